This is an optimization exercise on Yosys and OpenROAD, whose aim is a short achievable clock period and few clock cycles, not a production implementation.
In this exercise RTL edits were held to simulation tests only and were not proved equivalent to the original.
The runs stand in the order in which they began. Some may have run side by side, so a run need not build on the results above it, and the first need not be the original design.
The series may have gaps, and a smaller design here may also do less where the tests do not look.
Power is estimated from default activity; no workload was simulated.

File: design/flow/design.v
module PC(
    input clk,rst,
    input [31:0]Next_PC,
    output reg [31:0]PC
    );
    always @(posedge clk, posedge rst) 
    begin
        if(rst) 
            PC <= 0;
        else 
            PC <= Next_PC;
    end
endmodule
`timescale 1ns / 1ps
module ADD
    #(parameter Width = 32)(
    input [Width-1:0] a,b,
    output [Width-1:0] sum
    );
    assign sum = a + b;
endmodule
module MUX_2_1
#(parameter Width = 32)(
input [Width-1:0] a,
input [Width-1:0] b,
input sel,
output reg [Width-1:0] out
);
always @(*)
begin
    case(sel)
        0:out = a;
        1:out = b;
    endcase        
end
endmodule
module MUX_3_1
#(parameter Width = 32)(
input [Width-1:0] a,
input [Width-1:0] b,
input [Width-1:0] c,
input [1:0] sel,
output reg [Width-1:0] out
);
always @(*)
begin
    case(sel)
        2'b00:out=a;
        2'b01:out=b;
        2'b10:out=c;
        default:out=0;   
    endcase        
end
endmodule
module Control(
    input   wire [6:0] opcode,
    output  reg jal,
    output  reg Branch,
    output  reg [1:0] Imm_gen,
    output  reg [1:0] RegScr,
    output  reg [1:0] ALUop,
    output  reg MemWrite,
    output  reg ALUSrc,
    output  reg RegWrite
    );
     always @(*) begin
        case(opcode)
            7'b0110011:          
            begin   
                jal      = 0;
                Branch   = 0;
                Imm_gen  = 2'b00; 
                RegScr   = 2'b00;
                ALUop    = 2'b10;
                MemWrite = 0;
                ALUSrc   = 0;
                RegWrite = 1;
            end
            7'b0010011:          
            begin   
                jal      = 0;
                Branch   = 0;
                Imm_gen  = 2'b00; 
                RegScr   = 2'b00;
                ALUop    = 2'b10;
                MemWrite = 0;
                ALUSrc   = 1;
                RegWrite = 1;
            end
            7'b0000011:          
            begin
                jal      = 0;
                Branch   = 0;
                Imm_gen  = 2'b00; 
                RegScr   = 2'b01;
                ALUop    = 2'b00;
                MemWrite = 0;
                ALUSrc   = 1;
                RegWrite = 1;
            end
            7'b0100011:          
            begin   
                jal      = 0;
                Branch   = 0;
                Imm_gen  = 2'b01; 
                RegScr   = 2'b00;
                ALUop    = 2'b00;
                MemWrite = 1;
                ALUSrc   = 1;
                RegWrite = 0;
            end
            7'b1100011:          
            begin   
                jal      = 0;
                Branch   = 1;
                Imm_gen  = 2'b10; 
                RegScr   = 2'b00;
                ALUop    = 2'b01;
                MemWrite = 0;
                ALUSrc   = 0;
                RegWrite = 0;
            end
            7'b1101111:          
            begin   
                jal      = 1;
                Branch   = 1;
                Imm_gen  = 2'b11; 
                RegScr   = 2'b10;
                ALUop    = 2'b00;
                MemWrite = 0;
                ALUSrc   = 0;
                RegWrite = 1;
            end
            default: begin 
                jal      = 0;
                Branch   = 0;
                Imm_gen  = 2'b00; 
                RegScr   = 2'b00;
                ALUop    = 2'b00;
                MemWrite = 0;
                ALUSrc   = 0;
                RegWrite = 0;  
            end
        endcase
    end
endmodule
`timescale 1ns / 1ps
module ALU_Control(
    input [1:0] ALUop,
    input [6:0] func7,
    input [2:0] func3,
    output reg [2:0] ALU_ctl_input
    );
      always @(*) 
    begin
        case (ALUop)
            2'b01: ALU_ctl_input=3'd1;
            default: ALU_ctl_input=3'd0;
        endcase   
    end
endmodule
module  ALU
    #(parameter WIDTH = 32)(
    input [WIDTH -1: 0]  a, b,
    input [2:0] s,
    output reg[WIDTH -1: 0] y,
    output zf
    );
    localparam ADD=3'd0,SUB=3'd1;
    reg tempt;
    always @(*)
    begin
        case(s)
            ADD:{tempt,y} =a + b;
            SUB:{tempt,y} =a - b;
            default:{tempt,y}=0;
        endcase
    end
    assign zf = ~|y;
endmodule
module ImmGen (
    input [1:0] Imm_gen,
    input [31:0] instruct,
    output reg [31:0]Imm
);
    always @(*) begin
        case(Imm_gen)
            2'b00:   
            begin     
                Imm[11:0] = instruct[31:20];
                if(instruct[31] == 1)
                     Imm[31:12] = 20'hfffff;
                else Imm[31:12] = 20'h00000;
            end
            2'b01:  
            begin   
                Imm[11:5] = instruct[31:25];
                Imm[4:0]  = instruct[11:7];
                if(instruct[31] == 1)
                     Imm[31:12] = 20'hfffff;
                else Imm[31:12] = 20'h00000;
            end
            2'b10:  
            begin   
                Imm[11]   = instruct[31];
                Imm[9:4]  = instruct[30:25];
                Imm[3:0]  = instruct[11:8];
                Imm[10]   = instruct[7];
                if(instruct[31] == 1)
                    Imm[31:12] = 19'h7ffff;
                else 
                    Imm[31:12] = 19'h00000;
            end
            2'b11:  
            begin   
                Imm[19]     = instruct[31];
                Imm[9:0]    = instruct[30:21];
                Imm[10]     = instruct[20];
                Imm[18:11]  = instruct[19:12];
                if(instruct[31] == 1)
                    Imm[31:20] = 11'h7ff;
                else 
                    Imm[31:20] = 11'h000;
            end
            default: 
            begin   
                Imm[31:0] = 32'd0;
            end
        endcase
    end
endmodule
module RF(
    input wire clk,we,
    input wire [4:0] wa, 
    input wire [31:0] wd, 
    input wire [4:0] ra1, ra2, ra3,
    output wire [31:0] rd1, rd2, rd3
    );
    reg [31:0] regfile[0:31];
    assign  rd1 = (ra1 == 5'd0) ? 32'd0 : regfile[ra1];
    assign  rd2 = (ra2 == 5'd0) ? 32'd0 : regfile[ra2];
    assign  rd3 = (ra3 == 5'd0) ? 32'd0 : regfile[ra3];
    always @ (posedge clk)
    begin
        if(we && wa != 0)
            regfile[wa] <= wd;
    end
endmodule
module  CPU(
  	input clk, 
  	input rst,
  	output [31:0] pc,           	 
  	input [31:0] instr,         	 
  	output [7:0] dmem_addr,     	 
  	output [31:0] dmem_wdata,   	 
  	output dmem_we,             	 
  	input [31:0] dmem_rdata,    	 
  	output [7:0] io_addr,      	 
  	output [31:0] io_dout,     	 
  	output io_we,              	 
  	input [31:0] io_din,    	 
  	input [7:0] m_rf_addr,   	 
  	output [31:0] rf_data    	 
);
	wire [31:0]Next_PC;
  	PC MY_PC(
		.clk(clk),
	  	.rst(rst),
	  	.Next_PC(Next_PC),
		.PC(pc)
  	);
	wire [31:0]PCADD4;
	ADD #(32)MY_PC_ADD(
		.a(pc),
		.b(32'd4),
		.sum(PCADD4)
	);
	wire [31:0] instruct;
	assign instruct = instr;
	wire jal; 
	wire Branch; 
	wire [1:0] Imm_gen;
	wire [1:0] RegScr; 
	wire [1:0] ALUop;
	wire MemWrite;
	wire ALUSrc;
	wire RegWrite;
	Control MY_Control(
        .opcode(instruct[6:0]),
        .jal(jal),
		.Branch(Branch),
        .Imm_gen(Imm_gen),
        .RegScr(RegScr),
        .ALUop(ALUop),
        .MemWrite(MemWrite),
        .ALUSrc(ALUSrc),
        .RegWrite(RegWrite)
    );
	wire [31:0]rd1, rd2, WriteData;
	RF MY_RF(
        .clk(clk),
        .we(RegWrite),
        .wa(instruct[11:7]),
        .ra1(instruct[19:15]),
        .ra2(instruct[24:20]),
        .ra3(m_rf_addr[4:0]),
        .rd1(rd1),
        .rd2(rd2),
        .rd3(rf_data),
        .wd(WriteData)
    );
	wire [31:0] Imm;
    ImmGen MY_ImmGen(
		.Imm_gen(Imm_gen),
		.instruct(instruct),
		.Imm(Imm)
	);
	wire [31:0] ALU_in2;
	MUX_2_1 #(32)MUX_ALU_SRC(
		.a(rd2),
        .b(Imm),
        .sel(ALUSrc),
        .out(ALU_in2)
	);
	wire [2:0] ALU_ctl_input;
	ALU_Control MY_ALU_Control(
    .ALUop(ALUop),
    .func7(instruct[31:25]),
    .func3(instruct[14:12]),
    .ALU_ctl_input(ALU_ctl_input)
	);
	wire [31:0] ALUresult;
    wire zero;
    ALU #(32)ALU(
        .a(rd1),
        .b(ALU_in2),
        .s(ALU_ctl_input),
        .y(ALUresult),
        .zf(zero)
    );
	wire [31:0] ReadData1;
	wire [7:0] DM_a_in;
    assign DM_a_in = ALUresult[9:0] >> 2;
    assign dmem_addr = DM_a_in;
    assign dmem_wdata = rd2;
    assign dmem_we = MemWrite & (~ALUresult[10]);
    assign ReadData1 = dmem_rdata;
	wire [31:0] mem_data_out;
	MUX_2_1 #(32)MUX_MEM_OUT(
		.a(ReadData1),
		.b(io_din),
		.sel(ALUresult[10]),
		.out(mem_data_out)
	);
    MUX_3_1 #(32)WriteData_MUX(
        .a(ALUresult),
        .b(mem_data_out),
		.c(PCADD4),
        .sel(RegScr),
        .out(WriteData)
    );
	wire [31:0] PCADDIMM;
	ADD #(32)PC_ADD_IMM(
		.a(pc),
		.b(Imm << 1),
		.sum(PCADDIMM)
	);
	MUX_2_1 #(32)MUX_PC_NEXT(
		.a(PCADD4),
		.b(PCADDIMM),
		.sel((Branch & zero) | jal),
		.out(Next_PC)
	);
	assign io_addr = ALUresult[7:0];
	assign io_dout = rd2;
	assign io_we = MemWrite & ALUresult[10];
endmodule
File: design/flow/run.sh
#!/bin/bash
# synth_recipe.tcl (not shown) runs the flow's synth.tcl, then flattens the netlist and writes it again
# the make line also repeats each setting of config.mk as NAME=value (left out here)
make -C /OpenROAD-flow-scripts/flow DESIGN_CONFIG=/design/flow/config.mk WORK_HOME=/design/flow/orfs CLKGATE_MAP_FILE= SYNTH_SCRIPT=/design/flow/synth_recipe.tcl finish
File: design/flow/config.mk
export PLATFORM = sky130hd
export DESIGN_NAME = CPU
export DESIGN_NICKNAME = CPU
export VERILOG_FILES = /design/flow/design.v
export SDC_FILE = /design/flow/constraint.sdc
export NUM_CORES = 4
export LEC_CHECK = 0
export CAP_MARGIN = 20
export CORE_MARGIN = 2
export CORE_UTILIZATION = 40
export SLEW_MARGIN = 20
File: design/flow/constraint.sdc
create_clock -name core_clock -period 8.5 [get_ports {clk}]
set_input_delay 1.7000 -clock core_clock [delete_from_list [all_inputs] [get_ports {clk}]]
set_output_delay 1.7000 -clock core_clock [all_outputs]
set_load 0.01 [all_outputs]
==> out/summary.md, run 1 <==
Setup repair after global routing could not meet its margin everywhere. The via count of the routed design is 43.0k. Row generation in the floorplan step produced 145 rows. The arrival time at the worst endpoint was 6.64 ns; the register clock-pin slew on the reported worst setup and hold paths was 0.06 ns.

Buffers placed on the I/O ports in this run total 247. The horizontal die dimension was 401 um; the worst path required time was 6.80 ns. The tools report the utilization of the core after routing as 48.4%. Number of levels in the clock H-tree: 3. Type of element capturing the critical path: an output port.

STA classifies the critical path startpoint as a primary input. By area the synthesized netlist is led by edfxtp_1, mux4_2, mux2i_1. The average size of a mapped cell is 16.8 um^2, and the layout net count is 4518.

For this run the aggregate overflow at the end of global routing stands at 0. After synthesis the netlist holds a flip-flop and latch count of 1055. Counting the buffers created by CTS gives 113. In this run the clock root is driven by a clkbuf_16. The initial antenna violation count is 10. The number of global-route vias before repair is 42.7k. The cell area that synthesis handed to floorplanning was 62900 um^2. The number of nets with antenna violations after routing was 0. The type of the setup path with the least slack was in -> out. Entering global routing, the biggest net connects 85 pins. After floorplanning, the core was sized to cover 156000 um^2. Counting along the longest clock path gives a buffer depth of 3. On the final layout, the worst clock skew is 0.0612 ns. The sequential element share of the synthesized area was 50.1%; the number of standard cells after synthesis was 3742. Total number of clock tree sinks: 1055.

Setup violations remaining at the end of the flow were counted as 0. For the global-route total usage across every layer, the log shows 28.3%. The final number of max-transition violations is 0, and the total of max-cap violations is 0. Once detailed placement completed, the half-perimeter wirelength came to 151 mm. At the pin with the least slew margin, the transition time is 1.14 ns. On the final layout, the worst hold slack is 0.637 ns.

Yosys mapped a number of flops with a built-in enable equal to 1024. The filler cells instantiated in the layout total 13.0k. For the total leakage power, the log shows 25.8 nW. The worst path in the final design needs a cycle of 8.34 ns, including I/O delays and setup. The leading cell type by number of instances after synthesis was edfxtp_1. Pin placement for this block handled 252 I/O pins. The post-route netlist has 38.5% of its cells at a drive strength greater than 1.

The count of yosys warnings during synthesis came out at 8. The first TritonRoute pass finished after 6 iterations. The die covers 160000 um^2. The run gives 229 mm as the total routed wirelength. In the synthesized netlist the async set-or-reset flop fraction comes to 2.94%. The flow ran to the end and the layout has no timing, DRC or antenna violations. The post-route fraction of the period consumed by the critical path was 98.1%; the hold violation count in the final report was 0.

For the starting DRC count in detailed routing, the log shows 5800. The synthesized design devotes to its leading area cell type 48.9% of total area. The largest area contributor in the synthesized netlist was edfxtp_1. Dividing the detail-routed wire length by the instance count gives 35.3 um. VDD sags by at most 0.000166 V. The largest driver fanout on the critical path was 26. In this run the power density over the cells is 222 nW/um^2.

The most used flip-flop cell after synthesis is edfxtp_1. For the achievable frequency, the log shows 120 MHz. The distinct cell type count after synthesis was 87. By count the netlist is led by edfxtp_1, mux4_2, mux2i_1. For the worst-skew pair, the clock arrives at the later sink with an insertion delay of 0.79 ns. The routability congestion estimate came out at 0.941.

Once the floorplan was initialized, standard cells occupied 40.3% of the core. The path class of the tightest hold or removal check is reg -> reg. The headroom to the max-slew limit was 21.5%; the relative area change from synthesis to final layout was 20.2%. The logs give 0 for the number of DRC violations after detailed routing and 323 mm for the first-pass GRT wire length. The die height works out to 401 um. TritonCTS built the clock tree. Dividing the detail-routed via count by the number of cells gives 6.60.
## final timing paths
path	startpoint	end	slack (ns)	cells past startpoint
setup / recovery	instr[21]	io_we	0.16	21
hold / removal	MY_PC.PC[1]	MY_PC.PC[1]	0.64	1
setup reg to reg	MY_RF.regfile[23][7]	MY_PC.PC[6]	1.27	30
hold reg to reg	MY_PC.PC[1]	MY_PC.PC[1]	0.64	1
max in group asynchronous	rst	MY_PC.PC[26]	6.80	3
min in group asynchronous	rst	MY_PC.PC[15]	1.33	3
## per-stage QoR
| stage | instances | power, mW | worst slack [ns] | cell area, um^2 | setup TNS (ns) |
|---|---|---|---|---|---|
| after floorplan | 3774 | 9.45 | 0.0105 | 63000 | 0 |
| after global placement | 6282 | 11.6 | -0.510 | 71600 | -14.22 |
| after detailed placement | 6287 | 11.7 | -0.494 | 71700 | -13.10 |
| after CTS | 6502 | 16.8 | 0.0906 | 75500 | 0 |
| after global routing | 6504 | 17.3 | -0.00209 | 75600 | -0.00209 |
| final | 6507 | 16.8 | 0.161 | 75600 | 0 |
## kinds of logic after synthesis
kind of cell / share of synthesized area, %
mux: 34.9
flops: 50.1
simple gates: 4.51
compound gates: 4.78
buf+inv: 2.85
xor+xnor: 1.46
fa+ha+maj: 1.32
other cells: 0.00596
## layout by cell type, fill, tap and decap left out, drive strengths merged, types with 22 or more instances in the layout
master	n
inv	54
ha	63
a21o	40
nand2	142
edfxtp	1024
o22ai	23
nand3	54
nor2b	25
o221ai	31
nand2b	23
clkdlybuf4s50	231
dfrtp	31
mux2i	252
mux4	852
a22oi	43
conb	33
a21oi	81
xor2	50
nor2	186
clkinv	58
nor3	31
buf	557
xnor2	54
and3	22
clkbuf	123
o21ai	49
## layer usage
metal	part of all wire [%]	up-vias	wire length (um)	track usage, %
met5	0.020	-	45	0
met4	4.1	6	9390	11.0
met2	47	2895	108000	45.4
met3	13	515	29500	7.70
li1	-	17168	-	-
met1	36	22390	82300	36.7
## area by class of cell
class                      instances  area (um^2)  share of cell area (%)
inverter                          45          169                   0.223
antenna                            3         7.51                 0.00993
clock inverter                    91          937                    1.24
clock buffer                     123         2890                    3.82
multi-input combinational       2343        30300                    40.0
tap                             2058         2570                    3.41
sequential                      1055        31500                    41.7
timing repair buffer             789         7250                    9.59
## repair_timing
item | CTS | global route
hold buffers | 0 | 0
setup buffers | 1 | 2
hold endpoints to repair | 0 | 0
pin swaps | 1 | 1
resized for setup | 4 | 14
setup endpoints to repair | 5 | 32
## worst max-delay path: stages
cell and delay [ns]:
buf_8 0.27, buf_12 0.21, mux4_2 0.54, nor3b_1 0.22
nor4_1 0.08, buf_4 0.13, nand3_1 0.17, buf_4 0.16
a21oi_1 0.06, a2111o_1 0.46, o31ai_1 0.26, xor2_1 0.10
ha_1 0.33, buf_4 0.16, and3_1 0.24, o311a_1 0.27
nor2_1 0.07, buf_4 0.15, xnor2_4 0.26, and2_1 0.18
clkdlybuf4s50_1 0.56
## power by group
| group | switching [mW] | leakage, nW | internal, mW |
|---|---|---|---|
| Combinational | 2.82 | 14.4 | 1.99 |
| Sequential | 0.140 | 9.56 | 6.69 |
| Clock | 2.26 | 1.85 | 2.90 |
## state kept, by name, indices dropped and copies added (netlist names)
| signal | cells |
|---|---|
| MY_PC.PC | 31 |
| MY_RF.regfile | 1024 |
Testbench counts, summed over its fixed seeds: cycles 98,510.
==> run 2: changes to the inputs <==
--- a/design/flow/design.v
+++ b/design/flow/design.v
@@ -249,3 +249,3 @@
 module  CPU(
-  	input clk, 
+  	input clk,
   	input rst,
@@ -264,114 +264,70 @@
 );
-	wire [31:0]Next_PC;
-  	PC MY_PC(
-		.clk(clk),
-	  	.rst(rst),
-	  	.Next_PC(Next_PC),
-		.PC(pc)
-  	);
-	wire [31:0]PCADD4;
-	ADD #(32)MY_PC_ADD(
-		.a(pc),
-		.b(32'd4),
-		.sum(PCADD4)
-	);
-	wire [31:0] instruct;
-	assign instruct = instr;
-	wire jal; 
-	wire Branch; 
-	wire [1:0] Imm_gen;
-	wire [1:0] RegScr; 
-	wire [1:0] ALUop;
-	wire MemWrite;
-	wire ALUSrc;
-	wire RegWrite;
-	Control MY_Control(
-        .opcode(instruct[6:0]),
-        .jal(jal),
-		.Branch(Branch),
-        .Imm_gen(Imm_gen),
-        .RegScr(RegScr),
-        .ALUop(ALUop),
-        .MemWrite(MemWrite),
-        .ALUSrc(ALUSrc),
-        .RegWrite(RegWrite)
-    );
-	wire [31:0]rd1, rd2, WriteData;
+	reg [31:0] pc_r;
+	reg        e_ld, e_st, e_wr;      
+	reg [4:0]  e_rd;
+	reg [31:0] e_a, e_b, e_sd;        
+	wire [31:0] e_sum = e_a + e_b;
+	wire [31:0] e_ldv = e_sum[10] ? io_din : dmem_rdata;
+	wire [31:0] e_res = e_ld ? e_ldv : e_sum;
+	assign dmem_addr  = e_sum[9:2];
+	assign dmem_wdata = e_sd;
+	assign dmem_we    = e_st & ~e_sum[10];
+	assign io_addr    = e_sum[7:0];
+	assign io_dout    = e_sd;
+	assign io_we      = e_st & e_sum[10];
+	wire [31:0] rf1, rf2;
 	RF MY_RF(
         .clk(clk),
-        .we(RegWrite),
-        .wa(instruct[11:7]),
-        .ra1(instruct[19:15]),
-        .ra2(instruct[24:20]),
+        .we(e_wr),
+        .wa(e_rd),
+        .ra1(instr[19:15]),
+        .ra2(instr[24:20]),
         .ra3(m_rf_addr[4:0]),
-        .rd1(rd1),
-        .rd2(rd2),
+        .rd1(rf1),
+        .rd2(rf2),
         .rd3(rf_data),
-        .wd(WriteData)
-    );
-	wire [31:0] Imm;
-    ImmGen MY_ImmGen(
-		.Imm_gen(Imm_gen),
-		.instruct(instruct),
-		.Imm(Imm)
-	);
-	wire [31:0] ALU_in2;
-	MUX_2_1 #(32)MUX_ALU_SRC(
-		.a(rd2),
-        .b(Imm),
-        .sel(ALUSrc),
-        .out(ALU_in2)
-	);
-	wire [2:0] ALU_ctl_input;
-	ALU_Control MY_ALU_Control(
-    .ALUop(ALUop),
-    .func7(instruct[31:25]),
-    .func3(instruct[14:12]),
-    .ALU_ctl_input(ALU_ctl_input)
-	);
-	wire [31:0] ALUresult;
-    wire zero;
-    ALU #(32)ALU(
-        .a(rd1),
-        .b(ALU_in2),
-        .s(ALU_ctl_input),
-        .y(ALUresult),
-        .zf(zero)
-    );
-	wire [31:0] ReadData1;
-	wire [7:0] DM_a_in;
-    assign DM_a_in = ALUresult[9:0] >> 2;
-    assign dmem_addr = DM_a_in;
-    assign dmem_wdata = rd2;
-    assign dmem_we = MemWrite & (~ALUresult[10]);
-    assign ReadData1 = dmem_rdata;
-	wire [31:0] mem_data_out;
-	MUX_2_1 #(32)MUX_MEM_OUT(
-		.a(ReadData1),
-		.b(io_din),
-		.sel(ALUresult[10]),
-		.out(mem_data_out)
-	);
-    MUX_3_1 #(32)WriteData_MUX(
-        .a(ALUresult),
-        .b(mem_data_out),
-		.c(PCADD4),
-        .sel(RegScr),
-        .out(WriteData)
+        .wd(e_res)
     );
-	wire [31:0] PCADDIMM;
-	ADD #(32)PC_ADD_IMM(
-		.a(pc),
-		.b(Imm << 1),
-		.sum(PCADDIMM)
-	);
-	MUX_2_1 #(32)MUX_PC_NEXT(
-		.a(PCADD4),
-		.b(PCADDIMM),
-		.sel((Branch & zero) | jal),
-		.out(Next_PC)
-	);
-	assign io_addr = ALUresult[7:0];
-	assign io_dout = rd2;
-	assign io_we = MemWrite & ALUresult[10];
+	assign pc = pc_r;
+	wire [6:0] op = instr[6:0];
+	wire [4:0] rs1 = instr[19:15];
+	wire [4:0] rs2 = instr[24:20];
+	wire [4:0] rd  = instr[11:7];
+	wire is_add  = (op == 7'b0110011);
+	wire is_addi = (op == 7'b0010011);
+	wire is_lw   = (op == 7'b0000011);
+	wire is_sw   = (op == 7'b0100011);
+	wire is_beq  = (op == 7'b1100011);
+	wire is_jal  = (op == 7'b1101111);
+	wire fw1 = e_wr & (e_rd == rs1);
+	wire fw2 = e_wr & (e_rd == rs2);
+	wire [31:0] r1 = fw1 ? e_res : rf1;
+	wire [31:0] r2 = fw2 ? e_res : rf2;
+	wire [31:0] immI = {{20{instr[31]}}, instr[31:20]};
+	wire [31:0] immS = {{20{instr[31]}}, instr[31:25], instr[11:7]};
+	wire [31:0] immB = {{20{instr[31]}}, instr[7], instr[30:25], instr[11:8], 1'b0};
+	wire [31:0] immJ = {{12{instr[31]}}, instr[19:12], instr[20], instr[30:21], 1'b0};
+	wire [31:0] pc4   = pc_r + 32'd4;
+	wire [31:0] pcimm = pc_r + (is_jal ? immJ : immB);
+	wire taken = is_jal | (is_beq & (r1 == r2));
+	wire [31:0] next_pc = taken ? pcimm : pc4;
+	always @(posedge clk, posedge rst) begin
+		if (rst) begin
+			pc_r <= 32'd0;
+			e_ld <= 1'b0;
+			e_st <= 1'b0;
+			e_wr <= 1'b0;
+		end else begin
+			pc_r <= next_pc;
+			e_ld <= is_lw;
+			e_st <= is_sw;
+			e_wr <= (is_add | is_addi | is_lw | is_jal) & (rd != 5'd0);
+		end
+	end
+	always @(posedge clk) begin
+		e_rd <= rd;
+		e_a  <= is_jal ? pc4 : r1;
+		e_b  <= is_add ? r2 : is_sw ? immS : is_jal ? 32'd0 : immI;
+		e_sd <= r2;
+	end
 endmodule
==> out/summary.md, run 2 <==
Among all flip-flop cells after synthesis, the most frequent one is edfxtp_1. The cell depth of the worst min-delay path works out to 1. The number of flops mapped to enable cells by yosys came out at 1024.

The worst setup slack after placement was 0.813 ns. Initial antenna violation count: 7. The most flop-heavy register is MY_RF.regfile. Launch instance of the worst min-delay path: pc_r[1]. The distinct cell type count after synthesis was 81. Entering global routing, the biggest net connects 93 pins. At the worst endpoint, the required time is 9.18 ns. Dividing the detail-routed wire length by the instance count gives 35.9 um.

The number of buffers inserted during clock tree synthesis is 119. The slew at the pin with the worst max-slew slack was 1.16 ns. The tools report the setup slack of the critical path after layout as 1.31 ns.

Once detailed placement completed, the half-perimeter wirelength came to 145 mm. The fraction of final layout cells with drive strength greater than 1 came out at 32.5%. The arrival time at the worst endpoint was 7.87 ns; the register bit total from synthesis was 1159. The tools report the final number of max-transition violations as 0. Once layout is complete, the utilization of the core stands at 46.0%. The longest clock path from root to sink contains 3 buffers. Yosys instantiated no cell more often than edfxtp_1. The standard cell core area is 164000 um^2, and the register clock-pin slew on the reported worst setup and hold paths is 0.06 ns. The run finished with no timing, DRC or antenna violations. Averaged over all synthesized cells, the footprint is 16.7 um^2. The sequential element share of the synthesized area is 50.9%. In this run the power spent charging and discharging nets is 4.72 mW. In this run the tightest slew margin relative to its limit is 22.8%. The worst setup path is captured at a flop. Via count of the routed design: 43.6k. The clock tree root driver cell was clkbuf_16. The initial cell density of the core is 40.1%.

Across all hold checks on the routed design, the worst slack comes to 0.624 ns. The initialized floorplan defines 149 standard-cell rows. Of all flip-flops after synthesis, the portion carrying an async set or reset was 2.93%. In the post-synthesis netlist, the biggest area contributors are edfxtp_1, mux4_2, dfxtp_1. The number of global-route vias before repair is 42.6k.

Relative to the synthesized area, the layout overhead comes to 14.7%. Setup violations remaining at the end of the flow were counted as 0. TritonCTS built the clock tree. Net switching is 29.5% of the power. Fill cells in the final layout number 14.1k. For this run, design rule violations remaining after detail routing come to 0. The total negative slack for setup checks is 0 ns, and the register share of total power is 43.6%. Subtracting the final worst setup slack from the clock period gives 7.19 ns.

The tools report the beginning of the worst register-to-register path as e_b[0]. The worst hold path terminates at pc_r[1]. Power comes to 16.0 mW.

Global routing finished with a remaining overflow of 0. The instance area at placement is 71600 um^2. The final instance area came out at 75700 um^2.

The startpoint class of the critical path was a flop. The analysis attributes to cell leakage a power of 24.6 nW. The number of levels in the clock H-tree came out at 3.

The die covers 168000 um^2. For the worst setup slack for register-to-register paths, the log shows 1.31 ns. Clock latency on the worst-skew pair, taken at its later pin, is 0.79 ns. Of all nets on the critical path, the largest fanout is 23.

After detailed placement, the design holds a cell count of 6258. In this run the count of I/O pins placed on the die edge is 252. The tools report the starting DRC count in detailed routing as 6035.

Across every metal layer, demand over resource in global routing totals 27.5%. After detailed routing, the number of vias per cell comes to 6.72. In this run the tool buffered the top-level ports with 247 buffer cells.

The class of the worst hold path was reg -> reg. The total power density per cell area is 212 nW/um^2, and the number of buffers added for setup after CTS is 0. The die height is 410 um.

Setup repair after global routing left no endpoint under its margin. Post-cts resize count: 0. The logic gate share of total power was 22.4%. The number of detailed-routing iterations run before antenna repair came out at 7. Type of the setup path with the least slack: reg -> reg. The worst path uses 84.6% of the clock period. The number of flip-flops in the largest register is 1024, and the final standard cell count with taps included and fillers excluded is 6486.

In the final design database the tool counted 4360 nets. The cell count after synthesis came out at 3963. For the total of max-cap violations, the log shows 0. Number of buffers inserted for hold repair after clock tree synthesis: 0. The top cell types in the final layout, fill and taps aside, are edfxtp_1, mux4_2, clkdlybuf4s50_1, nand2_1, buf_4. The clock network is responsible for 34.0% of the overall power. The internal power of the cells totals 11.3 mW.

The proportion of netlist area held by the largest area contributor came out at 46.6%. Sorting the synthesized cells by how often they occur yields edfxtp_1, mux4_2, nor2_1. The capture instance of the worst register-to-register path was pc_r[6]. In this run the remaining antenna-violating nets after routing total 0.

The mapped netlist covers 66000 um^2. The most common library cell in the layout ignoring fill and taps was edfxtp_1. The first global-routing pass estimated 327 mm of wire. The clock drives 1159 sinks. From left edge to right edge, the die measures 410 um.

Summed over all layers, the routed wires come to 233 mm. The routability congestion estimate is 0.979, and the final worst clock skew is 0.0466 ns. The logs give 0 for the hold violation count in the final report and 2 for the count of yosys warnings during synthesis.

IR analysis of the VDD net gives a maximum drop of 0.000176 V. The worst register-to-register path has a depth of 19. For the achievable frequency, the log shows 139 MHz.

Of all cell types, the one taking the most synthesized area is edfxtp_1.
run 2: cells by family (layout without fill, tap and decap cells):
logic type | count (synthesis) | after routing | share of synthesized area [%]
flip-flops | 1159 | 1159 | 50.9
multiplexers | 1066 | 1066 | 33.6
AND/OR/NAND/NOR | 634 | 634 | 4.48
AO/OA/AOI/OAI | 536 | 536 | 5.52
buffers and inverters | 398 | 697 | 2.86
XOR/XNOR | 105 | 105 | 1.39
adder cells (fa/ha/maj) | 64 | 64 | 1.24
other | 1 | 36 | 0.00568
run 2: how the worst max path moves through the flow:
stage	from	endpoint	slack, ns	cells past startpoint
after floorplan	instr[22]	pc_r[31]	1.76	22
after global placement	instr[22]	pc_r[3]	0.78	15
after detailed placement	instr[22]	pc_r[6]	0.81	16
after CTS	e_b[0]	pc_r[6]	1.36	19
after global routing	e_a[5]	pc_r[6]	1.07	17
final	e_b[0]	pc_r[6]	1.31	19
run 2: worst max-delay path, cell delays in order, from the launching register on:
cell      delay (ns)
dfxtp_1         0.34
ha_1            0.22
inv_1           0.08
fa_1            0.20
nor2b_1         0.08
o21a_1          0.22
o21ai_1         0.60
mux2_2          0.68
nor2_2          0.93
buf_4           0.34
mux2_2          0.43
a221oi_1        0.47
xnor2_1         0.27
o211ai_1        0.17
or4_1           0.67
or4_4           0.57
o21ai_4         0.16
buf_12          0.21
buf_4           0.19
mux2i_1         0.20
run 2: layout make-up:
cell class	instances	area [um^2]	area share (%)
well taps	2189	2740	3.62
clock inverters	82	907	1.20
inverters	44	170	0.225
flip-flops and latches	1159	33600	44.4
diodes	3	7.51	0.00992
multi-input cells	2438	31000	41.0
repair buffers	428	4110	5.43
clock buffers	143	3130	4.13
run 2: power by group through the flow:
stage          sequential, mW  clock [mW]  combinational, mW
5_1_grt                  7.01        5.70               3.81
3_5_place_dp             7.11           0               3.53
2_1_floorplan            7.11           0               2.10
3_3_place_gp             7.11           0               3.50
6_report                 6.99        5.44               3.58
4_1_cts                  6.99        5.49               3.54
run 2: per-layer routing:
metal	wire length [um]	share of wire, %	track usage [%]
met1	85900	37	36.6
met2	110000	47	43.8
met3	24500	11	5.02
met4	12300	5.3	13.2
met5	37	0.016	0
Testbench counts for the RTL of run 2, summed over its fixed seeds: cycles 98,702.
==> run 3: changes to the inputs <==
--- a/design/flow/config.mk
+++ b/design/flow/config.mk
@@ -7,2 +7,3 @@
 export LEC_CHECK = 0
+export ABC_CLOCK_PERIOD_IN_PS = 3000
 export CAP_MARGIN = 20
@@ -10,2 +11,3 @@
 export CORE_UTILIZATION = 40
+export SETUP_SLACK_MARGIN = 4.0
 export SLEW_MARGIN = 20
==> out/summary.md, run 3 <==
The run finished with no timing, DRC or antenna violations. The total routed wirelength was 252 mm; the cell count after placement was 6262. After detailed placement, the total cell area comes to 71800 um^2. For hold timing, the worst endpoint is pc_r[1]. In this run, synthesis inferred 1024 flip-flops with an integrated enable.

Among all cell types in the netlist, the one instantiated most often is edfxtp_1. The total power density per cell area was 204 nW/um^2; the total number of placement rows was 149. For this run, the register share of the synthesized area comes to 50.9%. The largest net degree at the start of global routing was 49. The leading register cell type out of synthesis was edfxtp_1. Largest area contributor in the synthesized netlist: edfxtp_1. The commonest cells after synthesis are edfxtp_1, mux4_2, nor2_1.

The cell depth of the worst min-delay path was 1. The die covers 168000 um^2. For the final database, setup skew stands at 0.0301 ns. By area the synthesized netlist is led by edfxtp_1, mux4_2, dfxtp_1.

The tools report the filler cell count as 13.5k. The overall overflow remaining after global route came out at 0. The layout net count is 4627. For the pin with the worst max-slew slack, the measured transition is 1.28 ns.

Number of port buffers: 247. The later pin in the worst-skew pair is clocked with a latency of 0.77 ns. In this run, the number of DRC markers left after iteration 0 of detailed routing was 6478. The clock tree root driver cell was clkbuf_16. Setup repair after global routing could not meet its margin everywhere. The final standard cell count with taps included and fillers excluded came out at 6752.

The achievable frequency is 176 MHz. The area taken by multi-input logic gates came out at 32600 um^2. The register clock-pin slew on the reported worst setup and hold paths came out at 0.06 ns.

The path class of the tightest hold or removal check is reg -> reg. The wire-length estimate of the detail-placed layout is 149 mm. The total leakage power is 27.4 nW, and the count of yosys warnings during synthesis is 2. After routing the design area is 81900 um^2.

The die is 410 um wide. Register bit total from synthesis: 1159. The die height was 410 um. In this run the deepest clock path goes through 3 buffers. The top cell types in the final layout, fill and taps aside, are edfxtp_1, mux4_2, buf_4, clkdlybuf4s50_1, nand2_1. For the netlist area before placement, the log shows 66000 um^2. The synthesized design devotes to its leading area cell type 46.6% of total area. The tools report the register area as 33600 um^2. The tools report the startpoint class of the critical path as a primary input. The average instance in the mapped netlist occupies 16.7 um^2. The number of buffers inserted during clock tree synthesis came out at 119.

After detailed routing, the number of vias per cell comes to 6.82. The tree built by TritonCTS fans out to 1159 sinks. STA puts the critical path data required time at 9.13 ns. In this run the standard cell core region covers 164000 um^2. The tools report the number of levels in the clock H-tree as 3. The logs give 81 for the distinct cell type count after synthesis and 2.95 ns for the worst setup slack for register-to-register paths.

Summing over every cut layer, the via total after detailed routing is 46.0k. The number of nets with antenna violations after routing was 0; the initial antenna violation count was 9. At the end of the flow the core is filled with cells to 49.8%. TritonCTS built the clock tree.

The fraction of final layout cells with drive strength greater than 1 was 41.7%. The share of flip-flops with an asynchronous set or reset after synthesis is 2.93%, and the number of flip-flops in the largest register is 1024. The largest driver fanout on the critical path came out at 9.

Synthesis produced 3963 cells. For the total of max-cap violations, the log shows 0. Beginning of the worst register-to-register path: e_b[0].

The worst setup path is of the in -> reg kind. Launch instance of the worst min-delay path: pc_r[1]. Leaving out fill and tap cells, the most frequent cell in the layout is edfxtp_1. Global routing used 29.5% of the available tracks. The number of detailed-routing iterations run before antenna repair is 6, and the time the final worst path needs with I/O delays and setup is 5.69 ns.

The first global-routing pass estimated 348 mm of wire. Once the floorplan was initialized, standard cells occupied 40.1% of the core. Setup violations remaining at the end of the flow were counted as 0.

For the number of I/O pins, the log shows 252. VDD sags by at most 0.000173 V. The run gives 44.8k as the number of global-route vias before repair. The tools report the arrival time at the worst endpoint as 6.32 ns. The congestion estimate from routability-driven global placement came to 0.939. Counting flops per register, the top entry is MY_RF.regfile. In the final routed layout, each cell accounts on average for 37.4 um. Hold violation count in the final report: 0. The worst path uses 67.0% of the clock period. For this run, design rule violations remaining after detail routing come to 0. The final number of max-transition violations is 0.

In this run the critical register-to-register path is captured at pc_r[18]. Adding up every negative setup slack in the final design gives 0 ns. From synthesis to final layout, the design area changed by 24.0%.

In this run, post-CTS hold repair placed 0 buffers. In this run the tightest slew margin relative to its limit is 14.5%. The tools report the type of element capturing the critical path as a flop.

The worst register-to-register path has a depth of 21.
-- run 3: final cells by class --
type	instances	area share [%]
multi-input cells	2440	39.8
well taps	2189	3.35
clock inverters	85	1.10
repair buffers	693	10.7
flip-flops and latches	1159	41.1
clock buffers	139	3.73
diodes	3	0.00917
inverters	44	0.231
-- run 3: layer usage --
layer	track usage (%)	wire length [um]	vias up	share of wire, %
li1	-	-	17844	-
met4	15.3	15700	6	6.2
met1	37.6	88100	24106	35
met3	6.97	29700	756	12
met2	47.3	119000	3310	47
met5	0	38	-	0.015
-- run 3: worst max-delay path by stage --
| stage | from | to | slack (ns) | depth (start not counted) |
|---|---|---|---|---|
| after CTS | instr[20] | pc_r[18] | 2.94 | 18 |
| after floorplan | instr[20] | pc_r[11] | 2.62 | 17 |
| final | instr[20] | pc_r[18] | 2.81 | 19 |
| after global routing | instr[20] | pc_r[18] | 2.78 | 19 |
| after global placement | instr[22] | pc_r[1] | 0.75 | 16 |
| after detailed placement | instr[22] | pc_r[1] | 0.75 | 16 |
-- run 3: through the flow --
stage / hold slack [ns] / power (mW) / setup WS [ns]
global placement: 0.634 / 10.7 / 0.750
CTS: 0.690 / 16.5 / 2.94
detailed placement: 0.643 / 10.7 / 0.752
global route: 0.689 / 17.2 / 2.78
finish: 0.684 / 16.7 / 2.81
floorplan: 0.599 / 9.28 / 2.62
-- run 3: logic make-up (layout without fill, tap and decap cells) --
family / after synthesis / in the layout / share of synthesized area [%]
flip-flops: 1159 / 1159 / 50.9
multiplexers: 1066 / 1067 / 33.6
adder cells (fa/ha/maj): 64 / 64 / 1.24
AO/OA/AOI/OAI: 536 / 537 / 5.52
buffers and inverters: 398 / 961 / 2.86
other: 1 / 36 / 0.00568
XOR/XNOR: 105 / 105 / 1.39
AND/OR/NAND/NOR: 634 / 634 / 4.48
-- run 3: power breakdown --
group / switching (mW) / total [mW] / leakage (nW) / internal [mW]
combinational: 2.49 / 4.27 / 15.0 / 1.78
clock: 2.39 / 5.43 / 1.91 / 3.04
sequential: 0.147 / 7.00 / 10.4 / 6.85
-- run 3: repair_timing --
item	in CTS	in global routing
hold endpoints to repair	0	0
gates cloned	65	6
gates resized for setup	611	119
setup endpoints to repair	456	78
buffers inserted	153	38
pin swaps	69	48
-- run 3: critical path: stages --
cell and delay [ns]:
buf_16 0.13, buf_16 0.16, buf_4 0.19, buf_16 0.14
mux4_2 0.49, mux4_2 0.52, mux2i_1 0.17, buf_4 0.19
o22a_1 0.14, o21ai_0 0.09, buf_4 0.20, xor2_4 0.21
nand4b_1 0.11, or4_4 0.54, or4_4 0.48, o21ai_4 0.21
buf_6 0.13, buf_12 0.14, mux2_4 0.31
==> run 4: changes to the inputs <==
--- a/design/flow/design.v
+++ b/design/flow/design.v
@@ -232,9 +232,10 @@
 module RF(
-    input wire clk,we,
-    input wire [4:0] wa, 
-    input wire [31:0] wd, 
-    input wire [4:0] ra1, ra2, ra3,
-    output wire [31:0] rd1, rd2, rd3
+    input wire clk,
+    input wire wea, web,
+    input wire [4:0] waa, wab,
+    input wire [31:0] wda, wdb,
+    input wire [4:0] ra1, ra2, ra3, ra4, rad,
+    output wire [31:0] rd1, rd2, rd3, rd4, rdd
     );
-    reg [31:0] regfile[0:31];
+    reg [31:0] regfile[1:31];
     assign  rd1 = (ra1 == 5'd0) ? 32'd0 : regfile[ra1];
@@ -242,6 +243,13 @@
     assign  rd3 = (ra3 == 5'd0) ? 32'd0 : regfile[ra3];
+    assign  rd4 = (ra4 == 5'd0) ? 32'd0 : regfile[ra4];
+    assign  rdd = (rad == 5'd0) ? 32'd0 : regfile[rad];
+    integer i;
     always @ (posedge clk)
     begin
-        if(we && wa != 0)
-            regfile[wa] <= wd;
+        for (i = 1; i < 32; i = i + 1) begin
+            if (wea && waa == i)
+                regfile[i] <= wda;
+            else if (web && wab == i)
+                regfile[i] <= wdb;
+        end
     end
@@ -264,62 +272,94 @@
 );
+	localparam IW = 4;                
+	localparam NI = 1 << IW;
 	reg [31:0] pc_r;
-	reg        e_ld, e_st, e_wr;      
-	reg [4:0]  e_rd;
-	reg [31:0] e_a, e_b, e_sd;        
-	wire [31:0] e_sum = e_a + e_b;
-	wire [31:0] e_ldv = e_sum[10] ? io_din : dmem_rdata;
-	wire [31:0] e_res = e_ld ? e_ldv : e_sum;
-	assign dmem_addr  = e_sum[9:2];
-	assign dmem_wdata = e_sd;
-	assign dmem_we    = e_st & ~e_sum[10];
-	assign io_addr    = e_sum[7:0];
-	assign io_dout    = e_sd;
-	assign io_we      = e_st & e_sum[10];
-	wire [31:0] rf1, rf2;
+	reg        a_ld, a_st, a_wr, b_wr;
+	reg [4:0]  a_rd, b_rd;
+	reg [31:0] a_a, a_b, a_sd, b_a, b_b;
+	reg [31:0]     ic_data [0:NI-1];
+	reg [7-IW:0]   ic_tag  [0:NI-1];
+	reg [NI-1:0]   ic_val;
+	wire [31:0] a_sum = a_a + a_b;
+	wire [31:0] b_sum = b_a + b_b;
+	wire [31:0] a_ldv = a_sum[10] ? io_din : dmem_rdata;
+	wire [31:0] a_res = a_ld ? a_ldv : a_sum;
+	assign dmem_addr  = a_sum[9:2];
+	assign dmem_wdata = a_sd;
+	assign dmem_we    = a_st & ~a_sum[10];
+	assign io_addr    = a_sum[7:0];
+	assign io_dout    = a_sd;
+	assign io_we      = a_st & a_sum[10];
+	assign pc = pc_r;
+	wire [31:0] i0 = instr;
+	wire [7:0]    w1  = pc_r[9:2] + 8'd1;           
+	wire [IW-1:0] x1  = w1[IW-1:0];
+	wire          hit = ic_val[x1] & (ic_tag[x1] == w1[7:IW]);
+	wire [31:0]   i1  = ic_data[x1];
+	wire [6:0] op0 = i0[6:0], op1 = i1[6:0];
+	wire [4:0] s10 = i0[19:15], s20 = i0[24:20], d0 = i0[11:7];
+	wire [4:0] s11 = i1[19:15], s21 = i1[24:20], d1 = i1[11:7];
+	wire add0 = (op0 == 7'b0110011), add1 = (op1 == 7'b0110011);
+	wire adi0 = (op0 == 7'b0010011), adi1 = (op1 == 7'b0010011);
+	wire lw0  = (op0 == 7'b0000011), lw1  = (op1 == 7'b0000011);
+	wire sw0  = (op0 == 7'b0100011), sw1  = (op1 == 7'b0100011);
+	wire beq0 = (op0 == 7'b1100011), beq1 = (op1 == 7'b1100011);
+	wire jal0 = (op0 == 7'b1101111), jal1 = (op1 == 7'b1101111);
+	wire wr0 = (add0 | adi0 | lw0 | jal0) & (d0 != 5'd0);
+	wire wr1 = (add1 | adi1 | lw1 | jal1) & (d1 != 5'd0);
+	wire mem0 = lw0 | sw0, mem1 = lw1 | sw1;
+	wire u11 = add1 | adi1 | lw1 | sw1 | beq1;       
+	wire u21 = add1 | sw1 | beq1;                    
+	wire [31:0] f10, f20, f11, f21;
 	RF MY_RF(
         .clk(clk),
-        .we(e_wr),
-        .wa(e_rd),
-        .ra1(instr[19:15]),
-        .ra2(instr[24:20]),
-        .ra3(m_rf_addr[4:0]),
-        .rd1(rf1),
-        .rd2(rf2),
-        .rd3(rf_data),
-        .wd(e_res)
+        .wea(a_wr), .waa(a_rd), .wda(a_res),
+        .web(b_wr), .wab(b_rd), .wdb(b_sum),
+        .ra1(s10), .ra2(s20), .ra3(s11), .ra4(s21),
+        .rad(m_rf_addr[4:0]),
+        .rd1(f10), .rd2(f20), .rd3(f11), .rd4(f21),
+        .rdd(rf_data)
     );
-	assign pc = pc_r;
-	wire [6:0] op = instr[6:0];
-	wire [4:0] rs1 = instr[19:15];
-	wire [4:0] rs2 = instr[24:20];
-	wire [4:0] rd  = instr[11:7];
-	wire is_add  = (op == 7'b0110011);
-	wire is_addi = (op == 7'b0010011);
-	wire is_lw   = (op == 7'b0000011);
-	wire is_sw   = (op == 7'b0100011);
-	wire is_beq  = (op == 7'b1100011);
-	wire is_jal  = (op == 7'b1101111);
-	wire fw1 = e_wr & (e_rd == rs1);
-	wire fw2 = e_wr & (e_rd == rs2);
-	wire [31:0] r1 = fw1 ? e_res : rf1;
-	wire [31:0] r2 = fw2 ? e_res : rf2;
-	wire [31:0] immI = {{20{instr[31]}}, instr[31:20]};
-	wire [31:0] immS = {{20{instr[31]}}, instr[31:25], instr[11:7]};
-	wire [31:0] immB = {{20{instr[31]}}, instr[7], instr[30:25], instr[11:8], 1'b0};
-	wire [31:0] immJ = {{12{instr[31]}}, instr[19:12], instr[20], instr[30:21], 1'b0};
-	wire [31:0] pc4   = pc_r + 32'd4;
-	wire [31:0] pcimm = pc_r + (is_jal ? immJ : immB);
-	wire taken = is_jal | (is_beq & (r1 == r2));
-	wire [31:0] next_pc = taken ? pcimm : pc4;
+	wire [31:0] r10 = (a_wr & (a_rd == s10)) ? a_res : (b_wr & (b_rd == s10)) ? b_sum : f10;
+	wire [31:0] r20 = (a_wr & (a_rd == s20)) ? a_res : (b_wr & (b_rd == s20)) ? b_sum : f20;
+	wire [31:0] r11 = (a_wr & (a_rd == s11)) ? a_res : (b_wr & (b_rd == s11)) ? b_sum : f11;
+	wire [31:0] r21 = (a_wr & (a_rd == s21)) ? a_res : (b_wr & (b_rd == s21)) ? b_sum : f21;
+	wire [31:0] immI0 = {{20{i0[31]}}, i0[31:20]};
+	wire [31:0] immS0 = {{20{i0[31]}}, i0[31:25], i0[11:7]};
+	wire [31:0] immB0 = {{20{i0[31]}}, i0[7], i0[30:25], i0[11:8], 1'b0};
+	wire [31:0] immJ0 = {{12{i0[31]}}, i0[19:12], i0[20], i0[30:21], 1'b0};
+	wire [31:0] immI1 = {{20{i1[31]}}, i1[31:20]};
+	wire [31:0] immS1 = {{20{i1[31]}}, i1[31:25], i1[11:7]};
+	wire [31:0] immB1 = {{20{i1[31]}}, i1[7], i1[30:25], i1[11:8], 1'b0};
+	wire [31:0] immJ1 = {{12{i1[31]}}, i1[19:12], i1[20], i1[30:21], 1'b0};
+	wire [31:0] pc4  = pc_r + 32'd4;
+	wire [31:0] pc8  = pc_r + 32'd8;
+	wire [31:0] tgt0 = pc_r + (jal0 ? immJ0 : immB0);
+	wire [31:0] tgt1 = pc4  + (jal1 ? immJ1 : immB1);
+	wire tk0 = jal0 | (beq0 & (r10 == r20));
+	wire tk1 = jal1 | (beq1 & (r11 == r21));
+	wire raw = wr0 & ((u11 & (s11 == d0)) | (u21 & (s21 == d0)));
+	wire waw = wr0 & wr1 & (d0 == d1);
+	wire can1 = hit & ~raw & ~waw & ~(mem0 & mem1);
+	wire iss1 = can1 & ~tk0;
+	wire [31:0] next_pc = tk0 ? tgt0 : ~can1 ? pc4 : tk1 ? tgt1 : pc8;
+	wire [31:0] ea0 = jal0 ? pc4 : r10;
+	wire [31:0] eb0 = add0 ? r20 : sw0 ? immS0 : jal0 ? 32'd0 : immI0;
+	wire [31:0] ea1 = jal1 ? pc8 : r11;
+	wire [31:0] eb1 = add1 ? r21 : sw1 ? immS1 : jal1 ? 32'd0 : immI1;
+	wire a_is1 = mem1 & ~mem0;
 	always @(posedge clk, posedge rst) begin
 		if (rst) begin
-			pc_r <= 32'd0;
-			e_ld <= 1'b0;
-			e_st <= 1'b0;
-			e_wr <= 1'b0;
+			pc_r   <= 32'd0;
+			a_ld   <= 1'b0;
+			a_st   <= 1'b0;
+			a_wr   <= 1'b0;
+			b_wr   <= 1'b0;
+			ic_val <= {NI{1'b0}};
 		end else begin
 			pc_r <= next_pc;
-			e_ld <= is_lw;
-			e_st <= is_sw;
-			e_wr <= (is_add | is_addi | is_lw | is_jal) & (rd != 5'd0);
+			a_ld <= a_is1 ? (lw1 & iss1) : lw0;
+			a_st <= a_is1 ? (sw1 & iss1) : sw0;
+			a_wr <= a_is1 ? (wr1 & iss1) : wr0;
+			b_wr <= a_is1 ? wr0 : (wr1 & iss1);
+			ic_val[pc_r[IW+1:2]] <= 1'b1;
 		end
@@ -327,6 +367,11 @@
 	always @(posedge clk) begin
-		e_rd <= rd;
-		e_a  <= is_jal ? pc4 : r1;
-		e_b  <= is_add ? r2 : is_sw ? immS : is_jal ? 32'd0 : immI;
-		e_sd <= r2;
+		a_rd <= a_is1 ? d1  : d0;
+		a_a  <= a_is1 ? ea1 : ea0;
+		a_b  <= a_is1 ? eb1 : eb0;
+		a_sd <= a_is1 ? r21 : r20;
+		b_rd <= a_is1 ? d0  : d1;
+		b_a  <= a_is1 ? ea0 : ea1;
+		b_b  <= a_is1 ? eb0 : eb1;
+		ic_data[pc_r[IW+1:2]] <= instr;
+		ic_tag[pc_r[IW+1:2]]  <= pc_r[9:IW+2];
 	end
==> out/summary.md, run 4 <==
The proportion of synthesized area in mux cells came out at 5.75%. The cell sitting at the root of the clock tree is a clkbuf_16. During I/O placement, the number of pins put on the boundary was 252. In the synthesized netlist, the cells that appear most often are edfxtp_1, nand2_1, a22oi_1.

The flow stopped in 5_1_grt. In this run the vertical extent of the chip is 544 um. CTS built an H-tree with a depth of 4.

Of the synthesized area, sequential elements account for 44.4%. The distinct cell type count after synthesis is 114, and the largest net degree at the start of global routing is 91. The largest area contributor in the synthesized netlist was edfxtp_1. The adder-cell share of the synthesized area was 1.46%; the simple-gate portion of the synthesized area was 15.7%. The synthesized netlist devotes 26.1% of its cell area to compound gates. The HPWL after detailed placement is 782 mm.

In this run the core area contains 198 standard-cell rows. Average size of a mapped cell: 9.45 um^2. By area the synthesized netlist is led by edfxtp_1, a22oi_1, nand2_1. The first-pass GRT wire length was 1780 mm; the netlist area before placement was 117000 um^2. At the end of routability-driven placement, the weighted congestion stood at 1.29.

The xor-xnor portion of the synthesized cell area is 1.95%, and the count of yosys warnings during synthesis is 35. The run stopped with a tool error. In this run the biggest area consumer among cell types represents 40.4% of the synthesized area. For the number of global-route vias before repair, the log shows 162k. The tool reported: "[ERROR GRT-0116] Global routing finished with congestion. Check the congestion regions in the DRC Viewer". The count of buffers added on input and output ports is 247. The register bit total from synthesis came out at 1789.

The share of flip-flops with an asynchronous set or reset after synthesis was 2.85%; the global-route total usage across every layer was 88.7%. The number of flops mapped to enable cells by yosys came out at 1568. Yosys instantiated no cell more often than edfxtp_1.

The logs give 40.1% for the initial cell density of the core and 1789 for the total number of clock tree sinks. The horizontal die dimension was 544 um. The number of buffers inserted during clock tree synthesis came out at 206. The clock passes through at most 4 buffers. Combinational family with the most area after synthesis: compound AO/OA/AOI/OAI gates.

The most used flip-flop cell after synthesis is edfxtp_1. Number of standard cells after synthesis: 12.3k. Summed over all layers, the global routing overflow is 3745.
-- run 4: power by group through the flow --
| stage | Clock (mW) | Sequential, mW | Combinational (mW) |
|---|---|---|---|
| 4_1_cts | 9.45 | 14.6 | 88.8 |
| 3_5_place_dp | 0 | 14.7 | 82.3 |
| 3_3_place_gp | 0 | 14.6 | 80.9 |
| 2_1_floorplan | 0 | 14.4 | 36.4 |
-- run 4: worst min path at each step --
stage / from / to
floorplan: ic_val[11] / ic_val[11]
global placement: ic_val[11] / ic_val[11]
detailed placement: ic_val[1] / ic_val[1]
CTS: ic_val[1] / ic_val[1]
-- run 4: cell families after synthesis --
group,count (synthesis)
XOR/XNOR,259
AO/OA/AOI/OAI,4490
other,1
buffers and inverters,1291
flip-flops,1789
adder cells (fa/ha/maj),134
multiplexers,456
AND/OR/NAND/NOR,3909
-- run 4: per-layer routing --
layer  GRT overflow  global-route usage [%]
met5             47                    70.8
met4            987                    83.9
met3            374                    81.9
met2           1970                    97.1
met1            367                    89.4
-- run 4: per-stage QoR --
step | setup slack (ns) | total power [mW] | instance area (um^2) | instances
3_3_place_gp | -0.341 | 95.4 | 132000 | 16526
2_1_floorplan | -0.408 | 50.7 | 117000 | 12329
4_1_cts | 1.19 | 113 | 142000 | 17137
3_5_place_dp | -0.482 | 97.1 | 132000 | 16534
-- run 4: what timing repair did --
| action | in CTS |
|---|---|
| hold buffers | 0 |
| setup endpoints to repair | 905 |
| buffers inserted | 215 |
| pin swaps | 112 |
| cloned | 9 |
| hold endpoints to repair | 0 |
| resized for setup | 325 |
Testbench counts for the RTL of run 4, summed over its fixed seeds: cycles 76,709.
==> run 5: changes to the inputs <==
--- a/design/flow/design.v
+++ b/design/flow/design.v
@@ -237,3 +237,4 @@
     input wire [4:0] ra1, ra2, ra3, ra4, rad,
-    output wire [31:0] rd1, rd2, rd3, rd4, rdd
+    output wire [31:0] rd1, rd2, rd3, rd4,
+    output reg [31:0] rdd
     );
@@ -244,3 +245,8 @@
     assign  rd4 = (ra4 == 5'd0) ? 32'd0 : regfile[ra4];
-    assign  rdd = (rad == 5'd0) ? 32'd0 : regfile[rad];
+    integer j;
+    always @(*) begin
+        rdd = 32'd0;
+        for (j = 1; j < 32; j = j + 1)
+            rdd = rdd | ({32{rad == j}} & regfile[j]);
+    end
     integer i;
@@ -275,5 +281,6 @@
 	reg [31:0] pc_r;
-	reg        a_ld, a_st, a_wr, b_wr;
+	reg        a_ld, a_st, a_wr, a_br, b_wr, b_br;
+	reg        a_y;                   
 	reg [4:0]  a_rd, b_rd;
-	reg [31:0] a_a, a_b, a_sd, b_a, b_b;
+	reg [31:0] a_a, a_b, a_sd, b_a, b_b, a_t, b_t;
 	reg [31:0]     ic_data [0:NI-1];
@@ -285,8 +292,14 @@
 	wire [31:0] a_res = a_ld ? a_ldv : a_sum;
+	wire a_tk = a_br & (a_a == a_b);
+	wire b_tk = b_br & (b_a == b_b);
+	wire a_kill = a_y & b_tk;         
+	wire b_kill = ~a_y & a_tk;        
+	wire redir = a_tk | (b_tk & ~b_kill);
+	wire [31:0] redir_pc = a_tk ? a_t : b_t;
 	assign dmem_addr  = a_sum[9:2];
 	assign dmem_wdata = a_sd;
-	assign dmem_we    = a_st & ~a_sum[10];
+	assign dmem_we    = a_st & ~a_kill & ~a_sum[10];
 	assign io_addr    = a_sum[7:0];
 	assign io_dout    = a_sd;
-	assign io_we      = a_st & a_sum[10];
+	assign io_we      = a_st & ~a_kill & a_sum[10];
 	assign pc = pc_r;
@@ -311,2 +324,4 @@
 	wire u21 = add1 | sw1 | beq1;                    
+	wire a_wb = a_wr & ~a_kill;
+	wire b_wb = b_wr & ~b_kill;
 	wire [31:0] f10, f20, f11, f21;
@@ -314,4 +329,4 @@
         .clk(clk),
-        .wea(a_wr), .waa(a_rd), .wda(a_res),
-        .web(b_wr), .wab(b_rd), .wdb(b_sum),
+        .wea(a_wb), .waa(a_rd), .wda(a_res),
+        .web(b_wb), .wab(b_rd), .wdb(b_sum),
         .ra1(s10), .ra2(s20), .ra3(s11), .ra4(s21),
@@ -337,14 +352,13 @@
 	wire [31:0] tgt1 = pc4  + (jal1 ? immJ1 : immB1);
-	wire tk0 = jal0 | (beq0 & (r10 == r20));
-	wire tk1 = jal1 | (beq1 & (r11 == r21));
 	wire raw = wr0 & ((u11 & (s11 == d0)) | (u21 & (s21 == d0)));
 	wire waw = wr0 & wr1 & (d0 == d1);
-	wire can1 = hit & ~raw & ~waw & ~(mem0 & mem1);
-	wire iss1 = can1 & ~tk0;
-	wire [31:0] next_pc = tk0 ? tgt0 : ~can1 ? pc4 : tk1 ? tgt1 : pc8;
+	wire iss1 = hit & ~raw & ~waw & ~(mem0 & mem1) & ~jal0;
+	wire [31:0] next_pc = redir ? redir_pc : jal0 ? tgt0 : ~iss1 ? pc4 : jal1 ? tgt1 : pc8;
 	wire [31:0] ea0 = jal0 ? pc4 : r10;
-	wire [31:0] eb0 = add0 ? r20 : sw0 ? immS0 : jal0 ? 32'd0 : immI0;
+	wire [31:0] eb0 = (add0 | beq0) ? r20 : sw0 ? immS0 : jal0 ? 32'd0 : immI0;
 	wire [31:0] ea1 = jal1 ? pc8 : r11;
-	wire [31:0] eb1 = add1 ? r21 : sw1 ? immS1 : jal1 ? 32'd0 : immI1;
+	wire [31:0] eb1 = (add1 | beq1) ? r21 : sw1 ? immS1 : jal1 ? 32'd0 : immI1;
 	wire a_is1 = mem1 & ~mem0;
+	wire v0 = ~redir;
+	wire v1 = ~redir & iss1;
 	always @(posedge clk, posedge rst) begin
@@ -355,3 +369,5 @@
 			a_wr   <= 1'b0;
+			a_br   <= 1'b0;
 			b_wr   <= 1'b0;
+			b_br   <= 1'b0;
 			ic_val <= {NI{1'b0}};
@@ -359,6 +375,8 @@
 			pc_r <= next_pc;
-			a_ld <= a_is1 ? (lw1 & iss1) : lw0;
-			a_st <= a_is1 ? (sw1 & iss1) : sw0;
-			a_wr <= a_is1 ? (wr1 & iss1) : wr0;
-			b_wr <= a_is1 ? wr0 : (wr1 & iss1);
+			a_ld <= a_is1 ? (lw1 & v1)  : (lw0 & v0);
+			a_st <= a_is1 ? (sw1 & v1)  : (sw0 & v0);
+			a_wr <= a_is1 ? (wr1 & v1)  : (wr0 & v0);
+			a_br <= a_is1 ? 1'b0        : (beq0 & v0);
+			b_wr <= a_is1 ? (wr0 & v0)  : (wr1 & v1);
+			b_br <= a_is1 ? (beq0 & v0) : (beq1 & v1);
 			ic_val[pc_r[IW+1:2]] <= 1'b1;
@@ -367,2 +385,3 @@
 	always @(posedge clk) begin
+		a_y  <= a_is1;
 		a_rd <= a_is1 ? d1  : d0;
@@ -371,2 +390,3 @@
 		a_sd <= a_is1 ? r21 : r20;
+		a_t  <= a_is1 ? tgt1 : tgt0;
 		b_rd <= a_is1 ? d0  : d1;
@@ -374,2 +394,3 @@
 		b_b  <= a_is1 ? eb0 : eb1;
+		b_t  <= a_is1 ? tgt0 : tgt1;
 		ic_data[pc_r[IW+1:2]] <= instr;
==> out/summary.md, run 5 <==
For this run, asynchronously set or reset flops after synthesis account for 2.91%. The run gives 4 as the number of buffers on the longest clock path. Last stage the flow got to: 5_1_grt.

The synthesized design devotes to its leading area cell type 41.0% of total area. Global routing consumed, over all layers together, 89.4% of the routing resources. The total number of clock tree sinks was 1856; the routability congestion estimate was 1.22. The commonest cells after synthesis are edfxtp_1, a22oi_1, nand2_1.

The run gives 215 as the number of buffers inserted during clock tree synthesis. The cell sitting at the root of the clock tree is a clkbuf_16. The estimated wirelength of the detail-placed design came out at 742 mm. The leading register cell type out of synthesis was edfxtp_1.

Die height: 540 um. Each instance of the synthesized netlist takes up on average 9.72 um^2. The number of global-route vias before repair is 164k, and the number of levels in the clock H-tree is 4.

By area the synthesized netlist is led by edfxtp_1, a22oi_1, o21ai_0. Summing every instance area after synthesis gives 115000 um^2. The run stopped with a tool error. The initialized floorplan defines 196 standard-cell rows. From left edge to right edge, the die measures 540 um. Of the synthesized area, sequential elements account for 46.2%. edfxtp_1 is the most common cell in the netlist. The number of port buffers is 248, and the distinct cell type count after synthesis is 99. The first error in the log reads "[ERROR GRT-0116] Global routing finished with congestion. Check the congestion regions in the DRC Viewer". After synthesis the netlist holds a flip-flop and latch count of 1856. The tools report the initial cell density of the core as 40.3%. The logs give 66 for the largest net degree at the start of global routing and 6064 for the overall overflow remaining after global route.

The number of I/O pins was 252. The number of flops mapped to enable cells by yosys was 1568. The biggest area contributor in the post-synthesis netlist is edfxtp_1.

The first global-routing pass estimated 1770 mm of wire. The number of standard cells after synthesis is 11.8k, and the count of yosys warnings during synthesis is 35. The instance area at placement is 129000 um^2.
-- run 5: cell types whose count changed after synthesis, sizes merged, moves of 39 or more --
cell | before | now
a2111oi | 77 | 23
o21ai | 1081 | 1155
a221oi | 236 | 318
and3 | 242 | 96
nor3 | 254 | 198
dfxtp | 170 | 234
nand2 | 1547 | 1387
nand4 | 348 | 309
mux2 | 69 | 23
nor2 | 780 | 670
a22oi | 1348 | 1503
a22o | 251 | 300
a21oi | 761 | 574
-- run 5: power by group through the flow --
stage | clock network [mW] | registers (mW) | logic, mW
floorplan | 0 | 15.0 | 31.6
global placement | 0 | 15.2 | 70.0
detailed placement | 0 | 15.4 | 71.5
CTS | 9.93 | 15.3 | 91.9
-- run 5: worst min-delay path by stage --
| stage | endpoint | slack [ns] | cells after the start |
|---|---|---|---|
| after detailed placement | pc_r[0] | 0.42 | 2 |
| after CTS | pc_r[6] | 0.45 | 2 |
| after floorplan | pc_r[0] | 0.40 | 2 |
| after global placement | pc_r[6] | 0.42 | 2 |
-- run 5: logic make-up after synthesis --
group	synth area share, %
flip-flops	46.2
AND/OR/NAND/NOR	13.6
buffers and inverters	4.52
AO/OA/AOI/OAI	27.5
adder cells (fa/ha/maj)	1.49
XOR/XNOR	1.81
multiplexers	4.93
-- run 5: what timing repair did --
item,4_1_cts
gates resized for setup,2153
gates cloned,51
pin swaps,679
hold buffers,0
setup buffers,913
endpoints found under the setup margin,2304
-- run 5: through the flow --
| stage | setup WS, ns | utilization, % | hold WS (ns) | std cells |
|---|---|---|---|---|
| 4_1_cts | 2.86 | 54.2 | 0.446 | 16985 |
| 3_3_place_gp | 1.07 | 45.1 | 0.423 | 15613 |
| 3_5_place_dp | 0.818 | 45.2 | 0.420 | 15625 |
| 2_1_floorplan | 2.36 | - | 0.403 | 11815 |
-- run 5: routing by layer --
| metal | track usage [%] | overflow |
|---|---|---|
| met1 | 89.5 | 669 |
| met2 | 98.8 | 3042 |
| met5 | 66.2 | 92 |
| met4 | 87.8 | 1567 |
| met3 | 81.0 | 694 |
Testbench counts for the RTL of run 5, summed over its fixed seeds: cycles 81,517.
==> run 6: changes to the inputs <==
--- a/design/flow/design.v
+++ b/design/flow/design.v
@@ -232,11 +232,9 @@
 module RF(
-    input wire clk,
-    input wire wea, web,
-    input wire [4:0] waa, wab,
-    input wire [31:0] wda, wdb,
-    input wire [4:0] ra1, ra2, ra3, ra4, rad,
-    output wire [31:0] rd1, rd2, rd3, rd4,
-    output reg [31:0] rdd
+    input wire clk,we,
+    input wire [4:0] wa, 
+    input wire [31:0] wd, 
+    input wire [4:0] ra1, ra2, ra3,
+    output wire [31:0] rd1, rd2, rd3
     );
-    reg [31:0] regfile[1:31];
+    reg [31:0] regfile[0:31];
     assign  rd1 = (ra1 == 5'd0) ? 32'd0 : regfile[ra1];
@@ -244,18 +242,6 @@
     assign  rd3 = (ra3 == 5'd0) ? 32'd0 : regfile[ra3];
-    assign  rd4 = (ra4 == 5'd0) ? 32'd0 : regfile[ra4];
-    integer j;
-    always @(*) begin
-        rdd = 32'd0;
-        for (j = 1; j < 32; j = j + 1)
-            rdd = rdd | ({32{rad == j}} & regfile[j]);
-    end
-    integer i;
     always @ (posedge clk)
     begin
-        for (i = 1; i < 32; i = i + 1) begin
-            if (wea && waa == i)
-                regfile[i] <= wda;
-            else if (web && wab == i)
-                regfile[i] <= wdb;
-        end
+        if(we && wa != 0)
+            regfile[wa] <= wd;
     end
@@ -278,106 +264,67 @@
 );
-	localparam IW = 4;                
-	localparam NI = 1 << IW;
 	reg [31:0] pc_r;
-	reg        a_ld, a_st, a_wr, a_br, b_wr, b_br;
-	reg        a_y;                   
-	reg [4:0]  a_rd, b_rd;
-	reg [31:0] a_a, a_b, a_sd, b_a, b_b, a_t, b_t;
-	reg [31:0]     ic_data [0:NI-1];
-	reg [7-IW:0]   ic_tag  [0:NI-1];
-	reg [NI-1:0]   ic_val;
-	wire [31:0] a_sum = a_a + a_b;
-	wire [31:0] b_sum = b_a + b_b;
-	wire [31:0] a_ldv = a_sum[10] ? io_din : dmem_rdata;
-	wire [31:0] a_res = a_ld ? a_ldv : a_sum;
-	wire a_tk = a_br & (a_a == a_b);
-	wire b_tk = b_br & (b_a == b_b);
-	wire a_kill = a_y & b_tk;         
-	wire b_kill = ~a_y & a_tk;        
-	wire redir = a_tk | (b_tk & ~b_kill);
-	wire [31:0] redir_pc = a_tk ? a_t : b_t;
-	assign dmem_addr  = a_sum[9:2];
-	assign dmem_wdata = a_sd;
-	assign dmem_we    = a_st & ~a_kill & ~a_sum[10];
-	assign io_addr    = a_sum[7:0];
-	assign io_dout    = a_sd;
-	assign io_we      = a_st & ~a_kill & a_sum[10];
-	assign pc = pc_r;
-	wire [31:0] i0 = instr;
-	wire [7:0]    w1  = pc_r[9:2] + 8'd1;           
-	wire [IW-1:0] x1  = w1[IW-1:0];
-	wire          hit = ic_val[x1] & (ic_tag[x1] == w1[7:IW]);
-	wire [31:0]   i1  = ic_data[x1];
-	wire [6:0] op0 = i0[6:0], op1 = i1[6:0];
-	wire [4:0] s10 = i0[19:15], s20 = i0[24:20], d0 = i0[11:7];
-	wire [4:0] s11 = i1[19:15], s21 = i1[24:20], d1 = i1[11:7];
-	wire add0 = (op0 == 7'b0110011), add1 = (op1 == 7'b0110011);
-	wire adi0 = (op0 == 7'b0010011), adi1 = (op1 == 7'b0010011);
-	wire lw0  = (op0 == 7'b0000011), lw1  = (op1 == 7'b0000011);
-	wire sw0  = (op0 == 7'b0100011), sw1  = (op1 == 7'b0100011);
-	wire beq0 = (op0 == 7'b1100011), beq1 = (op1 == 7'b1100011);
-	wire jal0 = (op0 == 7'b1101111), jal1 = (op1 == 7'b1101111);
-	wire wr0 = (add0 | adi0 | lw0 | jal0) & (d0 != 5'd0);
-	wire wr1 = (add1 | adi1 | lw1 | jal1) & (d1 != 5'd0);
-	wire mem0 = lw0 | sw0, mem1 = lw1 | sw1;
-	wire u11 = add1 | adi1 | lw1 | sw1 | beq1;       
-	wire u21 = add1 | sw1 | beq1;                    
-	wire a_wb = a_wr & ~a_kill;
-	wire b_wb = b_wr & ~b_kill;
-	wire [31:0] f10, f20, f11, f21;
+	reg        e_ld, e_st, e_wr, e_br;  
+	reg [4:0]  e_rd;
+	reg [31:0] e_a, e_b, e_sd;        
+	reg [31:0] e_t;                   
+	wire [31:0] e_sum = e_a + e_b;
+	wire [31:0] e_ldv = e_sum[10] ? io_din : dmem_rdata;
+	wire [31:0] e_res = e_ld ? e_ldv : e_sum;
+	wire        redir = e_br & (e_a == e_b);
+	assign dmem_addr  = e_sum[9:2];
+	assign dmem_wdata = e_sd;
+	assign dmem_we    = e_st & ~e_sum[10];
+	assign io_addr    = e_sum[7:0];
+	assign io_dout    = e_sd;
+	assign io_we      = e_st & e_sum[10];
+	wire [31:0] rf1, rf2;
 	RF MY_RF(
         .clk(clk),
-        .wea(a_wb), .waa(a_rd), .wda(a_res),
-        .web(b_wb), .wab(b_rd), .wdb(b_sum),
-        .ra1(s10), .ra2(s20), .ra3(s11), .ra4(s21),
-        .rad(m_rf_addr[4:0]),
-        .rd1(f10), .rd2(f20), .rd3(f11), .rd4(f21),
-        .rdd(rf_data)
+        .we(e_wr),
+        .wa(e_rd),
+        .ra1(instr[19:15]),
+        .ra2(instr[24:20]),
+        .ra3(m_rf_addr[4:0]),
+        .rd1(rf1),
+        .rd2(rf2),
+        .rd3(rf_data),
+        .wd(e_res)
     );
-	wire [31:0] r10 = (a_wr & (a_rd == s10)) ? a_res : (b_wr & (b_rd == s10)) ? b_sum : f10;
-	wire [31:0] r20 = (a_wr & (a_rd == s20)) ? a_res : (b_wr & (b_rd == s20)) ? b_sum : f20;
-	wire [31:0] r11 = (a_wr & (a_rd == s11)) ? a_res : (b_wr & (b_rd == s11)) ? b_sum : f11;
-	wire [31:0] r21 = (a_wr & (a_rd == s21)) ? a_res : (b_wr & (b_rd == s21)) ? b_sum : f21;
-	wire [31:0] immI0 = {{20{i0[31]}}, i0[31:20]};
-	wire [31:0] immS0 = {{20{i0[31]}}, i0[31:25], i0[11:7]};
-	wire [31:0] immB0 = {{20{i0[31]}}, i0[7], i0[30:25], i0[11:8], 1'b0};
-	wire [31:0] immJ0 = {{12{i0[31]}}, i0[19:12], i0[20], i0[30:21], 1'b0};
-	wire [31:0] immI1 = {{20{i1[31]}}, i1[31:20]};
-	wire [31:0] immS1 = {{20{i1[31]}}, i1[31:25], i1[11:7]};
-	wire [31:0] immB1 = {{20{i1[31]}}, i1[7], i1[30:25], i1[11:8], 1'b0};
-	wire [31:0] immJ1 = {{12{i1[31]}}, i1[19:12], i1[20], i1[30:21], 1'b0};
-	wire [31:0] pc4  = pc_r + 32'd4;
-	wire [31:0] pc8  = pc_r + 32'd8;
-	wire [31:0] tgt0 = pc_r + (jal0 ? immJ0 : immB0);
-	wire [31:0] tgt1 = pc4  + (jal1 ? immJ1 : immB1);
-	wire raw = wr0 & ((u11 & (s11 == d0)) | (u21 & (s21 == d0)));
-	wire waw = wr0 & wr1 & (d0 == d1);
-	wire iss1 = hit & ~raw & ~waw & ~(mem0 & mem1) & ~jal0;
-	wire [31:0] next_pc = redir ? redir_pc : jal0 ? tgt0 : ~iss1 ? pc4 : jal1 ? tgt1 : pc8;
-	wire [31:0] ea0 = jal0 ? pc4 : r10;
-	wire [31:0] eb0 = (add0 | beq0) ? r20 : sw0 ? immS0 : jal0 ? 32'd0 : immI0;
-	wire [31:0] ea1 = jal1 ? pc8 : r11;
-	wire [31:0] eb1 = (add1 | beq1) ? r21 : sw1 ? immS1 : jal1 ? 32'd0 : immI1;
-	wire a_is1 = mem1 & ~mem0;
-	wire v0 = ~redir;
-	wire v1 = ~redir & iss1;
+	assign pc = pc_r;
+	wire [6:0] op = instr[6:0];
+	wire [4:0] rs1 = instr[19:15];
+	wire [4:0] rs2 = instr[24:20];
+	wire [4:0] rd  = instr[11:7];
+	wire is_add  = (op == 7'b0110011);
+	wire is_addi = (op == 7'b0010011);
+	wire is_lw   = (op == 7'b0000011);
+	wire is_sw   = (op == 7'b0100011);
+	wire is_beq  = (op == 7'b1100011);
+	wire is_jal  = (op == 7'b1101111);
+	wire fw1 = e_wr & (e_rd == rs1);
+	wire fw2 = e_wr & (e_rd == rs2);
+	wire [31:0] r1 = fw1 ? e_res : rf1;
+	wire [31:0] r2 = fw2 ? e_res : rf2;
+	wire [31:0] immI = {{20{instr[31]}}, instr[31:20]};
+	wire [31:0] immS = {{20{instr[31]}}, instr[31:25], instr[11:7]};
+	wire [31:0] immB = {{20{instr[31]}}, instr[7], instr[30:25], instr[11:8], 1'b0};
+	wire [31:0] immJ = {{12{instr[31]}}, instr[19:12], instr[20], instr[30:21], 1'b0};
+	wire [31:0] pc4   = pc_r + 32'd4;
+	wire [31:0] pcimm = pc_r + (instr[3] ? immJ : immB);
+	wire bsame = is_beq & (rs1 == rs2);
+	wire jump  = is_jal | bsame;
+	wire [31:0] next_pc = redir ? e_t : jump ? pcimm : pc4;
 	always @(posedge clk, posedge rst) begin
 		if (rst) begin
-			pc_r   <= 32'd0;
-			a_ld   <= 1'b0;
-			a_st   <= 1'b0;
-			a_wr   <= 1'b0;
-			a_br   <= 1'b0;
-			b_wr   <= 1'b0;
-			b_br   <= 1'b0;
-			ic_val <= {NI{1'b0}};
+			pc_r <= 32'd0;
+			e_ld <= 1'b0;
+			e_st <= 1'b0;
+			e_wr <= 1'b0;
+			e_br <= 1'b0;
 		end else begin
 			pc_r <= next_pc;
-			a_ld <= a_is1 ? (lw1 & v1)  : (lw0 & v0);
-			a_st <= a_is1 ? (sw1 & v1)  : (sw0 & v0);
-			a_wr <= a_is1 ? (wr1 & v1)  : (wr0 & v0);
-			a_br <= a_is1 ? 1'b0        : (beq0 & v0);
-			b_wr <= a_is1 ? (wr0 & v0)  : (wr1 & v1);
-			b_br <= a_is1 ? (beq0 & v0) : (beq1 & v1);
-			ic_val[pc_r[IW+1:2]] <= 1'b1;
+			e_ld <= is_lw & ~redir;
+			e_st <= is_sw & ~redir;
+			e_wr <= (is_add | is_addi | is_lw | is_jal) & (rd != 5'd0) & ~redir;
+			e_br <= is_beq & ~bsame & ~redir;
 		end
@@ -385,14 +332,7 @@
 	always @(posedge clk) begin
-		a_y  <= a_is1;
-		a_rd <= a_is1 ? d1  : d0;
-		a_a  <= a_is1 ? ea1 : ea0;
-		a_b  <= a_is1 ? eb1 : eb0;
-		a_sd <= a_is1 ? r21 : r20;
-		a_t  <= a_is1 ? tgt1 : tgt0;
-		b_rd <= a_is1 ? d0  : d1;
-		b_a  <= a_is1 ? ea0 : ea1;
-		b_b  <= a_is1 ? eb0 : eb1;
-		b_t  <= a_is1 ? tgt0 : tgt1;
-		ic_data[pc_r[IW+1:2]] <= instr;
-		ic_tag[pc_r[IW+1:2]]  <= pc_r[9:IW+2];
+		e_rd <= rd;
+		e_a  <= is_jal ? pc4 : r1;
+		e_b  <= (is_add | is_beq) ? r2 : is_sw ? immS : is_jal ? 32'd0 : immI;
+		e_t  <= pcimm;
+		e_sd <= r2;
 	end
==> out/summary.md, run 6 <==
The flow ran to the end and the layout has no timing, DRC or antenna violations. For the worst-skew pair, the clock arrives at the later sink with an insertion delay of 0.79 ns. In the global route stage, met3 resource usage came out at 6.02%. For the number of nets with antenna violations after routing, the log shows 0. The largest area contributor in the synthesized netlist was edfxtp_1.

The region available for standard cell placement spans 164000 um^2. Measured against its own limit, the worst slew margin works out to 21.9%. The routed layout has 42.5k vias. The synthesized netlist devotes 3.71% of its cell area to simple gates.

Of all nets on the critical path, the largest fanout is 15. The share of the synthesized area in compound gates (AO/OA/AOI/OAI) was 4.14%. The library cells used most frequently in the layout, excluding fill and tap cells, are edfxtp_1, mux4_2, clkdlybuf4s50_1, nand2_1, clkbuf_16. In the routed design, unresolved DRC markers number 0. The estimated wirelength of the detail-placed design is 135 mm. Setup repair after global routing could not meet its margin everywhere. The initial cell density of the core was 40.1%; the die height was 410 um. Compared with the post-synthesis result, the final layout area differs by 18.7%. Along the worst hold path, the cell count comes to 2.

For the pin with the worst max-slew slack, the measured transition is 1.14 ns. The largest net degree at the start of global routing is 101. The setup path with the least slack is of type in -> out. Average size of a mapped cell: 17.4 um^2. The hold violation count in the final report is 0. Sorting the synthesized cells by area gives the leading types as edfxtp_1, mux4_2, dfxtp_1. The horizontal die dimension is 410 um. The run gives 252 as the number of I/O pins. The final worst clock skew was 0.0356 ns. The final number of max-transition violations is 0, and the total number of clock tree sinks is 1193. The number of global-route vias before repair came out at 41.8k.

Counting the fill cells in the layout gives 13.7k. The worst setup slack after placement came out at 1.87 ns. For this run, the register share of the synthesized area comes to 52.0%. Class of the worst hold path: reg -> reg. Data on the critical path is required at its endpoint by 6.80 ns.

The run gives 322 mm as the first-pass GRT wire length. The number of buffers inserted during clock tree synthesis is 131, and the total negative slack for setup checks is 0 ns. Cells with a size suffix above 1 make up 38.9% of the layout. Routability-driven placement finished with a final weighted congestion of 0.960. For met2 alone, demand over resource in global routing was 44.1%. Summed over all layers, the global routing overflow is 0. The library cell used most frequently in the layout, excluding fill and tap cells, is edfxtp_1.

The initial antenna violation count was 9. Most flop-heavy register: MY_RF.regfile. The analysis attributes to cell leakage a power of 25.7 nW. The number of standard cells after synthesis was 3792. In the synthesized netlist, the cells that appear most often are edfxtp_1, mux4_2, nor2_1. For the total number of placement rows, the log shows 149.

The starting DRC count in detailed routing is 6015, and the number of flip-flops in the largest register is 1024. For the worst flop-to-flop path, the logic depth is 15. Of the total synthesized cell area, the portion taken by full adders, half adders and majority gates is 1.24%. The H-tree generated during clock tree synthesis spans 4 levels.

Summing all placed instances gives a cell area of 71100 um^2. The clock tree root driver cell is clkbuf_16. The total power density per cell area came out at 218 nW/um^2. The type of element capturing the critical path was an output port.

The setup slack of the critical path after layout was 3.04 ns; the die area was 168000 um^2. The average detailed-routed wire length per instance came out at 36.4 um. Layout net count: 4265. Clock-pin slew was measured on the worst setup and hold paths at 0.06 ns. The total of max-cap violations was 0. Startpoint class of the critical path: a primary input. Summing all non-filler instances in the final layout gives an area of 78300 um^2.

After Yosys synthesis, XOR and XNOR cells account for 1.27% of the synthesized area. The clock passes through at most 3 buffers. Of the post-synthesis cell area, the part taken by muxes is 34.8%. Among all cell types in the netlist, the one instantiated most often is edfxtp_1. The number of flops mapped to enable cells by yosys works out to 1024. The logs give 5 for the number of detailed-routing iterations run before antenna repair and 27.4% for the global-route total usage across every layer.

By area, the combinational part of the netlist is dominated by multiplexers. Global routing used 36.6% of the available met1 tracks. Across the VDD grid, the largest voltage drop is 0.000229 V.

Achievable frequency: 183 MHz. At the worst endpoint, the arrival time is 3.76 ns. In this run the most used layer during global routing was met2. For the finished layout, the period the worst path requires is 5.46 ns. Leading register cell type out of synthesis: edfxtp_1. The register bit total from synthesis was 1193; the distinct cell type count after synthesis was 77. The mapped netlist covers 66000 um^2.

The top cell type by area accounts for 46.6% of the synthesized area. For this block, the routed nets add up to 232 mm of wire. During synthesis, Yosys emitted a total of 2 warnings. Setup violations remaining at the end of the flow were counted as 0. Buffers placed on the I/O ports in this run total 248. TritonCTS built the clock tree.

The final critical path takes up 64.2% of the cycle. The via count normalized by instance count was 6.65; the share of flip-flops with an asynchronous set or reset after synthesis was 3.02%.
run 6: cell types whose count changed after synthesis, moves of 473 or more:
cell / change
a22oi_1: -1498
o21ai_0: -1051
nand2_1: -1225
clkbuf_1: -711
nor2_1: -482
edfxtp_1: -544
mux4_2: +810
a21oi_1: -473
run 6: metal layers:
| layer | up-vias | wire length [um] |
|---|---|---|
| met5 | - | 13 |
| met1 | 22727 | 87100 |
| met3 | 435 | 25100 |
| met2 | 2643 | 111000 |
| li1 | 16656 | - |
| met4 | 2 | 9230 |
run 6: cell families (layout without fill, tap and decap cells):
group,Yosys count,after routing
multiplexers,1095,1095
AND/OR/NAND/NOR,534,534
XOR/XNOR,96,96
AO/OA/AOI/OAI,413,413
flip-flops,1193,1193
adder cells (fa/ha/maj),64,64
other,1,33
buffers and inverters,396,768
run 6: report_power, final:
part / switching, mW / internal (mW)
clock network: 2.43 / 3.36
logic: 2.34 / 1.56
registers: 0.177 / 7.17
run 6: worst paths after layout:
| path | slack, ns | endpoint | start |
|---|---|---|---|
| worst max-delay path | 3.04 | rf_data[21] | m_rf_addr[0] |
| worst min-delay path | 0.41 | pc_r[23] | e_t[23] |
| worst max register to register | 4.03 | MY_RF.regfile[29][9] | e_b[0] |
| worst min register to register | 0.41 | pc_r[23] | e_t[23] |
| max in group asynchronous | 6.68 | e_ld | rst |
| min in group asynchronous | 1.38 | pc_r[6] | rst |
run 6: timing repair:
item / 4_1_cts / 5_1_grt
gates cloned: 28 / 9
hold buffers: 0 / 0
pin swaps: 12 / 25
setup buffers: 63 / 30
setup endpoints to repair: 269 / 221
resized for setup: 297 / 82
run 6: layout make-up:
cell class | count | area, um^2 | area share (%)
well taps | 2189 | 2740 | 3.50
clock inverters | 62 | 569 | 0.727
clock buffers | 171 | 3700 | 4.73
inverters | 39 | 161 | 0.206
flip-flops and latches | 1193 | 34300 | 43.8
repair buffers | 492 | 5830 | 7.45
multi-input cells | 2234 | 30900 | 39.5
diodes | 1 | 2.50 | 0.00320
repair inverters | 4 | 30.0 | 0.0384
run 6: stage by stage:
stage / cells / hold WS (ns) / util [%] / power, mW
floorplan: 3823 / 0.388 / - / 9.63
CTS: 6345 / 0.415 / 47.2 / 16.9
global placement: 6020 / 0.417 / 43.2 / 11.0
detailed placement: 6021 / 0.405 / 43.3 / 11.0
global route: 6384 / 0.438 / 47.6 / 17.6
finish: 6385 / 0.413 / 47.6 / 17.0
run 6: worst max-delay path: stages:
cell           delay (ns)
bufbuf_16            0.32
mux4_2               0.53
mux4_2               0.53
mux2i_4              0.30
nor2_1               0.06
dlygate4sd2_1        0.29
Testbench counts for the RTL of run 6, summed over its fixed seeds: cycles 99,954.
==> run 7: changes to the inputs <==
--- a/design/flow/config.mk
+++ b/design/flow/config.mk
@@ -10,4 +10,5 @@
 export CORE_MARGIN = 2
-export CORE_UTILIZATION = 40
-export SETUP_SLACK_MARGIN = 4.0
+export CORE_UTILIZATION = 55
+export PLACE_DENSITY = 0.7
+export SETUP_SLACK_MARGIN = 3.6
 export SLEW_MARGIN = 20
==> out/summary.md, run 7 <==
Netlist area before placement: 66000 um^2. The run gives 8 as the initial antenna violation count. On the final layout, the worst clock skew is 0.0273 ns.

The peak per-stage delay on the critical path is 0.53 ns. In this run the mean area of a mapped cell was 17.4 um^2. In this run the horizontal extent of the chip is 350 um.

For the number of buffers on the longest clock path, the log shows 3. Compared with the post-synthesis result, the final layout area differs by 16.9%. For the worst setup path, the data required time is 6.80 ns.

The filler cell count is 8227. After the first detailed-routing iteration, the DRC count stood at 6106. In this run the worst path has a maximum fanout of 6. The tools report the number of global-route vias before repair as 42.0k.

The biggest area contributor in the post-synthesis netlist is edfxtp_1. The register clock-pin slew on the reported worst setup and hold paths is 0.06 ns, and the die area is 123000 um^2. The pre-antenna-repair detailed-routing pass consisted of 8 iterations.

The most numerous cell type found on the critical path is buf_16. The logs give 0.420 ns for the hold slack and 2 for the count of yosys warnings during synthesis. Setup repair after global routing could not meet its margin everywhere. The total of max-cap violations was 0; the register bit total from synthesis was 1193.

Using the TritonRoute via totals, the vias-per-cell ratio works out to 7.42. In this run, synthesis inferred 1024 flip-flops with an integrated enable. In the finished design, the share of the clock period the worst path needs comes to 65.1%.

The sequential element share of the synthesized area was 52.0%; the achievable frequency was 181 MHz. The most used flip-flop cell after synthesis is edfxtp_1. At the pin with the least slew margin, the transition time is 1.22 ns. The first-pass GRT wire length is 312 mm, and the die height is 350 um. The tools report the count of endpoints failing setup in the final report as 0. Total negative slack for setup checks: 0 ns. Yosys attributes the largest share of cell area to edfxtp_1, mux4_2, dfxtp_1. The proportion of netlist area held by the largest area contributor was 46.6%. For this design the static power due to leakage is 25.6 nW. For the hold violation count in the final report, the log shows 0. The logs give 4.88 mW for the switching power and 131 for the number of buffers inserted during clock tree synthesis. The class of the worst hold path was reg -> reg. The number of hold buffers added after CTS was 0. TritonCTS built the clock tree. Sorting the synthesized cells by how often they occur yields edfxtp_1, mux4_2, nor2_1.

In this run switching power makes up 28.9% of total power. The run gives 34300 um^2 as the register area. Per report_power, the combinational group accounts for 22.4% of the total.

For the worst setup slack for register-to-register paths, the log shows 3.70 ns. The slowest stage of the critical path belongs to the cell mux4_2. The instance area at placement is 70200 um^2. Leaving out fill and tap cells, the most frequent cells in the layout are edfxtp_1, mux4_2, clkdlybuf4s50_1, nand2_1, nor2_1.

Dividing the detail-routed wire length by the instance count gives 38.5 um. The multi-input combinational cells in the finished layout cover a total of 30600 um^2. The post-route netlist has 37.3% of its cells at a drive strength greater than 1. For the via count of the routed design, the log shows 43.1k. STA classifies the critical path startpoint as a primary input. The tools report the clock latency on the worst-skew pair as 0.78 ns.

The final instance area was 77100 um^2. Detailed placement finished with a half-perimeter wire length of 130 mm. Of all flip-flops after synthesis, the portion carrying an async set or reset was 3.02%. The run finished with no timing, DRC or antenna violations. The run gives 3.84 ns as the arrival time at the worst endpoint. The root buffer cell chosen for the clock tree is clkbuf_16.

The worst-case IR drop observed on VDD is 0.000208 V. Of the total power, the clock network draws 34.2%. The total overflow left after global routing is 0.

For the number of DRC violations after detailed routing, the log shows 0. The register with the most flip-flops in the layout has 1024 of them. Global routing used 36.7% of the available tracks across all layers.

The number of nets with antenna violations after routing is 0. The standard cell core area was 119000 um^2. For the final number of max-transition violations, the log shows 0. In this run the power density over the cells is 220 nW/um^2. The layout net count was 4247; the total number of placement rows was 127. The leading cell type by number of instances after synthesis was edfxtp_1.

The time the final worst path needs with I/O delays and setup was 5.54 ns; the internal power contribution was 12.0 mW. Leaving out fill and tap cells, the most frequent cell in the layout is edfxtp_1. The tools report the largest net degree at the start of global routing as 113. The number of levels in the clock H-tree is 4.

In this run, flip-flops and latches consume 43.4% of the power. Once the floorplan was initialized, standard cells occupied 55.2% of the core. The routability congestion estimate was 0.954. Ranked by flip-flop count, first place goes to MY_RF.regfile.

The total number of clock tree sinks was 1193; the headroom to the max-slew limit was 18.3%. The signal on the critical path passes through buf_16 > buf_16 > buf_4 > buf_12 > buf_16 > mux4_2 > mux4_2 > mux2i_4 > nor2_1 > buf_2. The type of element capturing the critical path is an output port.

The worst setup path is of the in -> out kind. In this run the tool buffered the top-level ports with 248 buffer cells. The number of standard cells after synthesis is 3792.

For the number of I/O pins, the log shows 252. After detailed routing, the total wire length is 224 mm. In this run, distinct cell masters in the synthesized netlist total 77.
## run 7: changes by cell type in the layout (fill, tap and decap cells not counted), sizes merged, moves of 5 or more
cell / change
buf: -24
bufbuf: +6
clkdlybuf4s50: +5
clkinv: -7
diode: +5
inv: +11
## run 7: logic make-up after synthesis
group,Yosys count,share of synthesized area [%]
flip-flops,1193,52.0
AO/OA/AOI/OAI,413,4.14
buffers and inverters,396,2.77
other,1,0.00569
XOR/XNOR,96,1.27
AND/OR/NAND/NOR,534,3.71
multiplexers,1095,34.8
adder cells (fa/ha/maj),64,1.24
## run 7: final timing paths
path | start | endpoint | cells after the start
min in group asynchronous | rst | pc_r[5] | 3
min reg2reg | e_t[17] | pc_r[17] | 2
max in group asynchronous | rst | e_ld | 3
max reg2reg | e_a[9] | MY_RF.regfile[23][0] | 11
max | m_rf_addr[0] | rf_data[0] | 10
min | e_t[17] | pc_r[17] | 2
## run 7: layer usage
layer / share of wire (%) / vias up / track usage [%]
met2: 47 / 3236 / 56.8
met5: 0.0058 / - / 0
met3: 14 / 604 / 11.2
li1: - / 16659 / -
met4: 5.0 / 2 / 16.6
met1: 34 / 22549 / 48.4
## run 7: critical path: cells and delay by family
kind | cells | cell delay [ns]
muxes | 3 | 1.25
buffers and inverters | 6 | 0.80
and+or+nand+nor | 1 | 0.06
## run 7: what timing repair did
action | in CTS | in global routing
setup endpoints to repair | 142 | 80
gates resized for setup | 248 | 43
pin swaps | 8 | 9
gates cloned | 31 | 6
setup buffers | 59 | 27
## run 7: power by group through the flow
| stage | registers, mW | logic [mW] | clock network, mW |
|---|---|---|---|
| final | 7.34 | 3.80 | 5.78 |
| after global routing | 7.37 | 4.00 | 6.02 |
| after CTS | 7.35 | 3.68 | 5.79 |
| after detailed placement | 7.47 | 3.49 | 0 |
| after global placement | 7.46 | 3.45 | 0 |
| after floorplan | 7.44 | 2.16 | 0 |
## run 7: per-stage QoR
| stage | worst slack, ns | total power [mW] | cells | utilization, % |
|---|---|---|---|---|
| floorplan | 3.49 | 9.60 | 3823 | - |
| global placement | 1.60 | 10.9 | 5429 | 58.7 |
| detailed placement | 1.61 | 11.0 | 5430 | 58.7 |
| CTS | 2.96 | 16.8 | 5759 | 64.1 |
| global route | 2.93 | 17.4 | 5796 | 64.5 |
| finish | 2.96 | 16.9 | 5801 | 64.5 |
## run 7: layout make-up
class | instances | area share, %
Inverter | 39 | 0.195
Timing Repair inverter | 1 | 0.00974
Clock buffer | 173 | 4.70
Timing Repair Buffer | 477 | 7.34
Tap cell | 1612 | 2.62
Clock inverter | 66 | 0.889
Sequential cell | 1193 | 44.5
Multi-Input combinational cell | 2234 | 39.7
Antenna cell | 6 | 0.0195

[static timing again, ports no longer ideal]
In the flow no input, the clock included, has a driving cell. The finished layouts below were timed again as built, in two steps. Step 1 sets driving cells, clkbuf_16 on the clock port and buf_2 on the other inputs (assumed; they add their load-dependent delay and slew). Step 2 adds t to the input delays and takes it off the output delays; t is the mean of the earliest and latest rising clock arrival at the registers after step 1. Input paths then give back, and output paths get back, about the clock's delay inside the block. a / b / c = ideal ports / drivers / drivers and shift; a / b = the first two.
run	t (ns)	setup WS [ns]	slew at the worst register clock pin (ns)	worst data-port slew with drivers (ns)
run 1	0.843	0.161 / 0.103 / -0.453	0.08 / 0.08	0.24
run 2	0.864	1.310 / 1.310 / 0.604	0.07 / 0.07	0.09
run 3	0.839	2.806 / 2.397 / 1.679	0.07 / 0.07	0.75
run 6	0.852	3.042 / 2.532 / 2.532	0.07 / 0.07	0.56
run 7	0.839	2.964 / 2.507 / 2.507	0.07 / 0.07	0.53
With both steps, setup timing fails in run 1, where it was met with ideal ports. The setup slack of run 3, which loses most, moves by -0.409 ns with the drivers and by -1.127 ns with both steps.
